Background: an optimization exercise with open tools, aiming at small area. Do not read the settings as production practice. Only simulation tests tie the RTL to the original design; equivalence was not proved. The runs stand in the order in which they began. Some may have run side by side, so a run need not build on the results above it, and the first need not be the original design. Not every run is shown, and edits may drop behaviour that the tests do not exercise. Power figures rest on the tool's default switching activity, not on a simulated workload.

### design/flow/run.sh
#!/bin/bash
# synth_recipe.tcl (not shown) runs the flow's synth.tcl, then flattens the netlist and writes it again
# the make line also repeats each setting of config.mk as NAME=value (left out here)
make -C /OpenROAD-flow-scripts/flow DESIGN_CONFIG=/design/flow/config.mk WORK_HOME=/design/flow/orfs CLKGATE_MAP_FILE= SYNTH_SCRIPT=/design/flow/synth_recipe.tcl finish
### design/flow/config.mk
export PLATFORM = sky130hd
export DESIGN_NAME = mac_top
export DESIGN_NICKNAME = mac_top
export VERILOG_FILES = /design/flow/design.v
export SDC_FILE = /design/flow/constraint.sdc
export NUM_CORES = 4
export LEC_CHECK = 0
export CAP_MARGIN = 20
export CORE_AREA = 5 5 735 735
export DIE_AREA = 0 0 740 740
export SLEW_MARGIN = 20
### design/flow/constraint.sdc
create_clock -name core_clock -period 6.0 [get_ports {clk}]
set_input_delay 1.2000 -clock core_clock [delete_from_list [all_inputs] [get_ports {clk}]]
set_output_delay 1.2000 -clock core_clock [all_outputs]
set_load 0.01 [all_outputs]
### design/flow/design.v
module crc32(
    input logic clk,
    input logic rst_n,
    input logic valid_in,
    input logic [7:0] data_in,
    input logic last_in,
    output logic [31:0] crc_out,
    output logic crc_valid
);
    logic [31:0] crc;
    always_ff @(posedge clk or negedge rst_n) begin
        if (!rst_n) begin
            crc <= 32'hFFFFFFFF;
            crc_valid <= 0;
        end else begin
            if (valid_in) begin
                crc <= {crc[30:0], crc[31] ^ data_in[0]};  
                crc_valid <= last_in;
            end else begin
                crc_valid <= 0;
            end
        end
    end
    assign crc_out = crc;
endmodule
module mac_rx(
    input logic clk,
    input logic rst_n,
    input logic in_valid,
    input logic [7:0] in_data,
    input logic in_last,
    output logic out_packet_valid,
    output logic [7:0] out_byte,
    output logic out_last,
    output logic crc_ok
);
    logic [31:0] crc;
    logic crc_valid;
    crc32 u_crc(.clk(clk), .rst_n(rst_n), .valid_in(in_valid), .data_in(in_data), .last_in(in_last), .crc_out(crc), .crc_valid(crc_valid));
    always_ff @(posedge clk or negedge rst_n) begin
        if (!rst_n) begin
            out_packet_valid <= 0;
            out_byte <= 0;
            out_last <= 0;
            crc_ok <= 0;
        end else begin
            if (in_valid) begin
                out_packet_valid <= 1;
                out_byte <= in_data;
                out_last <= in_last;
                if (crc_valid) begin
                    crc_ok <= (crc[0] == 0);
                end
            end else begin
                out_packet_valid <= 0;
                out_last <= 0;
            end
        end
    end
endmodule
module mac_tx(
    input logic clk,
    input logic rst_n,
    input logic start,
    input logic [2047:0] payload,  
    input logic signed [31:0] payload_len,
    output logic tx_valid,
    output logic [7:0] tx_byte,
    output logic tx_last
);
    int idx;
    typedef enum logic [1:0] {IDLE, STREAM, CRC} state_t;
    state_t state;
    always_ff @(posedge clk or negedge rst_n) begin
        if (!rst_n) begin
            state <= IDLE; idx <= 0; tx_valid <= 0; tx_byte <= 0; tx_last <= 0;
        end else begin
            case (state)
                IDLE: begin
                    tx_valid <= 0; tx_last <= 0;
                    if (start) begin state <= STREAM; idx <= 0; end
                end
                STREAM: begin
                    if (idx < payload_len) begin
                        tx_valid <= 1; tx_byte <= payload[idx[7:0]*8 +: 8]; tx_last <= 0;
                        idx <= idx + 1;
                    end else begin
                        state <= CRC; tx_valid <= 1; tx_byte <= 8'h00; tx_last <= 1;  
                    end
                end
                CRC: begin
                    tx_valid <= 0; tx_last <= 0; state <= IDLE;
                end
            endcase
        end
    end
endmodule
module mac_top (
    input logic clk,
    input logic rst_n,
    input logic rx_valid,
    input logic [7:0] rx_data,
    input logic rx_last,
    input logic tx_start,
    input logic [2047:0] tx_payload,  
    input logic [31:0] tx_len,  
    output logic tx_valid,
    output logic [7:0] tx_byte,
    output logic tx_last,
    output logic rx_packet_valid,
    output logic rx_byte,
    output logic rx_last_o,
    output logic rx_crc_ok
);
    logic [7:0] rx_byte_w;  
    assign rx_byte = rx_byte_w[0];
    mac_rx u_rx(.clk(clk), .rst_n(rst_n), .in_valid(rx_valid), .in_data(rx_data), .in_last(rx_last), .out_packet_valid(rx_packet_valid), .out_byte(rx_byte_w), .out_last(rx_last_o), .crc_ok(rx_crc_ok));
    mac_tx u_tx(.clk(clk), .rst_n(rst_n), .start(tx_start), .payload(tx_payload), .payload_len(tx_len), .tx_valid(tx_valid), .tx_byte(tx_byte), .tx_last(tx_last));
endmodule
==> results by group, run 1 <==
Power
  • Cell Int Power: 5.60 mW
  • Clock power share: 5.6%
  • Sw Share: 50.3%
  • Part of the power in combinational logic: 86.3%
  • Pleak: 15.6 nW
  • Pwr Density: 217 mW/mm²
  • Flop pwr share: 8.1%
  • Peak VDD IR: 0.152 mV
  • Switching power: 5.67 mW

Finish
  • Final core occ: 9.79%
  • Final std cells w/o fill: 10859
  • # fillers: 61201
  • Final #Nets: 5863
  • P&R area growth vs syn: 144%
  • Final instance area: 0.0520 mm²
  • Layout cells sized above 1: 20.7%

Die
  • Core ar.: 0.532 mm²
  • Die Height: 740 µm
  • # rows: 268
  • Initial Utilization: 4.02%
  • IO Pins: 2107
  • Die X: 740 µm
  • Die area: 0.548 mm²

Global route
  • Antenna violations before repair: 257
  • Total track usage: 11.3%
  • Gr ovfl total: 0
  • Global-route wire length before repair: 388000 µm
  • Largest net degree at the start of global routing: 107
  • Vias in the first global route: 29813

Clock tree
  • Sink Count: 80
  • Clock buffers created by TritonCTS: 9
  • Clk root buf: clkbuf_16
  • Clock Pin Slew Worst Setup and Hold Paths: 0.08 ns
  • CTS tree: yes
  • CTS resizes: 0
  • Latest clock arrival within the worst-skew pair: 0.38 ns
  • Hold Buf Count CTS: 0
  • Post-CTS Repair Setup Buffers: 0
  • CTS H-tree depth: 3
  • CTS Buffer Depth: 2

Flow run
  • Number of max-cap violations: 0

Routing
  • Routed Antenna Nets: 0
  • Detailed-route via count: 28460
  • DRT Pass-1 Iters: 6
  • Drt wl/cell: 30.0 µm
  • DR DRC count: 0
  • Overall routed net length: 326000 µm
  • 1st-iter DRT viols: 2086
  • Vias per inst: 2.62

STA
  • Final Skew: 0.0189 ns
  • Setup tns final: 0 ns
  • RSZ-0062 raised after global routing: no
  • Tightest Pin Transition: 1.17 ns
  • Final setup fails: 0
  • Tmin final: 4.56 ns
  • Final worst-path cycle share: 76.0%
  • Maximum clock frequency: 219 MHz
  • Count of pins over their slew limit: 0
  • Max-slew headroom: 21.7%
  • Hold Slack: 0.499 ns
  • Fin. Hold Viols: 0

Synth
  • YS warnings: 3
  • Synth top cells by count: 523 x mux4_2, 154 x mux2i_1, 91 x clkbuf_1, 89 x nand2_1
  • Synth top area cells: mux4_2 55%, mux2i_1 7.2%, dfrtp_1 5.6%
  • Most common cell in the netlist: mux4_2
  • Post-Synthesis Cell Area: 0.0214 mm²
  • Syn_nets: 3844
  • Number of synthesized flops with an enable pin: 0
  • Post-synth top area cell: mux4_2
  • Mean Syn Cell Area: 12.5 µm²
  • Register area share after synthesis: 9.56%
  • Post-Syn Instances: 1714
  • Synth Flop Type: dfrtp_1
  • Synth top area share: 55.1%
  • Yosys reg bits: 80
  • Ys async rst share: 100%
  • Yosys cell types: 68

Placement
  • Input/output buffers: 2099
  • Placed cell area: 0.0515 mm²
  • GPL Wtd Cong: 0.953
  • Dpl hpwl: 300000 µm
  • Placed cell count: 10742

Setup path
  • Worst EP required: 6.27 ns
  • Crit-path most repeated cell: a21oi_1
  • Cells along the critical path: buf_4 -> buf_12 -> mux4_2 -> o21ai_0 -> nor2_1 -> or4_1 -> a21oi_1 -> a21oi_1 -> a41o_1
  • Critical path buffers and inverters: 2
  • CP delay by family, top: compound AO/OA/AOI/OAI gates
  • Slowest stage cell, crit path: dfrtp_4
  • Arr. time, crit path: 4.82 ns
  • Crit Path Class: reg2reg
  • CP peak stage delay: 0.92 ns
  • Critical Path Sink Type: register
  • CP Launch Type: register
  • CP Max Fanout: 62

Hold path
  • HP Class: reg2reg

Run status
  • Status: timing/DRC/antenna clean
[registers in the layout, summed over array words and instances (netlist names)]
signal and cells:
u_rx.out_last 1, u_tx.idx 32, u_rx.out_packet_valid 1, u_rx.out_byte 1, u_rx.crc_ok 1, u_tx.state 2, u_tx.tx_byte 8, u_tx.tx_valid 1
u_rx.u_crc.crc 32, u_tx.tx_last 1
[power groups by stage]
stage               sequential (mW)  clock [mW]  combinational [mW]
floorplan                     0.807           0                4.84
detailed placement            0.941           0                10.3
finish                        0.917       0.629                9.73
global placement              0.934           0                10.3
CTS                           0.934       0.649                10.3
global route                  0.947       0.670                10.5
[final cells by class]
cell class | instances | area (µm²) | area share [%]
flip-flops and latches | 80 | 2060 | 3.97
well taps | 7020 | 8780 | 16.9
multi-input cells | 1386 | 18300 | 35.2
repair buffers | 2211 | 22100 | 42.5
clock buffers | 11 | 243 | 0.466
diodes | 101 | 253 | 0.486
inverters | 45 | 184 | 0.353
clock inverters | 5 | 80.1 | 0.154
[metal layers]
layer	vias to the layer above	wire length (µm)	GRT usage, %
met5	-	462	0
met4	70	12300	3.20
met3	459	24000	3.10
met2	1946	166000	20.7
met1	14259	123000	12.8
li1	11726	-	-
[tightest hold or removal path, stage by stage (launching register included)]
cell	delay [ns]
dfrtp_1	0.36
nand2_1	0.06
o41ai_1	0.05
[path summary, 6_finish.rpt]
kind,from,end,slack (ns),cells past startpoint
max,u_tx.idx[1],u_tx.tx_byte[7],1.44,9
min,u_tx.tx_last,u_tx.tx_last,0.50,2
max reg2reg,u_tx.idx[1],u_tx.tx_byte[7],1.44,9
min reg2reg,u_tx.tx_last,u_tx.tx_last,0.50,2
max in group asynchronous,rst_n,u_tx.idx[3],4.07,2
min in group asynchronous,rst_n,u_rx.crc_ok,0.80,1
[per-stage QoR]
step	total power [mW]	setup slack, ns
2_1_floorplan	5.65	2.45
3_3_place_gp	11.2	0.667
3_5_place_dp	11.2	0.935
4_1_cts	11.9	0.913
5_1_grt	12.1	1.05
6_report	11.3	1.44
[cells in the final DEF, fill, tap and decap left out, types with 33 or more instances in the layout]
master / Yosys / routed
clkdlybuf4s50_1: 0 / 2098
mux4_2: 523 / 523
mux2i_1: 154 / 149
diode_2: 0 / 101
buf_4: 21 / 90
nand2_1: 89 / 87
nor2_1: 66 / 62
a221oi_1: 66 / 55
nand3_1: 51 / 51
o21ai_0: 48 / 45
a21oi_1: 44 / 44
inv_1: 43 / 41
dfrtp_1: 48 / 40
ha_1: 37 / 36
a22oi_1: 33 / 33
[kinds of logic after synthesis]
logic type | Yosys count | share of synthesized area [%]
mux | 709 | 64.0
simple gates | 319 | 7.37
fa+ha+maj | 37 | 2.17
compound gates | 320 | 11.1
flops | 80 | 9.56
buf+inv | 248 | 5.77
xor+xnor | 1 | 0.0410
==> run 2: changes to the inputs <==
==> design/flow/design.v (replaced) <==
module crc32(
    input logic clk,
    input logic rst_n,
    input logic valid_in,
    input logic data_in,
    output logic [31:0] crc_n  
);
    logic [31:0] shifted, nxt;
    assign shifted = {crc_n[30:0], crc_n[31] ^ data_in};
    for (genvar i = 0; i < 32; i++) begin : g_mux
        mux2 u_m(.a(crc_n[i]), .b(shifted[i]), .s(valid_in), .y(nxt[i]));
    end
    always_ff @(posedge clk or negedge rst_n) begin
        if (!rst_n) crc_n <= '0;
        else crc_n <= nxt;
    end
endmodule
module mux2(input logic a, input logic b, input logic s, output logic y);
    assign y = s ? b : a;
endmodule
module mac_rx(
    input logic clk,
    input logic rst_n,
    input logic in_valid,
    input logic in_bit,
    input logic in_last,
    output logic out_packet_valid,
    output logic out_bit,
    output logic out_last,
    output logic crc_ok
);
    logic [31:0] crc_n;
    crc32 u_crc(.clk(clk), .rst_n(rst_n), .valid_in(in_valid), .data_in(in_bit), .crc_n(crc_n));
    always_ff @(posedge clk) out_bit <= in_bit;
    always_ff @(posedge clk or negedge rst_n) begin
        if (!rst_n) begin
            out_packet_valid <= 1'b0;
            out_last <= 1'b0;
            crc_ok <= 1'b0;
        end else begin
            out_packet_valid <= in_valid;
            out_last <= in_valid & in_last;
            if (in_valid && out_last) crc_ok <= crc_n[0];  
        end
    end
endmodule
module mac_tx(
    input logic clk,
    input logic rst_n,
    input logic start,
    input logic [2047:0] payload,  
    input logic [8:0] payload_len,  
    output logic tx_valid,
    output logic [7:0] tx_byte,
    output logic tx_last
);
    logic streaming;
    logic [8:0] idx;
    logic more;
    logic [255:0] sel_n;
    logic [7:0] byte_sel;
    assign more = idx < payload_len;
    assign tx_last = tx_valid & ~streaming;
    always_ff @(posedge clk or negedge rst_n) begin
        if (!rst_n) begin
            streaming <= 1'b0;
            tx_valid <= 1'b0;
        end else begin
            streaming <= streaming ? more : (start & ~tx_valid);
            tx_valid <= streaming;
        end
    end
    byte_dec u_dec(.idx(idx[7:0]), .sel_n(sel_n));
    for (genvar b = 0; b < 8; b++) begin : g_bit
        logic [255:0] col;
        for (genvar i = 0; i < 256; i++) begin : g_col
            assign col[i] = payload[8*i + b];
        end
        bit_sel u_sel(.d(col), .sel_n(sel_n), .q(byte_sel[b]));
    end
    always_ff @(posedge clk) begin
        idx <= streaming ? idx + 9'd1 : 9'd0;
        tx_byte <= more ? byte_sel : 8'h00;
    end
endmodule
module byte_dec(
    input logic [7:0] idx,
    output logic [255:0] sel_n
);
    logic [15:0] lo, hi;
    always_comb begin
        lo = '0; hi = '0;
        lo[idx[3:0]] = 1'b1;
        hi[idx[7:4]] = 1'b1;
    end
    for (genvar i = 0; i < 256; i++) begin : g_sel
        nand2 u_s(.a(hi[i / 16]), .b(lo[i % 16]), .y(sel_n[i]));
    end
endmodule
module bit_sel(
    input logic [255:0] d,
    input logic [255:0] sel_n,
    output logic q
);
    logic [127:0] z;
    for (genvar k = 0; k < 128; k++) begin : g_pair
        oai22 u_p(.a(d[2*k]), .sa(sel_n[2*k]), .b(d[2*k+1]), .sb(sel_n[2*k+1]), .y(z[k]));
    end
    nor128 u_r(.z(z), .y(q));
endmodule
module nor128(input logic [127:0] z, output logic y);
    assign y = ~|z;
endmodule
module oai22(input logic a, input logic sa, input logic b, input logic sb, output logic y);
    assign y = ~((a | sa) & (b | sb));
endmodule
module nand2(input logic a, input logic b, output logic y);
    assign y = ~(a & b);
endmodule
module mac_top (
    input logic clk,
    input logic rst_n,
    input logic rx_valid,
    input logic [7:0] rx_data,
    input logic rx_last,
    input logic tx_start,
    input logic [2047:0] tx_payload,  
    input logic [31:0] tx_len,  
    output logic tx_valid,
    output logic [7:0] tx_byte,
    output logic tx_last,
    output logic rx_packet_valid,
    output logic rx_byte,
    output logic rx_last_o,
    output logic rx_crc_ok
);
    mac_rx u_rx(.clk(clk), .rst_n(rst_n), .in_valid(rx_valid), .in_bit(rx_data[0]), .in_last(rx_last),
                .out_packet_valid(rx_packet_valid), .out_bit(rx_byte), .out_last(rx_last_o), .crc_ok(rx_crc_ok));
    mac_tx u_tx(.clk(clk), .rst_n(rst_n), .start(tx_start), .payload(tx_payload), .payload_len(tx_len[8:0]),
                .tx_valid(tx_valid), .tx_byte(tx_byte), .tx_last(tx_last));
endmodule
==> design/flow/flow/run.sh (new file) <==
#!/bin/bash
# The standard layout, except that the port buffers are the smallest buffer
# (sky130_fd_sc_hd__buf_1) instead of the cell buffer_ports picks on its own.
# Each ORFS step keeps its own log under orfs/logs/; make's output goes to standard.log.
set -euo pipefail
cd "$(dirname "$0")/.."
bash standard.sh "BUFFER_PORTS_ARGS=-buffer_cell sky130_fd_sc_hd__buf_1" finish > standard.log 2>&1
==> design/flow/standard.sh (new file) <==
#!/bin/bash
# synth_recipe.tcl (not shown) runs the flow's synth.tcl, then flattens the netlist and writes it again
# the make line also repeats each setting of config.mk as NAME=value (left out here)
make -C /OpenROAD-flow-scripts/flow DESIGN_CONFIG=/design/flow/config.mk WORK_HOME=/design/flow/orfs CLKGATE_MAP_FILE= SYNTH_SCRIPT=/design/flow/synth_recipe.tcl "${@:-finish}"
--- a/design/flow/config.mk
+++ b/design/flow/config.mk
@@ -8,4 +8,7 @@
 export CAP_MARGIN = 20
-export CORE_AREA = 5 5 735 735
-export DIE_AREA = 0 0 740 740
+export CORE_AREA = 5 5 615 615
+export CTS_CLUSTER_DIAMETER = 60
+export DIE_AREA = 0 0 620 620
 export SLEW_MARGIN = 20
+export SYNTH_HIERARCHICAL = 1
+export SYNTH_MINIMUM_KEEP_SIZE = 0
removed: design/flow/run.sh
==> run 2 against run 1 <==
  * Non-clock buffer count is 299 higher
  * Wire length is 31% higher
  * Maximum frequency is 18% lower
  * Power is 54% lower
  * Die area is 30% lower
  * Global-route usage is 9.5 points higher
  * Clock power is 39% lower
  * Combinational power is 57% lower
  * Via count is 15% higher
  * Synthesized cell count is 8.9% higher
  * Area after synthesis is 42% lower
  * Final area is 39% lower
==> results by group, run 2 <==
STA
  • Fin. Hold Viols: 0
  • Final worst-path cycle share: 92.6%
  • Final Skew: 0.0308 ns
  • Setup tns final: 0 ns
  • Count of pins over their slew limit: 0
  • RSZ-0062 raised after global routing: no
  • Final setup fails: 0
  • Maximum clock frequency: 180 MHz
  • Max-slew headroom: 14.5%
  • Tightest Pin Transition: 1.28 ns
  • Tmin final: 5.56 ns
  • Setup ws final: 0.444 ns

Placement
  • GPL Wtd Cong: 0.965
  • Placed cell area: 0.0310 mm²
  • Input/output buffers: 2076
  • Dpl hpwl: 398000 µm
  • Placement Setup Slack: 0.360 ns

Synth
  • Post-Synthesis Cell Area: 0.0124 mm²
  • YS warnings: 10
  • Syn_nets: 3976
  • Mean Syn Cell Area: 6.67 µm²
  • Post-Syn Instances: 1866

Setup path
  • CP delay by family, top: simple AND/OR/NAND/NOR gates
  • Slowest stage cell, crit path: nor4_1
  • Worst EP required: 6.30 ns
  • Critical path buffers and inverters: 5
  • CP Max Fanout: 11
  • Crit Path Class: reg2reg
  • Critical Path Sink Type: register
  • CP peak stage delay: 0.75 ns
  • Arr. time, crit path: 5.86 ns
  • Crit-path most repeated cell: buf_4
  • CP Launch Type: register
  • Cells along the critical path: inv_1 -> ha_1 -> nor2b_1 -> a31oi_1 -> nor2b_4 -> buf_12 -> nand2_1 -> buf_4 -> o22ai_1 -> nor4_1 -> buf_4 -> nand4_1 -> buf_4 -> or4_1 -> nor2_1 -> and2_2

Clock tree
  • Sink Count: 55
  • Hold Buf Count CTS: 0
  • Latest clock arrival within the worst-skew pair: 0.36 ns
  • Post-CTS Repair Setup Buffers: 0
  • CTS H-tree depth: 2
  • CTS resizes: 0
  • CTS tree: yes
  • CTS Buffer Depth: 2
  • Clock buffers created by TritonCTS: 5
  • Clk root buf: clkbuf_16
  • Clock Pin Slew Worst Setup and Hold Paths: 0.12 ns

Die
  • Die X: 620 µm
  • Core ar.: 0.371 mm²
  • Die Height: 620 µm
  • Die area: 0.384 mm²
  • IO Pins: 2107
  • # rows: 224
  • Initial Utilization: 3.35%

Routing
  • Routed Antenna Nets: 0
  • Vias per inst: 3.44
  • 1st-iter DRT viols: 2968
  • Overall routed net length: 426000 µm
  • Drt wl/cell: 45.0 µm
  • DR DRC count: 0
  • Detailed-route via count: 32604
  • DRT Pass-1 Iters: 7

Run status
  • Status: timing/DRC/antenna clean

Power
  • Peak VDD IR: 0.189 mV
  • Pleak: 8.92 nW
  • Total power: 5.19 mW
  • Pwr Density: 165 mW/mm²

Global route
  • Gr ovfl total: 0
  • Vias in the first global route: 31228
  • Total track usage: 20.8%
  • Global-route wire length before repair: 483000 µm
  • Antenna violations before repair: 258
  • Largest net degree at the start of global routing: 38

Finish
  • Commonest non-fill, non-tap cell in the layout: buf_1
  • Top reg by flops: u_rx.u_crc.crc_n
  • Layout cells sized above 1: 15.2%
  • P&R area growth vs syn: 153%
  • Final #Nets: 6488
  • Commonest non-fill, non-tap cells in the layout: 2074 x buf_1, 985 x o22ai_1, 411 x buf_4, 260 x nand2_1, 155 x nor4_1
  • Number of flip-flops in the largest register: 32
  • Final instance area: 0.0315 mm²
  • Final core occ: 8.49%
  • Top flop regs: u_rx.u_crc.crc_n: 32 flops, u_tx.idx: 9 flops, u_tx.tx_byte: 8 flops

Flow run
  • Number of max-cap violations: 0

Hold path
  • HP Class: reg2reg
## run 2: stage by stage
stage               instances  hold WS, ns
floorplan                1866        0.394
global placement         9334        0.492
detailed placement       9343        0.493
CTS                      9351        0.482
global route             9418        0.505
finish                   9472        0.497
## run 2: final cells by class
class | instances | area, µm²
antenna | 121 | 303
clock buffer | 5 | 125
clock inverter | 3 | 33.8
fill | 44283 | 340000
inverter | 13 | 48.8
multi-input combinational | 1793 | 12200
sequential | 55 | 1290
tap | 4972 | 6220
timing repair buffer | 2510 | 11300
## run 2: path summary, 6_finish.rpt
check,start,endpoint,slack [ns],depth (start not counted)
worst max-delay path,u_tx.idx[1],u_tx.tx_byte[7],0.44,16
worst min-delay path,u_rx.u_crc.crc_n[8],u_rx.u_crc.crc_n[9],0.50,1
worst max register to register,u_tx.idx[1],u_tx.tx_byte[7],0.44,16
worst min register to register,u_rx.u_crc.crc_n[8],u_rx.u_crc.crc_n[9],0.50,1
max in group asynchronous,rst_n,u_tx.tx_valid,4.46,1
min in group asynchronous,rst_n,u_rx.u_crc.crc_n[6],0.95,1
## run 2: report_power, final
part	switching, mW	total [mW]	internal, mW
registers	0.115	0.623	0.509
logic	2.88	4.19	1.31
clock network	0.218	0.382	0.164
total	3.21	5.19	1.98
## run 2: per-layer routing
layer | GRT usage, % | part of all wire, % | vias up
met1 | 23.6 | 38 | 15833
met4 | 5.42 | 3.1 | 94
met3 | 5.63 | 7.8 | 551
met2 | 38.2 | 51 | 2436
li1 | - | - | 13690
met5 | 0.450 | 0.15 | -
==> run 3: changes to the inputs <==
==> design/flow/flow/run.sh (replaced) <==
#!/bin/bash
# The standard layout, except that:
#  - the port buffers are the smallest buffer (sky130_fd_sc_hd__buf_1) instead of the cell
#    buffer_ports picks on its own;
#  - tx_payload's pins are put in index order around the die edge (flow/pins.tcl) before the
#    I/O placer places the other ports.
# Each ORFS step keeps its own log under orfs/logs/; make's output goes to standard.log.
set -euo pipefail
cd "$(dirname "$0")/.."
bash standard.sh "BUFFER_PORTS_ARGS=-buffer_cell sky130_fd_sc_hd__buf_1" \
  "PRE_IO_PLACEMENT_TCL=$PWD/flow/pins.tcl" finish > standard.log 2>&1
==> design/flow/flow/pins.tcl (new file) <==
# Place tx_payload[0..2047] in index order around the die edge (counter-clockwise from the
# bottom-left corner), at the same pitch and pin shapes the I/O placer uses on its own:
# met2 pins every second met2 track on the bottom and top edges, met3 pins every second
# met3 track on the right and left edges. Neighbouring payload bytes then sit side by side,
# so the byte-select tree stays local. place_pins puts the remaining ports in the free slots.
set block [ord::get_db_block]
set dbu [$block getDbUnitsPerMicron]
set die [$block getDieArea]
set W [expr {double([$die dx]) / $dbu}]
set H [expr {double([$die dy]) / $dbu}]
set hx 0.07;  set hl 0.485
set vy 0.15;  set vl 0.8
set x0 2.07;  set dx 0.92
set y0 1.70;  set dy 1.36
set xs {}
for {set x $x0} {$x < $W - 4.0} {set x [expr {$x + $dx}]} { lappend xs $x }
set ys {}
for {set y $y0} {$y < $H - 1.7} {set y [expr {$y + $dy}]} { lappend ys $y }
set slots {}
foreach x $xs { lappend slots [list met2 $x [expr {$hl / 2}] [expr {2 * $hx}] $hl] }
foreach y $ys { lappend slots [list met3 [expr {$W - $vl / 2}] $y $vl [expr {2 * $vy}]] }
foreach x [lreverse $xs] { lappend slots [list met2 $x [expr {$H - $hl / 2}] [expr {2 * $hx}] $hl] }
foreach y [lreverse $ys] { lappend slots [list met3 [expr {$vl / 2}] $y $vl [expr {2 * $vy}]] }
puts "pins.tcl: [llength $slots] slots on a ${W} x ${H} die"
for {set n 0} {$n < 2048} {incr n} {
  lassign [lindex $slots $n] layer x y w h
  place_pin -pin_name "tx_payload\[$n\]" -layer $layer -location [list $x $y] -pin_size [list $w $h]
}
--- a/design/flow/config.mk
+++ b/design/flow/config.mk
@@ -11,2 +11,3 @@
 export DIE_AREA = 0 0 620 620
+export GPL_TIMING_DRIVEN = 0
 export SLEW_MARGIN = 20
==> run 3 against run 2 <==
  * The run now fails in global routing
  * Area after synthesis unchanged
  * Synthesized cell count unchanged
==> results by group, run 3 <==
Clock tree
  • CTS H-tree depth: 2
  • Clk root buf: clkbuf_16
  • CTS Buffer Depth: 2
  • Post-CTS Repair Setup Buffers: 0
  • Clock buffers created by TritonCTS: 5

Synth
  • Post-Synthesis Cell Area: 0.0124 mm²
  • Post-Syn Instances: 1866
  • Mean Syn Cell Area: 6.67 µm²
  • Syn_nets: 3976
  • YS warnings: 10

Die
  • # rows: 224
  • IO Pins: 59
  • Initial Utilization: 3.35%
  • Die Height: 620 µm
  • Die X: 620 µm

Run status
  • Status: aborted with a tool error
  • Tool Error: [ERROR DRT-0416] Term tx_payload[0] contains offgrid pin shape. Pin shape ( 2000 -2 ) ( 2140 488 ) is not a multiple of the manufacturing grid 5.
  • Fail Step: global routing

Placement
  • Placed cell count: 9120
  • GPL Wtd Cong: 0.957
  • Input/output buffers: 2076
  • Dpl hpwl: 218000 µm
  • Placement Setup Slack: -0.702 ns
  • Placed cell area: 0.0305 mm²
-- run 3: worst min-delay path by stage --
stage / from / to / slack, ns / cells past startpoint
CTS: u_tx.streaming / u_tx.tx_valid / 0.44 / 0
detailed placement: u_tx.streaming / u_tx.tx_valid / 0.41 / 0
global placement: u_tx.streaming / u_tx.tx_valid / 0.42 / 0
floorplan: u_tx.streaming / u_tx.tx_valid / 0.39 / 0
-- run 3: timing repair --
action	in CTS
hold buffers	0
gates resized for setup	38
setup endpoints to repair	8
pin swaps	8
-- run 3: power groups by stage --
stage	combinational (mW)	clock (mW)	sequential (mW)
floorplan	0.931	0	0.603
global placement	4.45	0	0.617
detailed placement	5.28	0	0.617
CTS	5.40	0.294	0.615
==> run 4: changes to the inputs <==
==> design/flow/flow/pins.tcl (replaced) <==
# Place tx_payload[0..2047] in index order around the die edge (counter-clockwise from the
# bottom-left corner), at the same pitch and pin shapes the I/O placer uses on its own:
# met2 pins every second met2 track on the bottom and top edges, met3 pins every second
# met3 track on the right and left edges. Neighbouring payload bytes then sit side by side,
# so the byte-select tree stays local. place_pins puts the remaining ports in the free slots.
# All coordinates are in nm (integers) so that every shape stays on the 5 nm grid.
set block [ord::get_db_block]
set die [$block getDieArea]
set W [$die dx]
set H [$die dy]
proc um {v} { return [format %.3f [expr {$v / 1000.0}]] }
set slots {}
set xs {}
for {set x 2070} {$x < $W - 4000} {incr x 920} { lappend xs $x }
set ys {}
for {set y 1700} {$y < $H - 1700} {incr y 1360} { lappend ys $y }
foreach x $xs { lappend slots [list met2 $x 245 140 490] }
foreach y $ys { lappend slots [list met3 [expr {$W - 400}] $y 800 300] }
foreach x [lreverse $xs] { lappend slots [list met2 $x [expr {$H - 245}] 140 490] }
foreach y [lreverse $ys] { lappend slots [list met3 400 $y 800 300] }
puts "pins.tcl: [llength $slots] slots on a $W x $H nm die"
for {set n 0} {$n < 2048} {incr n} {
  lassign [lindex $slots $n] layer x y w h
  place_pin -pin_name "tx_payload\[$n\]" -layer $layer -location [list [um $x] [um $y]] -pin_size [list [um $w] [um $h]]
}
==> run 4 against run 3 <==
  * Now clean on timing, DRC and antenna
  * Area after synthesis unchanged
  * Synthesized cell count unchanged
==> results by group, run 4 <==
Run status
  • Status: timing/DRC/antenna clean

STA
  • Tightest Pin Transition: 1.22 ns
  • RSZ-0062 raised after global routing: no
  • Count of pins over their slew limit: 0
  • Final Skew: 0.00337 ns
  • Final setup fails: 0
  • Final worst-path cycle share: 97.3%
  • Fin. Hold Viols: 0
  • Max-slew headroom: 18.3%
  • Tmin final: 5.84 ns
  • Maximum clock frequency: 171 MHz
  • Setup tns final: 0 ns

Setup path
  • Worst EP required: 6.23 ns
  • Worst Reg-to-Reg Cells: 14
  • Critical Path Sink Type: register
  • Critical path origin: u_tx.idx[0]
  • Crit Path Class: reg2reg
  • Reg2Reg Setup Slack: 0.16 ns
  • CP Launch Type: register
  • CP Max Fanout: 14
  • Reg2reg end: u_tx.tx_byte[7]
  • Worst reg2reg path startpoint: u_tx.idx[0]
  • Arr. time, crit path: 6.07 ns
  • CP endpoint: u_tx.tx_byte[7]

Clock tree
  • Clock Pin Slew Worst Setup and Hold Paths: 0.07 ns
  • CTS tree: yes
  • Post-CTS Repair Setup Buffers: 0
  • Clock buffers created by TritonCTS: 5
  • CTS Buffer Depth: 2
  • CTS H-tree depth: 2
  • Latest clock arrival within the worst-skew pair: 0.29 ns
  • Hold Buf Count CTS: 0
  • Sink Count: 55
  • Clk root buf: clkbuf_16

Power
  • Cell Int Power: 2.25 mW
  • Sw Share: 62.7%
  • Switching power: 3.77 mW
  • Flop pwr share: 10.3%
  • Total power: 6.01 mW
  • Peak VDD IR: 0.307 mV
  • Pleak: 8.23 nW
  • Part of the power in combinational logic: 85.0%
  • Clock power share: 4.7%
  • Pwr Density: 195 mW/mm²

Finish
  • Commonest non-fill, non-tap cells in the layout: 2074 x buf_1, 984 x o22ai_1, 258 x nand2_1, 146 x nor4_1, 95 x nor4_2
  • Final #Nets: 6260
  • Commonest non-fill, non-tap cell in the layout: buf_1
  • Final core occ: 8.29%
  • Top flop regs: u_rx.u_crc.crc_n: 32 flops, u_tx.idx: 9 flops, u_tx.tx_byte: 8 flops
  • # fillers: 43971
  • Final std cells w/o fill: 9134
  • Final instance area: 0.0308 mm²
  • Layout cells sized above 1: 11.0%
  • Top reg by flops: u_rx.u_crc.crc_n
  • P&R area growth vs syn: 148%
  • Number of flip-flops in the largest register: 32

Die
  • Die Height: 620 µm
  • Die area: 0.384 mm²
  • Core ar.: 0.371 mm²
  • # rows: 224
  • Die X: 620 µm
  • Initial Utilization: 3.35%
  • IO Pins: 59

Flow run
  • Number of max-cap violations: 0

Routing
  • Vias per inst: 3.19
  • DRT Pass-1 Iters: 7
  • Drt wl/cell: 25.3 µm
  • 1st-iter DRT viols: 2918
  • DR DRC count: 0
  • Overall routed net length: 232000 µm
  • Detailed-route via count: 29100
  • Routed Antenna Nets: 0

Synth
  • YS warnings: 10
  • Mean Syn Cell Area: 6.67 µm²
  • Syn_nets: 3976
  • Post-Synthesis Cell Area: 0.0124 mm²
  • Post-Syn Instances: 1866

Global route
  • Antenna violations before repair: 63
  • Largest net degree at the start of global routing: 26
  • Global-route wire length before repair: 272000 µm
  • Gr ovfl total: 0
  • Total track usage: 10.9%
  • Vias in the first global route: 27079

Placement
  • Placed cell count: 9115
  • Input/output buffers: 2076
  • GPL Wtd Cong: 0.945
  • Dpl hpwl: 216000 µm
  • Placed cell area: 0.0304 mm²

Hold path
  • HP Class: reg2reg
-- run 4: critical path, stage by stage, from the launching register on --
cell and delay (ns):
dfxtp_1 0.66, inv_1 0.13, ha_1 0.30, nor2b_1 0.21, a31oi_1 0.62, nor2b_4 0.24
buf_16 0.23, buf_12 0.17, nand2_1 0.21, o22ai_1 0.18, nor4_2 0.60, nand4_1 0.78
or4_4 0.93, nor2_1 0.24, and2_2 0.18
-- run 4: stage by stage --
stage | hold WS (ns) | setup slack (ns)
detailed placement | 0.433 | -0.787
CTS | 0.448 | 0.0320
finish | 0.439 | 0.164
global route | 0.471 | 0.0770
global placement | 0.418 | -13.88
floorplan | 0.394 | 2.78
-- run 4: worst min-delay path by stage --
stage	start	to	slack (ns)	cells past startpoint
floorplan	u_tx.streaming	u_tx.tx_valid	0.39	0
finish	u_tx.streaming	u_tx.tx_valid	0.44	0
detailed placement	u_tx.streaming	u_tx.tx_valid	0.43	0
global route	u_tx.streaming	u_tx.tx_valid	0.47	0
CTS	u_tx.streaming	u_tx.tx_valid	0.45	0
global placement	u_tx.streaming	u_tx.tx_valid	0.42	0
-- run 4: what timing repair did --
action	in CTS	in global routing
endpoints found under the setup margin	8	5
cloned	0	0
pin swaps	9	1
gates resized for setup	41	3
-- run 4: routing by layer --
layer / vias up / wire length, µm / global-route usage (%)
li1: 13078 / - / -
met1: 13944 / 99600 / 15.0
met2: 1932 / 103000 / 17.2
met3: 136 / 23800 / 2.90
met4: 10 / 4540 / 1.86
met5: - / 137 / 0
-- run 4: cell type report --
type | count | area [µm²] | area share [%]
multi-input cells | 1793 | 12500 | 40.4
repair buffers | 2277 | 10600 | 34.4
well taps | 4972 | 6220 | 20.2
flip-flops and latches | 55 | 1290 | 4.18
clock buffers | 6 | 129 | 0.418
inverters | 13 | 48.8 | 0.158
plain buffers | 5 | 32.5 | 0.106
diodes | 11 | 27.5 | 0.0894
clock inverters | 2 | 17.5 | 0.0569
-- run 4: power groups by stage --
| stage | logic, mW | clock network [mW] | registers, mW |
|---|---|---|---|
| after floorplan | 0.931 | 0 | 0.603 |
| after global placement | 4.45 | 0 | 0.616 |
| after detailed placement | 5.25 | 0 | 0.618 |
| after CTS | 5.38 | 0.293 | 0.614 |
| after global routing | 5.43 | 0.308 | 0.636 |
| final | 5.11 | 0.285 | 0.617 |
==> run 5: changes to the inputs <==
--- a/design/flow/design.v
+++ b/design/flow/design.v
@@ -59,3 +59,3 @@
     logic more;
-    logic [255:0] sel_n;
+    logic [255:0] sel;
     logic [7:0] byte_sel;
@@ -72,3 +72,3 @@
     end
-    byte_dec u_dec(.idx(idx[7:0]), .sel_n(sel_n));
+    byte_dec u_dec(.idx(idx[7:0]), .sel(sel));
     for (genvar b = 0; b < 8; b++) begin : g_bit
@@ -78,3 +78,3 @@
         end
-        bit_sel u_sel(.d(col), .sel_n(sel_n), .q(byte_sel[b]));
+        bit_sel u_sel(.d(col), .sel(sel), .q(byte_sel[b]));
     end
@@ -87,12 +87,11 @@
     input logic [7:0] idx,
-    output logic [255:0] sel_n
+    output logic [255:0] sel
 );
-    logic [15:0] lo, hi;
-    always_comb begin
-        lo = '0; hi = '0;
-        lo[idx[3:0]] = 1'b1;
-        hi[idx[7:4]] = 1'b1;
+    logic [15:0] lo_n, hi_n;
+    for (genvar i = 0; i < 16; i++) begin : g_pre
+        assign lo_n[i] = idx[3:0] != i;
+        assign hi_n[i] = idx[7:4] != i;
     end
     for (genvar i = 0; i < 256; i++) begin : g_sel
-        nand2 u_s(.a(hi[i / 16]), .b(lo[i % 16]), .y(sel_n[i]));
+        nor2 u_s(.a(hi_n[i / 16]), .b(lo_n[i % 16]), .y(sel[i]));
     end
@@ -101,16 +100,17 @@
     input logic [255:0] d,
-    input logic [255:0] sel_n,
+    input logic [255:0] sel,
     output logic q
 );
-    logic [127:0] z;
-    for (genvar k = 0; k < 128; k++) begin : g_pair
-        oai22 u_p(.a(d[2*k]), .sa(sel_n[2*k]), .b(d[2*k+1]), .sb(sel_n[2*k+1]), .y(z[k]));
+    logic [85:0] z;
+    for (genvar k = 0; k < 85; k++) begin : g_tri
+        aoi222 u_t(.a(d[3*k]), .sa(sel[3*k]), .b(d[3*k+1]), .sb(sel[3*k+1]), .c(d[3*k+2]), .sc(sel[3*k+2]), .y(z[k]));
     end
-    nor128 u_r(.z(z), .y(q));
+    nand2 u_last(.a(d[255]), .b(sel[255]), .y(z[85]));
+    nand86 u_r(.z(z), .y(q));
 endmodule
-module nor128(input logic [127:0] z, output logic y);
-    assign y = ~|z;
+module nand86(input logic [85:0] z, output logic y);
+    assign y = ~&z;
 endmodule
-module oai22(input logic a, input logic sa, input logic b, input logic sb, output logic y);
-    assign y = ~((a | sa) & (b | sb));
+module aoi222(input logic a, input logic sa, input logic b, input logic sb, input logic c, input logic sc, output logic y);
+    assign y = ~((a & sa) | (b & sb) | (c & sc));
 endmodule
@@ -118,2 +118,5 @@
     assign y = ~(a & b);
+endmodule
+module nor2(input logic a, input logic b, output logic y);
+    assign y = ~(a | b);
 endmodule
==> run 5 against run 4 <==
  * Now fails the layout checks on negative setup slack
  * Utilization fell by 0.27 points
  * Largest cell class is now non-clock buffers
  * Maximum frequency fell by 2.8%
  * Flip-flop and latch count did not move
  * Highest routed layer is now met4
  * Cell count fell by 3.9%
  * Area after synthesis fell by 4.4%
  * Sequential share of layout area rose by 0.17 points
  * Clock-buffer cell count fell by 1
  * Clock skew rose by 0.032 ns
  * Global-route usage rose by 0.95 points
  * Critical path type unchanged
  * Worst setup slack got worse by 0.17 ns
  * Combinational power fell by 28%
  * Wire length rose by 8.7%
==> results by group, run 5 <==
Die
  • Core ar.: 0.371 mm²
  • # rows: 224
  • Die X: 620 µm
  • IO Pins: 59
  • Die Height: 620 µm
  • Die area: 0.384 mm²
  • Initial Utilization: 3.20%

STA
  • Maximum clock frequency: 167 MHz
  • Final setup fails: 1
  • Tmin final: 6.00 ns
  • Final worst-path cycle share: 100%
  • Setup ws final: -0.00472 ns
  • Max-slew headroom: 8.95%
  • Fin. Hold Viols: 0
  • Setup tns final: -0.00472 ns
  • Final Skew: 0.0354 ns
  • RSZ-0062 raised after global routing: no
  • Count of pins over their slew limit: 0
  • Tightest Pin Transition: 1.37 ns

Clock tree
  • Clk root buf: clkbuf_16
  • Clock buffers created by TritonCTS: 5
  • Hold Buf Count CTS: 0
  • Latest clock arrival within the worst-skew pair: 0.36 ns
  • CTS H-tree depth: 2
  • CTS Buffer Depth: 2
  • Sink Count: 55
  • Clock Pin Slew Worst Setup and Hold Paths: 0.13 ns
  • CTS tree: yes

Global route
  • Gr ovfl total: 0
  • Largest net degree at the start of global routing: 32
  • Global-route wire length before repair: 287000 µm
  • Vias in the first global route: 25735
  • Total track usage: 11.8%
  • Antenna violations before repair: 35

Power
  • Pleak: 8.01 nW
  • Pwr Density: 156 mW/mm²
  • Peak VDD IR: 0.252 mV
  • Total power: 4.65 mW

Setup path
  • Crit Path Class: reg2reg
  • Critical Path Sink Type: register
  • Cells along the critical path: clkbuf_2 -> nand4b_1 -> buf_6 -> buf_6 -> buf_6 -> nor2_1 -> a222oi_1 -> nand4_1 -> nor4_4 -> nand4_1 -> or4_1 -> and2_2
  • Worst EP required: 6.27 ns
  • CP Launch Type: register
  • Crit-path most repeated cell: buf_6
  • CP delay by family, top: simple AND/OR/NAND/NOR gates
  • Arr. time, crit path: 6.27 ns
  • CP peak stage delay: 0.97 ns
  • Slowest stage cell, crit path: nand4_1
  • Critical path buffers and inverters: 4
  • CP Max Fanout: 12

Finish
  • Top flop regs: u_rx.u_crc.crc_n: 32 flops, u_tx.idx: 9 flops, u_tx.tx_byte: 8 flops
  • P&R area growth vs syn: 151%
  • Number of flip-flops in the largest register: 32
  • # fillers: 43840
  • Commonest non-fill, non-tap cells in the layout: 2072 x buf_1, 680 x a222oi_1, 257 x nor2_1, 179 x nand4_1, 158 x buf_4
  • Commonest non-fill, non-tap cell in the layout: buf_1
  • Layout cells sized above 1: 11.9%
  • Top reg by flops: u_rx.u_crc.crc_n
  • Final #Nets: 5888

Synth
  • YS warnings: 9
  • Post-Synthesis Cell Area: 0.0119 mm²
  • Mean Syn Cell Area: 8.66 µm²
  • Syn_nets: 3476
  • Post-Syn Instances: 1374

Routing
  • Detailed-route via count: 28903
  • Vias per inst: 3.29
  • Overall routed net length: 252000 µm
  • Routed Antenna Nets: 0
  • DRT Pass-1 Iters: 17
  • DR DRC count: 0
  • Drt wl/cell: 28.7 µm
  • 1st-iter DRT viols: 5981

Placement
  • Input/output buffers: 2076
  • GPL Wtd Cong: 0.960
  • Dpl hpwl: 229000 µm

Run status
  • Status: finished with violations
  • Layout Check Fails: negative setup slack

Flow run
  • Number of max-cap violations: 0

Hold path
  • HP Class: reg2reg
## run 5: final timing paths
check	startpoint	to	slack, ns	depth (start not counted)
min reg2reg	u_tx.streaming	u_tx.tx_valid	0.47	0
max reg2reg	u_tx.idx[3]	u_tx.tx_byte[0]	-0.005	12
min in group asynchronous	rst_n	u_rx.u_crc.crc_n[17]	0.77	1
max in group asynchronous	rst_n	u_rx.u_crc.crc_n[3]	4.79	2
min	u_tx.streaming	u_tx.tx_valid	0.47	0
max	u_tx.idx[3]	u_tx.tx_byte[0]	-0.005	12
## run 5: where the power goes
part           internal (mW)  switching [mW]
sequential             0.508           0.114
clock                  0.163           0.208
combinational           1.22            2.43
## run 5: stage by stage
| stage | utilization [%] | hold slack (ns) | cells | setup WS [ns] | cell area, µm² |
|---|---|---|---|---|---|
| after floorplan | - | 0.394 | 1374 | 2.94 | 11900 |
| final | 8.03 | 0.473 | 8779 | -0.00472 | 29800 |
| after detailed placement | 7.88 | 0.429 | 8734 | -1.37 | 29300 |
| after global routing | 8.02 | 0.495 | 8770 | 0.000871 | 29800 |
| after CTS | 8.01 | 0.486 | 8758 | 0.0102 | 29700 |
| after global placement | 6.98 | 0.415 | 8422 | -6.83 | 25900 |
## run 5: area by class of cell
class                           count  area [µm²]  area share [%]
Tap cell                         4972        6220            20.9
Timing Repair Buffer             2405       11100            37.1
Buffer                             10        73.8           0.248
Inverter                            9        33.8           0.113
Antenna cell                       20        50.0           0.168
Clock buffer                        5         125           0.420
Sequential cell                    55        1300            4.35
Clock inverter                      3        33.8           0.113
Multi-Input combinational cell   1300       10900            36.6
## run 5: worst reg2reg max path: cells and delay by family (launching register included)
kind | cells | cell delay [ns]
AOI/OAI and AO/OA | 1 | 0.75
buffers and inverters | 4 | 0.99
DFF | 1 | 0.51
and+or+nand+nor | 7 | 3.72
## run 5: what timing repair did
action                     CTS  global route
cloned                       0             0
setup endpoints to repair    8             4
setup buffers               16             0
pin swaps                   21             1
gates resized for setup     32             2
## run 5: layer usage
| metal | up-vias | part of all wire (%) | track usage (%) |
|---|---|---|---|
| met4 | 0 | 2.2 | 2.50 |
| met1 | 14091 | 39 | 14.7 |
| met5 | - | 0 | 0 |
| met2 | 2388 | 49 | 20.5 |
| li1 | 12293 | - | - |
| met3 | 131 | 9.9 | 3.13 |
==> run 6: changes to the inputs <==
--- a/design/flow/design.v
+++ b/design/flow/design.v
@@ -59,3 +59,3 @@
     logic more;
-    logic [255:0] sel;
+    logic [255:0] sel_n;
     logic [7:0] byte_sel;
@@ -72,3 +72,3 @@
     end
-    byte_dec u_dec(.idx(idx[7:0]), .sel(sel));
+    byte_dec u_dec(.idx(idx[7:0]), .sel_n(sel_n));
     for (genvar b = 0; b < 8; b++) begin : g_bit
@@ -78,3 +78,3 @@
         end
-        bit_sel u_sel(.d(col), .sel(sel), .q(byte_sel[b]));
+        bit_sel u_sel(.d(col), .sel_n(sel_n), .q(byte_sel[b]));
     end
@@ -87,11 +87,12 @@
     input logic [7:0] idx,
-    output logic [255:0] sel
+    output logic [255:0] sel_n
 );
-    logic [15:0] lo_n, hi_n;
-    for (genvar i = 0; i < 16; i++) begin : g_pre
-        assign lo_n[i] = idx[3:0] != i;
-        assign hi_n[i] = idx[7:4] != i;
+    logic [15:0] lo, hi;
+    always_comb begin
+        lo = '0; hi = '0;
+        lo[idx[3:0]] = 1'b1;
+        hi[idx[7:4]] = 1'b1;
     end
     for (genvar i = 0; i < 256; i++) begin : g_sel
-        nor2 u_s(.a(hi_n[i / 16]), .b(lo_n[i % 16]), .y(sel[i]));
+        nand2 u_s(.a(hi[i / 16]), .b(lo[i % 16]), .y(sel_n[i]));
     end
@@ -100,17 +101,16 @@
     input logic [255:0] d,
-    input logic [255:0] sel,
+    input logic [255:0] sel_n,
     output logic q
 );
-    logic [85:0] z;
-    for (genvar k = 0; k < 85; k++) begin : g_tri
-        aoi222 u_t(.a(d[3*k]), .sa(sel[3*k]), .b(d[3*k+1]), .sb(sel[3*k+1]), .c(d[3*k+2]), .sc(sel[3*k+2]), .y(z[k]));
+    logic [127:0] z;
+    for (genvar k = 0; k < 128; k++) begin : g_pair
+        oai22 u_p(.a(d[2*k]), .sa(sel_n[2*k]), .b(d[2*k+1]), .sb(sel_n[2*k+1]), .y(z[k]));
     end
-    nand2 u_last(.a(d[255]), .b(sel[255]), .y(z[85]));
-    nand86 u_r(.z(z), .y(q));
+    nor128 u_r(.z(z), .y(q));
 endmodule
-module nand86(input logic [85:0] z, output logic y);
-    assign y = ~&z;
+module nor128(input logic [127:0] z, output logic y);
+    assign y = ~|z;
 endmodule
-module aoi222(input logic a, input logic sa, input logic b, input logic sb, input logic c, input logic sc, output logic y);
-    assign y = ~((a & sa) | (b & sb) | (c & sc));
+module oai22(input logic a, input logic sa, input logic b, input logic sb, output logic y);
+    assign y = ~((a | sa) & (b | sb));
 endmodule
@@ -118,5 +118,2 @@
     assign y = ~(a & b);
-endmodule
-module nor2(input logic a, input logic b, output logic y);
-    assign y = ~(a | b);
 endmodule
==> design/flow/flow/run.sh (replaced) <==
#!/bin/bash
# The standard layout, except that:
#  - the port buffers are the smallest buffer (sky130_fd_sc_hd__buf_1) instead of the cell
#    buffer_ports picks on its own;
#  - tx_payload's pins are put in index order along the bottom and top edges
#    (flow/pins2.tcl) before the I/O placer places the other ports.
# Each ORFS step keeps its own log under orfs/logs/; make's output goes to standard.log.
set -euo pipefail
cd "$(dirname "$0")/.."
bash standard.sh "BUFFER_PORTS_ARGS=-buffer_cell sky130_fd_sc_hd__buf_1" \
  "PRE_IO_PLACEMENT_TCL=$PWD/flow/pins2.tcl" finish > standard.log 2>&1
==> design/flow/flow/pins2.tcl (new file) <==
# Place tx_payload[0..2047] in index order along the bottom edge (left to right, bits
# 0..1023) and then the top edge (right to left, bits 1024..2047): one met2 pin on every
# met2 track, with the pin shape the I/O placer uses. Neighbouring payload bytes then sit
# side by side, so the byte-select tree stays local and the die can stay small.
# place_pins then puts the remaining ports on the left and right edges.
# All coordinates are in nm (integers) so that every shape stays on the 5 nm grid.
set block [ord::get_db_block]
set die [$block getDieArea]
set W [$die dx]
set H [$die dy]
proc um {v} { return [format %.3f [expr {$v / 1000.0}]] }
set xs {}
for {set k 0} {$k < 1024} {incr k} { lappend xs [expr {2070 + 460 * $k}] }
if {[lindex $xs end] > $W - 4000} { error "pins2.tcl: die too narrow for 1024 pins per edge" }
set slots {}
foreach x $xs { lappend slots [list $x 245] }
foreach x [lreverse $xs] { lappend slots [list $x [expr {$H - 245}]] }
for {set n 0} {$n < 2048} {incr n} {
  lassign [lindex $slots $n] x y
  place_pin -pin_name "tx_payload\[$n\]" -layer met2 -location [list [um $x] [um $y]] -pin_size {0.14 0.49}
}
--- a/design/flow/config.mk
+++ b/design/flow/config.mk
@@ -8,5 +8,5 @@
 export CAP_MARGIN = 20
-export CORE_AREA = 5 5 615 615
+export CORE_AREA = 5 5 475 155
 export CTS_CLUSTER_DIAMETER = 60
-export DIE_AREA = 0 0 620 620
+export DIE_AREA = 0 0 480 160
 export GPL_TIMING_DRIVEN = 0
removed: design/flow/flow/pins.tcl
==> run 6 against run 5 <==
  * The run now fails in global routing
  * Synthesized cell count grew 36%
  * Area after synthesis grew 4.6%
==> results by group, run 6 <==
Run status
  • Status: aborted with a tool error
  • Fail Step: global routing
  • Tool Error: [ERROR GRT-0116] Global routing finished with congestion. Check the congestion regions in the DRC Viewer.

Synth
  • Post-Syn Instances: 1866
  • Syn_nets: 3976
  • YS warnings: 10
  • Mean Syn Cell Area: 6.67 µm²
  • Post-Synthesis Cell Area: 0.0124 mm²

Placement
  • Placement Setup Slack: 0.314 ns
  • Dpl hpwl: 181000 µm
  • Input/output buffers: 2076
  • GPL Wtd Cong: 1.20

Clock tree
  • Post-CTS Repair Setup Buffers: 0
  • CTS H-tree depth: 2
  • CTS resizes: 0
  • Clock buffers created by TritonCTS: 5
  • Clk root buf: clkbuf_16
  • Hold Buf Count CTS: 0
  • CTS Buffer Depth: 2

Global route
  • Global-route wire length before repair: 272000 µm
  • Gr ovfl total: 20
  • Largest net degree at the start of global routing: 36
  • Vias in the first global route: 32203
  • Total track usage: 52.2%

Die
  • Initial Utilization: 18.0%
  • # rows: 54
  • Die Height: 160 µm
  • IO Pins: 59
  • Die X: 480 µm
[run 6: worst min path at each step]
stage | end | slack, ns | cells after the start | startpoint
after floorplan | u_tx.tx_valid | 0.39 | 0 | u_tx.streaming
after global placement | u_tx.tx_valid | 0.41 | 0 | u_tx.streaming
after detailed placement | u_tx.tx_valid | 0.44 | 0 | u_tx.streaming
after CTS | u_tx.tx_valid | 0.46 | 0 | u_tx.streaming
[run 6: through the flow]
step / cell area, µm² / cells
floorplan: 12400 / 1866
global placement: 21400 / 4894
detailed placement: 22800 / 4974
CTS: 23000 / 4982
[run 6: routing by layer]
| metal | GRT usage [%] | GRT overflow |
|---|---|---|
| met5 | 4.11 | 0 |
| met4 | 52.9 | 2 |
| met3 | 29.2 | 0 |
| met2 | 66.4 | 18 |
| met1 | 58.8 | 0 |
[run 6: power by group through the flow]
stage          registers (mW)  logic, mW  clock network (mW)
4_1_cts                 0.633       3.03               0.391
3_5_place_dp            0.640       3.01                   0
3_3_place_gp            0.627       2.67                   0
2_1_floorplan           0.603      0.931                   0
==> run 7: changes to the inputs <==
==> design/flow/flow/run.sh (replaced) <==
#!/bin/bash
# The standard layout, except that:
#  - synthesis maps with ABC_LOAD_IN_FF=1 (the platform's 5 makes ABC upsize every gate
#    that drives a module port); the registers are the standard synthesis's;
#  - the port buffers are the smallest buffer (sky130_fd_sc_hd__buf_1) instead of the cell
#    buffer_ports picks on its own;
#  - tx_payload's pins are put in index order around the die edge (flow/pins.tcl) before
#    the I/O placer places the other ports.
# Each ORFS step keeps its own log under orfs/logs/; make's output goes to standard.log.
set -euo pipefail
cd "$(dirname "$0")/.."
bash standard.sh ABC_LOAD_IN_FF=1 "BUFFER_PORTS_ARGS=-buffer_cell sky130_fd_sc_hd__buf_1" \
  "PRE_IO_PLACEMENT_TCL=$PWD/flow/pins.tcl" finish > standard.log 2>&1
==> design/flow/flow/pins.tcl (new file) <==
# Place tx_payload[0..2047] in index order around the die edge (counter-clockwise from the
# bottom-left corner), at the same pitch and pin shapes the I/O placer uses on its own:
# met2 pins every second met2 track on the bottom and top edges, met3 pins every second
# met3 track on the right and left edges. Neighbouring payload bytes then sit side by side,
# so the byte-select tree stays local. place_pins puts the remaining ports in the free slots.
# All coordinates are in nm (integers) so that every shape stays on the 5 nm grid.
set block [ord::get_db_block]
set die [$block getDieArea]
set W [$die dx]
set H [$die dy]
proc um {v} { return [format %.3f [expr {$v / 1000.0}]] }
set slots {}
set xs {}
for {set x 2070} {$x < $W - 4000} {incr x 920} { lappend xs $x }
set ys {}
for {set y 1700} {$y < $H - 1700} {incr y 1360} { lappend ys $y }
foreach x $xs { lappend slots [list met2 $x 245 140 490] }
foreach y $ys { lappend slots [list met3 [expr {$W - 400}] $y 800 300] }
foreach x [lreverse $xs] { lappend slots [list met2 $x [expr {$H - 245}] 140 490] }
foreach y [lreverse $ys] { lappend slots [list met3 400 $y 800 300] }
puts "pins.tcl: [llength $slots] slots on a $W x $H nm die"
for {set n 0} {$n < 2048} {incr n} {
  lassign [lindex $slots $n] layer x y w h
  place_pin -pin_name "tx_payload\[$n\]" -layer $layer -location [list [um $x] [um $y]] -pin_size [list [um $w] [um $h]]
}
--- a/design/flow/config.mk
+++ b/design/flow/config.mk
@@ -8,6 +8,7 @@
 export CAP_MARGIN = 20
-export CORE_AREA = 5 5 475 155
+export CORE_AREA = 5 5 615 615
 export CTS_CLUSTER_DIAMETER = 60
-export DIE_AREA = 0 0 480 160
+export DIE_AREA = 0 0 620 620
 export GPL_TIMING_DRIVEN = 0
+export SETUP_SLACK_MARGIN = 0.1
 export SLEW_MARGIN = 20
removed: design/flow/flow/pins2.tcl
==> run 7 against run 6 <==
  * Now clean on timing, DRC and antenna
  * Area after synthesis is 0.96% lower
  * Synthesized cell count stayed put
==> results by group, run 7 <==
Finish
  • Top flop regs: u_rx.u_crc.crc_n: 32 flops, u_tx.idx: 9 flops, u_tx.tx_byte: 8 flops
  • Number of flip-flops in the largest register: 32
  • Commonest non-fill, non-tap cell in the layout: buf_1
  • Top reg by flops: u_rx.u_crc.crc_n
  • Commonest non-fill, non-tap cells in the layout: 2074 x buf_1, 984 x o22ai_1, 258 x nand2_1, 146 x nor4_1, 96 x nor4_2
  • P&R area growth vs syn: 149%
  • Final instance area: 0.0307 mm²
  • Final #Nets: 6258
  • Layout cells sized above 1: 10.1%
  • # fillers: 43980

Clock tree
  • Sink Count: 55
  • CTS tree: yes
  • Latest clock arrival within the worst-skew pair: 0.29 ns
  • Clock Pin Slew Worst Setup and Hold Paths: 0.07 ns
  • Clock buffers created by TritonCTS: 5
  • CTS Buffer Depth: 2
  • CTS H-tree depth: 2
  • Clk root buf: clkbuf_16

Run status
  • Status: timing/DRC/antenna clean

STA
  • Final setup fails: 0
  • Final Skew: 0.00529 ns
  • Count of pins over their slew limit: 0
  • Maximum clock frequency: 172 MHz
  • Fin. Hold Viols: 0
  • Tightest Pin Transition: 1.17 ns
  • Setup tns final: 0 ns
  • Final worst-path cycle share: 97.0%
  • Tmin final: 5.82 ns
  • Max-slew headroom: 21.5%
  • RSZ-0062 raised after global routing: yes

Routing
  • Overall routed net length: 232000 µm
  • Drt wl/cell: 25.4 µm
  • Vias per inst: 3.16
  • Routed Antenna Nets: 0
  • Detailed-route via count: 28864
  • 1st-iter DRT viols: 2638
  • DR DRC count: 0
  • DRT Pass-1 Iters: 5

Setup path
  • Reg2reg end: u_tx.tx_byte[7]
  • Reg2Reg Setup Slack: 0.18 ns
  • Worst EP required: 6.24 ns
  • Worst Reg-to-Reg Cells: 15
  • Arr. time, crit path: 6.06 ns
  • CP Max Fanout: 14
  • CP Launch Type: register
  • Worst reg2reg path startpoint: u_tx.idx[0]
  • Critical path origin: u_tx.idx[0]
  • Critical Path Sink Type: register
  • Crit Path Class: reg2reg

Global route
  • Met3 Resource Use GR: 2.36%
  • Largest net degree at the start of global routing: 36
  • Met1 usage in global routing: 15.2%
  • Total track usage: 10.9%
  • Antenna violations before repair: 52
  • Gr ovfl total: 0
  • Top Usage Layer GRT: met2
  • Vias in the first global route: 26746
  • Global-route wire length before repair: 272000 µm
  • Met2 Resource Use GR: 17.4%

Placement
  • Dpl hpwl: 217000 µm
  • Input/output buffers: 2076
  • GPL Wtd Cong: 0.959
  • Placed cell area: 0.0303 mm²

Die
  • Die Height: 620 µm
  • Core ar.: 0.371 mm²
  • Die X: 620 µm
  • Initial Utilization: 3.32%
  • # rows: 224
  • Die area: 0.384 mm²
  • IO Pins: 59

Hold path
  • Hold EP: u_tx.tx_valid
  • Worst Hold Depth: 0
  • Hold_sp: u_tx.streaming
  • HP Class: reg2reg

Power
  • Pwr Density: 193 mW/mm²
  • Peak VDD IR: 0.326 mV
  • Pleak: 8.11 nW

Synth
  • Syn_nets: 3976
  • Post-Synthesis Cell Area: 0.0123 mm²
  • Post-Syn Instances: 1866
  • YS warnings: 10
  • Mean Syn Cell Area: 6.60 µm²

Flow run
  • Number of max-cap violations: 0
## run 7: critical path: stages, from the launching register on
cell and delay [ns]:
dfxtp_1 0.65, inv_1 0.14, ha_1 0.31, nor2b_1 0.22, a31oi_1 0.28, nor3_2 0.14
buf_6 0.20, buf_4 0.20, nand2_1 0.43, o22ai_4 0.17, buf_16 0.19, nor4_2 0.62
nand4_1 0.80, or4_4 0.93, nor2_1 0.21, and2_0 0.15
## run 7: worst max path at each step
stage | end | slack (ns) | cells past startpoint
2_1_floorplan | u_tx.tx_byte[0] | 2.82 | 13
3_3_place_gp | u_tx.tx_byte[6] | -13.94 | 12
3_5_place_dp | u_tx.tx_byte[7] | -0.75 | 16
4_1_cts | u_tx.tx_byte[7] | 0.13 | 17
5_1_grt | u_tx.tx_byte[6] | 0.08 | 15
6_report | u_tx.tx_byte[7] | 0.18 | 15
## run 7: per-stage QoR
step	instances	total power [mW]	hold WS, ns	setup slack (ns)	util, %
after floorplan	1866	1.43	0.394	2.82	-
after CTS	9121	6.23	0.444	0.126	8.26
final	9129	5.93	0.444	0.181	8.26
after detailed placement	9113	5.78	0.419	-0.753	8.15
after global placement	8914	4.96	0.420	-13.94	7.09
after global routing	9121	6.29	0.493	0.0829	8.26
## run 7: timing repair
action,in CTS,in global routing
gates cloned,0,0
gates resized for setup,46,1
hold buffers,0,0
setup buffers,0,0
endpoints found under the setup margin,8,2
pin swaps,9,0
## run 7: report_power, final
| group | internal, mW | switching (mW) | leakage, nW |
|---|---|---|---|
| Clock | 0.161 | 0.139 | 0.0772 |
| Combinational | 1.49 | 3.54 | 7.43 |
| Sequential | 0.509 | 0.0961 | 0.604 |
| Total | 2.16 | 3.77 | 8.11 |
## run 7: layout make-up
| class | count | area [µm²] | share of cell area (%) |
|---|---|---|---|
| multi-input combinational | 1793 | 12300 | 40.2 |
| timing repair buffer | 2275 | 10600 | 34.5 |
| tap | 4972 | 6220 | 20.3 |
| sequential | 55 | 1290 | 4.20 |
| clock buffer | 5 | 125 | 0.408 |
| inverter | 13 | 48.8 | 0.159 |
| clock inverter | 3 | 33.8 | 0.110 |
| buffer | 5 | 32.5 | 0.106 |
| antenna | 8 | 20.0 | 0.0652 |
## run 7: metal layers
metal / wire (µm) / part of all wire [%] / vias to the layer above
met5: 358 / 0.15 / -
li1: - / - / 13093
met4: 4140 / 1.8 / 4
met1: 101000 / 44 / 13891
met3: 21300 / 9.2 / 108
met2: 104000 / 45 / 1768
==> run 8: changes to the inputs <==
--- a/design/flow/design.v
+++ b/design/flow/design.v
@@ -59,3 +59,3 @@
     logic more;
-    logic [255:0] sel_n;
+    logic [255:0] sel;
     logic [7:0] byte_sel;
@@ -72,3 +72,3 @@
     end
-    byte_dec u_dec(.idx(idx[7:0]), .sel_n(sel_n));
+    byte_dec u_dec(.idx(idx[7:0]), .sel(sel));
     for (genvar b = 0; b < 8; b++) begin : g_bit
@@ -78,3 +78,3 @@
         end
-        bit_sel u_sel(.d(col), .sel_n(sel_n), .q(byte_sel[b]));
+        bit_sel u_sel(.d(col), .sel(sel), .q(byte_sel[b]));
     end
@@ -87,12 +87,11 @@
     input logic [7:0] idx,
-    output logic [255:0] sel_n
+    output logic [255:0] sel
 );
-    logic [15:0] lo, hi;
-    always_comb begin
-        lo = '0; hi = '0;
-        lo[idx[3:0]] = 1'b1;
-        hi[idx[7:4]] = 1'b1;
+    logic [15:0] lo_n, hi_n;
+    for (genvar i = 0; i < 16; i++) begin : g_pre
+        assign lo_n[i] = idx[3:0] != i;
+        assign hi_n[i] = idx[7:4] != i;
     end
     for (genvar i = 0; i < 256; i++) begin : g_sel
-        nand2 u_s(.a(hi[i / 16]), .b(lo[i % 16]), .y(sel_n[i]));
+        nor2 u_s(.a(hi_n[i / 16]), .b(lo_n[i % 16]), .y(sel[i]));
     end
@@ -101,16 +100,17 @@
     input logic [255:0] d,
-    input logic [255:0] sel_n,
+    input logic [255:0] sel,
     output logic q
 );
-    logic [127:0] z;
-    for (genvar k = 0; k < 128; k++) begin : g_pair
-        oai22 u_p(.a(d[2*k]), .sa(sel_n[2*k]), .b(d[2*k+1]), .sb(sel_n[2*k+1]), .y(z[k]));
+    logic [85:0] z;
+    for (genvar k = 0; k < 85; k++) begin : g_tri
+        aoi222 u_t(.a(d[3*k]), .sa(sel[3*k]), .b(d[3*k+1]), .sb(sel[3*k+1]), .c(d[3*k+2]), .sc(sel[3*k+2]), .y(z[k]));
     end
-    nor128 u_r(.z(z), .y(q));
+    nand2 u_last(.a(d[255]), .b(sel[255]), .y(z[85]));
+    nand86 u_r(.z(z), .y(q));
 endmodule
-module nor128(input logic [127:0] z, output logic y);
-    assign y = ~|z;
+module nand86(input logic [85:0] z, output logic y);
+    assign y = ~&z;
 endmodule
-module oai22(input logic a, input logic sa, input logic b, input logic sb, output logic y);
-    assign y = ~((a | sa) & (b | sb));
+module aoi222(input logic a, input logic sa, input logic b, input logic sb, input logic c, input logic sc, output logic y);
+    assign y = ~((a & sa) | (b & sb) | (c & sc));
 endmodule
@@ -118,2 +118,5 @@
     assign y = ~(a & b);
+endmodule
+module nor2(input logic a, input logic b, output logic y);
+    assign y = ~(a | b);
 endmodule
--- a/design/flow/config.mk
+++ b/design/flow/config.mk
@@ -7,3 +7,3 @@
 export LEC_CHECK = 0
-export CAP_MARGIN = 20
+export CAP_MARGIN = 5
 export CORE_AREA = 5 5 615 615
@@ -12,4 +12,4 @@
 export GPL_TIMING_DRIVEN = 0
-export SETUP_SLACK_MARGIN = 0.1
-export SLEW_MARGIN = 20
+export SETUP_SLACK_MARGIN = 0.2
+export SLEW_MARGIN = 5
 export SYNTH_HIERARCHICAL = 1
==> run 8 against run 7 <==
  * The layout now fails its checks (max-slew violations)
  * Clock skew barely moved
  * Hold slack got worse by 0.0063 ns
  * First-iteration DRC count is 110% higher
  * Wire length up 8.6%
  * Register-to-register slack got worse by 0.02 ns
  * Worst setup slack got worse by 0.015 ns
  * Critical path depth is 5 lower
  * Critical endpoint is now u_tx.tx_byte[1]
==> results by group, run 8 <==
STA
  • Tmin final: 5.83 ns
  • RSZ-0062 raised after global routing: yes
  • Maximum clock frequency: 171 MHz
  • Fin. Hold Viols: 0
  • Tightest Pin Transition: 1.72 ns
  • Final setup fails: 0
  • Final Skew: 0.00531 ns
  • Setup tns final: 0 ns
  • Final worst-path cycle share: 97.2%
  • Max-slew headroom: -14.4%
  • Count of pins over their slew limit: 7

Setup path
  • Arr. time, crit path: 6.11 ns
  • Crit Path Class: reg2reg
  • Cells along the critical path: clkbuf_4 -> nand4bb_2 -> nor2_1 -> a222oi_1 -> nand4_1 -> nor4_2 -> buf_4 -> nand4_1 -> or4_4 -> and2_0
  • Worst EP required: 6.28 ns
  • CP delay by family, top: simple AND/OR/NAND/NOR gates
  • Worst reg2reg path startpoint: u_tx.idx[6]
  • Critical path buffers and inverters: 2
  • Critical Path Sink Type: register
  • CP Launch Type: register
  • Crit-path most repeated cell: nand4_1
  • CP peak stage delay: 1.40 ns
  • Critical path origin: u_tx.idx[6]
  • Slowest stage cell, crit path: a222oi_1
  • CP Max Fanout: 16

Placement
  • GPL Wtd Cong: 0.964
  • Input/output buffers: 2076
  • Placed cell area: 0.0287 mm²
  • Dpl hpwl: 229000 µm
  • Placed cell count: 8690

Routing
  • 1st-iter DRT viols: 5473
  • DRT Pass-1 Iters: 17
  • Detailed-route via count: 28726
  • Vias per inst: 3.28
  • Overall routed net length: 252000 µm
  • Drt wl/cell: 28.8 µm
  • DR DRC count: 0
  • Routed Antenna Nets: 0

Finish
  • Final #Nets: 5855
  • Final std cells w/o fill: 8746
  • Final core occ: 7.94%
  • Commonest non-fill, non-tap cells in the layout: 2072 x buf_1, 680 x a222oi_1, 257 x nor2_1, 179 x nand4_1, 135 x buf_4
  • Commonest non-fill, non-tap cell in the layout: buf_1
  • Number of flip-flops in the largest register: 32
  • Layout cells sized above 1: 10.1%
  • Final instance area: 0.0295 mm²
  • P&R area growth vs syn: 151%
  • Top reg by flops: u_rx.u_crc.crc_n
  • Top flop regs: u_rx.u_crc.crc_n: 32 flops, u_tx.idx: 9 flops, u_tx.tx_byte: 8 flops

Clock tree
  • Clock buffers created by TritonCTS: 5
  • CTS tree: yes
  • CTS H-tree depth: 2
  • CTS Buffer Depth: 2
  • Sink Count: 55
  • Latest clock arrival within the worst-skew pair: 0.38 ns
  • Clk root buf: clkbuf_16
  • Clock Pin Slew Worst Setup and Hold Paths: 0.09 ns

Run status
  • Status: finished with violations
  • Layout Check Fails: max-slew violations

Power
  • Pleak: 7.76 nW
  • Peak VDD IR: 0.538 mV
  • Pwr Density: 153 mW/mm²

Synth
  • YS warnings: 9
  • Post-Synthesis Cell Area: 0.0118 mm²
  • Mean Syn Cell Area: 8.56 µm²
  • Syn_nets: 3476
  • Post-Syn Instances: 1374

Global route
  • Antenna violations before repair: 47
  • Largest net degree at the start of global routing: 38
  • Gr ovfl total: 0
  • Vias in the first global route: 25641
  • Total track usage: 11.9%
  • Global-route wire length before repair: 288000 µm

Die
  • # rows: 224
  • Die X: 620 µm
  • IO Pins: 59
  • Die Height: 620 µm
  • Initial Utilization: 3.17%
  • Core ar.: 0.371 mm²
  • Die area: 0.384 mm²

Flow run
  • Number of max-cap violations: 0

Hold path
  • HP Class: reg2reg
  • Hold_sp: u_tx.streaming
==> run 8: cell type report <==
cell class | count | area [µm²]
multi-input cells | 1300 | 10800
clock buffers | 5 | 125
repair buffers | 2372 | 10800
well taps | 4972 | 6220
inverters | 9 | 33.8
diodes | 20 | 50.0
fillers | 43846 | 342000
flip-flops and latches | 55 | 1300
plain buffers | 10 | 73.8
clock inverters | 3 | 33.8
==> run 8: through the flow <==
stage	hold slack, ns	setup slack, ns	power [mW]
after floorplan	0.394	2.99	1.15
after global placement	0.416	-6.73	3.70
after detailed placement	0.424	-1.83	4.25
after CTS	0.436	0.177	4.68
after global routing	0.456	0.173	4.80
final	0.438	0.166	4.50
==> run 8: path summary, 6_finish.rpt <==
check	end	slack (ns)	cells past startpoint
worst max-delay path	u_tx.tx_byte[1]	0.17	10
worst min-delay path	u_tx.tx_valid	0.44	0
worst max register to register	u_tx.tx_byte[1]	0.17	10
worst min register to register	u_tx.tx_valid	0.44	0
max in group asynchronous	u_rx.u_crc.crc_n[23]	4.47	1
min in group asynchronous	u_rx.u_crc.crc_n[20]	1.02	1
==> run 8: layer usage <==
metal	routed length (µm)	GRT usage, %	vias up
met5	115	0	-
met4	5190	2.63	6
met3	23500	3.23	114
met2	124000	20.5	2309
met1	99300	14.7	14063
li1	-	-	12234
==> run 8: power breakdown <==
group | internal, mW | switching [mW]
registers | 0.508 | 0.104
logic | 1.12 | 2.44
clock network | 0.161 | 0.171
==> run 8: repair_timing <==
item / in CTS / in global routing
setup buffers: 25 / 0
hold buffers: 0 / 0
setup endpoints to repair: 8 / 5
pin swaps: 34 / 5
resized for setup: 46 / 6
hold endpoints to repair: 0 / 0
==> run 9: changes to the inputs <==
--- a/design/flow/design.v
+++ b/design/flow/design.v
@@ -108,6 +108,25 @@
     nand2 u_last(.a(d[255]), .b(sel[255]), .y(z[85]));
-    nand86 u_r(.z(z), .y(q));
+    logic [21:0] f1;  
+    logic [5:0] n2;   
+    logic [1:0] f3;   
+    for (genvar k = 0; k < 21; k++) begin : g_l1
+        nand4 u_g(.a(z[4*k]), .b(z[4*k+1]), .c(z[4*k+2]), .d(z[4*k+3]), .y(f1[k]));
+    end
+    nand2 u_l1(.a(z[84]), .b(z[85]), .y(f1[21]));
+    for (genvar k = 0; k < 5; k++) begin : g_l2
+        nor4 u_g(.a(f1[4*k]), .b(f1[4*k+1]), .c(f1[4*k+2]), .d(f1[4*k+3]), .y(n2[k]));
+    end
+    nor2 u_l2(.a(f1[20]), .b(f1[21]), .y(n2[5]));
+    nand3 u_l3a(.a(n2[0]), .b(n2[1]), .c(n2[2]), .y(f3[0]));
+    nand3 u_l3b(.a(n2[3]), .b(n2[4]), .c(n2[5]), .y(f3[1]));
+    assign q = f3[0] | f3[1];
 endmodule
-module nand86(input logic [85:0] z, output logic y);
-    assign y = ~&z;
+module nand4(input logic a, input logic b, input logic c, input logic d, output logic y);
+    assign y = ~(a & b & c & d);
+endmodule
+module nor4(input logic a, input logic b, input logic c, input logic d, output logic y);
+    assign y = ~(a | b | c | d);
+endmodule
+module nand3(input logic a, input logic b, input logic c, output logic y);
+    assign y = ~(a & b & c);
 endmodule
--- a/design/flow/flow/run.sh
+++ b/design/flow/flow/run.sh
@@ -6,3 +6,3 @@
 #    buffer_ports picks on its own;
-#  - tx_payload's pins are put in index order around the die edge (flow/pins.tcl) before
+#  - tx_payload pins are put around the die edge in 12-byte blocks (flow/pins4.tcl) before
 #    the I/O placer places the other ports.
@@ -12,2 +12,2 @@
 bash standard.sh ABC_LOAD_IN_FF=1 "BUFFER_PORTS_ARGS=-buffer_cell sky130_fd_sc_hd__buf_1" \
-  "PRE_IO_PLACEMENT_TCL=$PWD/flow/pins.tcl" finish > standard.log 2>&1
+  "PRE_IO_PLACEMENT_TCL=$PWD/flow/pins4.tcl" finish > standard.log 2>&1
==> design/flow/flow/pins4.tcl (new file) <==
# Place the tx_payload pins around the die edge (counter-clockwise from the bottom-left
# corner) in blocks of 12 payload bytes (one block per first-level group of the byte-select
# tree), and inside a block bit by bit: bit 0 of the block's bytes, then bit 1, and so on.
# Pins go at the same pitch and with the same shapes the I/O placer uses on its own:
# met2 pins every second met2 track on the bottom and top edges, met3 pins every second
# met3 track on the right and left edges. The gates that combine one bit of a block then sit
# next to each other. place_pins puts the remaining ports in the free slots.
# All coordinates are in nm (integers) so that every shape stays on the 5 nm grid.
set block [ord::get_db_block]
set die [$block getDieArea]
set W [$die dx]
set H [$die dy]
proc um {v} { return [format %.3f [expr {$v / 1000.0}]] }
set slots {}
set xs {}
for {set x 2070} {$x < $W - 4000} {incr x 920} { lappend xs $x }
set ys {}
for {set y 1700} {$y < $H - 1700} {incr y 1360} { lappend ys $y }
foreach x $xs { lappend slots [list met2 $x 245 140 490] }
foreach y $ys { lappend slots [list met3 [expr {$W - 400}] $y 800 300] }
foreach x [lreverse $xs] { lappend slots [list met2 $x [expr {$H - 245}] 140 490] }
foreach y [lreverse $ys] { lappend slots [list met3 400 $y 800 300] }
puts "pins.tcl: [llength $slots] slots on a $W x $H nm die"
set order {}
for {set b0 0} {$b0 < 256} {incr b0 12} {
  set b1 [expr {min($b0 + 12, 256)}]
  for {set bit 0} {$bit < 8} {incr bit} {
    for {set j $b0} {$j < $b1} {incr j} { lappend order [expr {8 * $j + $bit}] }
  }
}
for {set k 0} {$k < 2048} {incr k} {
  set n [lindex $order $k]
  lassign [lindex $slots $k] layer x y w h
  place_pin -pin_name "tx_payload\[$n\]" -layer $layer -location [list [um $x] [um $y]] -pin_size [list [um $w] [um $h]]
}
--- a/design/flow/config.mk
+++ b/design/flow/config.mk
@@ -7,3 +7,3 @@
 export LEC_CHECK = 0
-export CAP_MARGIN = 5
+export CAP_MARGIN = 20
 export CORE_AREA = 5 5 615 615
@@ -13,3 +13,3 @@
 export SETUP_SLACK_MARGIN = 0.2
-export SLEW_MARGIN = 5
+export SLEW_MARGIN = 20
 export SYNTH_HIERARCHICAL = 1
removed: design/flow/flow/pins.tcl
==> run 9 against run 8 <==
  * Now clean on timing, DRC and antenna
  * Critical path depth increased by 2
  * Largest power group unchanged
  * Final area decreased by 6.1%
  * Hold slack improved by 0.012 ns
  * Highest routed layer is now met4
  * Synthesized cell count increased by 1.2%
  * Global-route usage decreased by 5.1 points
  * Via count decreased by 5.9%
  * Clock skew decreased by 0.0019 ns
==> results by group, run 9 <==
Setup path
  • Reg2reg end: u_tx.tx_byte[2]
  • Worst reg2reg path startpoint: u_tx.idx[5]
  • Slowest stage cell, crit path: dfxtp_1
  • Arr. time, crit path: 5.56 ns
  • CP Max Fanout: 16
  • Critical Path Sink Type: register
  • Reg2Reg Setup Slack: 0.63 ns
  • Worst EP required: 6.18 ns
  • CP Launch Type: register
  • CP peak stage delay: 0.94 ns
  • Worst Reg-to-Reg Cells: 12
  • Crit Path Class: reg2reg
  • Cells along the critical path: clkbuf_2 -> buf_16 -> nand4bb_1 -> nor2_1 -> a222oi_1 -> nand4_1 -> nor4_2 -> buf_4 -> buf_6 -> nand3_1 -> or2_0 -> and2_0

Placement
  • GPL Wtd Cong: 0.964
  • Placement Setup Slack: 0.631 ns
  • Input/output buffers: 2076
  • Placed cell count: 8534
  • Dpl hpwl: 136000 µm

Global route
  • Antenna violations before repair: 6
  • Vias in the first global route: 22293
  • Gr ovfl total: 0
  • Total track usage: 6.79%
  • Largest net degree at the start of global routing: 36
  • Global-route wire length before repair: 182000 µm

Routing
  • DRT Pass-1 Iters: 17
  • 1st-iter DRT viols: 5439
  • Overall routed net length: 154000 µm
  • Vias per inst: 3.15
  • Routed Antenna Nets: 0
  • Drt wl/cell: 18.0 µm
  • Detailed-route via count: 27026
  • DR DRC count: 0

Synth
  • Mean Syn Cell Area: 8.49 µm²
  • Post-Synthesis Cell Area: 0.0118 mm²
  • Syn_nets: 3492
  • Post-Syn Instances: 1390
  • YS warnings: 9

Clock tree
  • CTS resizes: 0
  • CTS H-tree depth: 2
  • CTS tree: yes
  • Sink Count: 55
  • CTS Buffer Depth: 2
  • Clk root buf: clkbuf_16
  • Latest clock arrival within the worst-skew pair: 0.29 ns
  • Post-CTS Repair Setup Buffers: 0
  • Clock Pin Slew Worst Setup and Hold Paths: 0.07 ns
  • Clock buffers created by TritonCTS: 5
  • Hold Buf Count CTS: 0

Hold path
  • Hold EP: u_tx.tx_valid
  • Hold_sp: u_tx.streaming
  • Worst Hold Depth: 0
  • HP Class: reg2reg

Die
  • IO Pins: 59
  • # rows: 224
  • Die Height: 620 µm
  • Initial Utilization: 3.18%
  • Die area: 0.384 mm²
  • Core ar.: 0.371 mm²
  • Die X: 620 µm

Flow run
  • Number of max-cap violations: 0

Finish
  • Number of flip-flops in the largest register: 32
  • Layout cells sized above 1: 4.82%
  • Multi-input logic area: 0.0108 mm²
  • P&R area growth vs syn: 135%
  • # fillers: 43858
  • Top reg by flops: u_rx.u_crc.crc_n
  • Commonest non-fill, non-tap cells in the layout: 2074 x buf_1, 680 x a222oi_1, 265 x nor2_1, 171 x nand4_1, 45 x buf_6
  • Commonest non-fill, non-tap cell in the layout: buf_1
  • Final #Nets: 5671
  • Final std cells w/o fill: 8567
  • Final core occ: 7.46%
  • Register Area: 0.00129 mm²
  • Top flop regs: u_rx.u_crc.crc_n: 32 flops, u_tx.idx: 9 flops, u_tx.tx_byte: 8 flops

STA
  • Tmin final: 5.37 ns
  • Setup ws final: 0.625 ns
  • Fin. Hold Viols: 0
  • Final Skew: 0.00340 ns
  • Tightest Pin Transition: 0.998 ns
  • Final worst-path cycle share: 89.6%
  • Final setup fails: 0
  • Hold Slack: 0.450 ns
  • Max-slew headroom: 33.1%
  • Count of pins over their slew limit: 0
  • RSZ-0062 raised after global routing: no
  • Maximum clock frequency: 186 MHz

Run status
  • Status: timing/DRC/antenna clean

Power
  • Peak VDD IR: 0.436 mV
  • Total power: 3.88 mW
  • Pwr Density: 140 mW/mm²
  • Pleak: 6.76 nW
run 9: cell count changes in the layout (fill, tap and decap cells not counted), moves of 10 or more:
cell / delta
buf_4: -110
buf_2: -40
buf_6: -36
nor4_2: +22
nand3_1: +16
or4_1: -10
run 9: critical path, delay by kind of cell (launching register included):
| family | cells | cell delay (ns) |
|---|---|---|
| AND/OR/NAND/NOR | 7 | 2.81 |
| buffers and inverters | 4 | 1.03 |
| flip-flops | 1 | 0.94 |
| AO/OA/AOI/OAI | 1 | 0.41 |
run 9: final cells by class:
type | count | area share (%)
clock buffer | 6 | 0.465
antenna | 25 | 0.226
multi-input combinational | 1316 | 39.0
clock inverter | 2 | 0.0587
sequential | 55 | 4.65
timing repair buffer | 2172 | 32.8
inverter | 9 | 0.122
tap | 4972 | 22.5
buffer | 10 | 0.217
run 9: how the worst max path moves through the flow:
stage                start               to  cells past startpoint
2_1_floorplan  u_tx.idx[3]  u_tx.tx_byte[0]                      9
3_3_place_gp   u_tx.idx[3]  u_tx.tx_byte[2]                      9
6_report       u_tx.idx[5]  u_tx.tx_byte[2]                     12
3_5_place_dp   u_tx.idx[4]  u_tx.tx_byte[7]                     11
5_1_grt        u_tx.idx[6]  u_tx.tx_byte[3]                     10
4_1_cts        u_tx.idx[4]  u_tx.tx_byte[7]                     11
run 9: per-stage QoR:
step / cell area, µm² / TNS [ns]
final: 27700 / 0
after global placement: 25800 / -35.95
after floorplan: 11800 / 0
after CTS: 27600 / 0
after detailed placement: 27500 / 0
after global routing: 27600 / 0
run 9: routing by layer:
layer,track usage [%],vias to the layer above,part of all wire (%)
li1,-,11871,-
met1,8.65,12749,38
met2,11.5,2284,48
met3,2.01,122,13
met4,0.915,0,1.4
met5,0.0250,-,0
run 9: report_power, final:
part           switching [mW]  leakage (nW)  internal, mW
combinational            2.03          6.09         0.947
clock                   0.130        0.0676         0.156
sequential              0.107         0.604         0.507
==> run 10: changes to the inputs <==
--- a/design/flow/flow/run.sh
+++ b/design/flow/flow/run.sh
@@ -4,2 +4,3 @@
 #    that drives a module port); the registers are the standard synthesis's;
+#  - after global routing, gates on paths with slack to spare are downsized (RECOVER_POWER=50);
 #  - the port buffers are the smallest buffer (sky130_fd_sc_hd__buf_1) instead of the cell
@@ -11,3 +12,3 @@
 cd "$(dirname "$0")/.."
-bash standard.sh ABC_LOAD_IN_FF=1 "BUFFER_PORTS_ARGS=-buffer_cell sky130_fd_sc_hd__buf_1" \
+bash standard.sh ABC_LOAD_IN_FF=1 RECOVER_POWER=50 "BUFFER_PORTS_ARGS=-buffer_cell sky130_fd_sc_hd__buf_1" \
   "PRE_IO_PLACEMENT_TCL=$PWD/flow/pins4.tcl" finish > standard.log 2>&1
==> run 10 against run 9 <==
  * Now fails the layout checks on max-capacitance violations, max-slew violations
  * First-iteration DRC count is 0.51% higher
  * Clock power hardly changed
  * Hold slack worse by 0.00058 ns
==> results by group, run 10 <==
Synth
  • Post-Synthesis Cell Area: 0.0118 mm²
  • Syn_nets: 3492
  • Mean Syn Cell Area: 8.49 µm²
  • YS warnings: 9
  • Post-Syn Instances: 1390

STA
  • Tmin final: 5.37 ns
  • Max-slew headroom: -17.0%
  • Final worst-path cycle share: 89.5%
  • Maximum clock frequency: 186 MHz
  • Count of pins over their slew limit: 36
  • Setup ws final: 0.628 ns
  • Fin. Hold Viols: 0
  • Final setup fails: 0
  • Final Skew: 0.00362 ns
  • Hold Slack: 0.449 ns
  • RSZ-0062 raised after global routing: no
  • Tightest Pin Transition: 1.76 ns

Run status
  • Layout Check Fails: max-capacitance violations, max-slew violations
  • Status: finished with violations

Finish
  • Top reg by flops: u_rx.u_crc.crc_n
  • Commonest non-fill, non-tap cells in the layout: 2074 x buf_1, 680 x a222oi_1, 265 x nor2_1, 171 x nand4_1, 45 x buf_6
  • # fillers: 43868
  • P&R area growth vs syn: 134%
  • Commonest non-fill, non-tap cell in the layout: buf_1
  • Top flop regs: u_rx.u_crc.crc_n: 32 flops, u_tx.idx: 9 flops, u_tx.tx_byte: 8 flops
  • Final #Nets: 5671
  • Number of flip-flops in the largest register: 32
  • Final core occ: 7.45%
  • Layout cells sized above 1: 4.73%
  • Final std cells w/o fill: 8562

Flow run
  • Number of max-cap violations: 1

Clock tree
  • CTS resizes: 0
  • CTS H-tree depth: 2
  • Clock buffers created by TritonCTS: 5
  • Hold Buf Count CTS: 0
  • Sink Count: 55
  • Clk root buf: clkbuf_16
  • CTS Buffer Depth: 2
  • Post-CTS Repair Setup Buffers: 0
  • Latest clock arrival within the worst-skew pair: 0.29 ns
  • CTS tree: yes
  • Clock Pin Slew Worst Setup and Hold Paths: 0.07 ns

Routing
  • Routed Antenna Nets: 0
  • DRT Pass-1 Iters: 17
  • 1st-iter DRT viols: 5467
  • Overall routed net length: 154000 µm
  • Vias per inst: 3.14
  • Drt wl/cell: 18.0 µm
  • DR DRC count: 0
  • Detailed-route via count: 26900

Placement
  • Placement Setup Slack: 0.631 ns
  • Input/output buffers: 2076
  • Dpl hpwl: 136000 µm
  • GPL Wtd Cong: 0.964
  • Placed cell count: 8534

Setup path
  • CP delay by family, top: simple AND/OR/NAND/NOR gates
  • CP Max Fanout: 16
  • Worst EP required: 6.19 ns
  • CP peak stage delay: 0.83 ns
  • Critical path buffers and inverters: 2
  • Arr. time, crit path: 5.56 ns
  • Crit Path Class: reg2reg
  • CP Launch Type: register
  • Critical Path Sink Type: register
  • Slowest stage cell, crit path: dfxtp_1
  • Cells along the critical path: clkbuf_2 -> or4_1 -> nor2_1 -> a222oi_1 -> nand4_1 -> nor4_2 -> buf_6 -> nand3_1 -> or2_0 -> and2_0

Die
  • Die area: 0.384 mm²
  • # rows: 224
  • Core ar.: 0.371 mm²
  • IO Pins: 59
  • Initial Utilization: 3.18%
  • Die X: 620 µm
  • Die Height: 620 µm

Global route
  • Vias in the first global route: 22293
  • Gr ovfl total: 0
  • Total track usage: 6.79%
  • Largest net degree at the start of global routing: 36
  • Antenna violations before repair: 6
  • Global-route wire length before repair: 182000 µm

Power
  • Pwr Density: 140 mW/mm²
  • Peak VDD IR: 0.438 mV
  • Pleak: 6.75 nW
  • Total power: 3.88 mW

Hold path
  • HP Class: reg2reg
[run 10: area by class of cell]
class                           count  area [µm²]  area share, %
Antenna cell                       20        50.0          0.181
Inverter                            9        33.8          0.122
Tap cell                         4972        6220           22.5
Timing Repair Buffer             2172        9050           32.7
Multi-Input combinational cell   1316       10800           39.1
Clock buffer                        6         129          0.466
Clock inverter                      2        16.3         0.0588
Sequential cell                    55        1290           4.66
Buffer                             10        60.1          0.217
[run 10: path summary, 6_finish.rpt]
| kind | slack [ns] | endpoint | cells past startpoint | from |
|---|---|---|---|---|
| setup / recovery | 0.63 | u_tx.tx_byte[0] | 10 | u_tx.idx[6] |
| hold / removal | 0.45 | u_tx.tx_valid | 0 | u_tx.streaming |
| setup reg to reg | 0.63 | u_tx.tx_byte[0] | 10 | u_tx.idx[6] |
| hold reg to reg | 0.45 | u_tx.tx_valid | 0 | u_tx.streaming |
| max in group asynchronous | 3.55 | u_rx.u_crc.crc_n[4] | 2 | rst_n |
| min in group asynchronous | 1.03 | u_rx.u_crc.crc_n[31] | 1 | rst_n |
[run 10: metal layers]
layer | routed length (µm) | track usage (%)
met2 | 74100 | 11.5
met3 | 19300 | 2.01
met1 | 58300 | 8.65
met5 | 0 | 0.0250
met4 | 2060 | 0.915
[run 10: where the power goes]
group / leakage (nW) / total (mW) / switching, mW / internal, mW
clock: 0.0676 / 0.286 / 0.130 / 0.156
combinational: 6.08 / 2.98 / 2.03 / 0.946
sequential: 0.604 / 0.614 / 0.108 / 0.507
[run 10: metrics by stage]
step | setup TNS, ns | area [µm²]
after global routing | 0 | 27600
after global placement | -35.95 | 25800
after CTS | 0 | 27600
after floorplan | 0 | 11800
after detailed placement | 0 | 27500
final | 0 | 27700
[run 10: worst register-to-register path, cell delays in order (launching register included)]
cell,delay (ns)
dfxtp_1,0.83
clkbuf_2,0.46
or4_1,0.68
nor2_1,0.40
a222oi_1,0.44
nand4_1,0.47
nor4_2,0.63
buf_6,0.22
nand3_1,0.52
or2_0,0.47
and2_0,0.15
==> run 11: changes to the inputs <==
--- a/design/flow/flow/run.sh
+++ b/design/flow/flow/run.sh
@@ -4,3 +4,2 @@
 #    that drives a module port); the registers are the standard synthesis's;
-#  - after global routing, gates on paths with slack to spare are downsized (RECOVER_POWER=50);
 #  - the port buffers are the smallest buffer (sky130_fd_sc_hd__buf_1) instead of the cell
@@ -12,3 +11,3 @@
 cd "$(dirname "$0")/.."
-bash standard.sh ABC_LOAD_IN_FF=1 RECOVER_POWER=50 "BUFFER_PORTS_ARGS=-buffer_cell sky130_fd_sc_hd__buf_1" \
+bash standard.sh ABC_LOAD_IN_FF=1 "BUFFER_PORTS_ARGS=-buffer_cell sky130_fd_sc_hd__buf_1" \
   "PRE_IO_PLACEMENT_TCL=$PWD/flow/pins4.tcl" finish > standard.log 2>&1
--- a/design/flow/config.mk
+++ b/design/flow/config.mk
@@ -7,3 +7,3 @@
 export LEC_CHECK = 0
-export CAP_MARGIN = 20
+export CAP_MARGIN = 10
 export CORE_AREA = 5 5 615 615
@@ -13,3 +13,3 @@
 export SETUP_SLACK_MARGIN = 0.2
-export SLEW_MARGIN = 20
+export SLEW_MARGIN = 10
 export SYNTH_HIERARCHICAL = 1
==> run 11 against run 10 <==
  * Now clean on timing, DRC and antenna
  * Cell count is 0.32% lower
  * Non-clock buffer count is 16 lower
  * Maximum frequency fell by 5.0%
  * Worst setup slack lost 0.28 ns
  * Sequential power grew 0.7%
  * Combinational power increased by 1%
  * Wire length rose by 0.22%
  * Power grew 2.3%
  * Area after synthesis stayed put
  * Global-route usage about the same
  * Largest power group unchanged
==> results by group, run 11 <==
Synth
  • Mean Syn Cell Area: 8.49 µm²
  • Syn_nets: 3492
  • Post-Syn Instances: 1390
  • YS warnings: 9
  • Post-Synthesis Cell Area: 0.0118 mm²

Setup path
  • Critical path buffers and inverters: 2
  • CP peak stage delay: 0.92 ns
  • CP Max Fanout: 16
  • Slowest stage cell, crit path: dfxtp_1
  • Cells along the critical path: clkbuf_2 -> nand4bb_1 -> nor2_1 -> a222oi_1 -> nand4_1 -> nor4_4 -> buf_8 -> nand3_1 -> or2_0 -> and2_0
  • Worst Reg-to-Reg Cells: 10
  • Worst EP required: 6.18 ns
  • CP delay by family, top: simple AND/OR/NAND/NOR gates
  • Critical Path Sink Type: register
  • Reg2Reg Setup Slack: 0.35 ns
  • CP Launch Type: register
  • Crit Path Class: reg2reg
  • Arr. time, crit path: 5.84 ns
  • WP depth: 10

Flow run
  • Number of max-cap violations: 0

Routing
  • DR DRC count: 0
  • 1st-iter DRT viols: 5457
  • Detailed-route via count: 26780
  • DRT Pass-1 Iters: 20
  • Routed Antenna Nets: 0
  • Overall routed net length: 154000 µm
  • Drt wl/cell: 18.1 µm
  • Vias per inst: 3.14

Placement
  • Placement Setup Slack: -0.144 ns
  • Dpl hpwl: 135000 µm
  • GPL Wtd Cong: 0.964
  • Input/output buffers: 2076
  • Placed cell area: 0.0273 mm²

Finish
  • Final instance area: 0.0276 mm²
  • Layout cells sized above 1: 4.36%
  • Number of flip-flops in the largest register: 32
  • Commonest non-fill, non-tap cell in the layout: buf_1
  • Top reg by flops: u_rx.u_crc.crc_n
  • Top flop regs: u_rx.u_crc.crc_n: 32 flops, u_tx.idx: 9 flops, u_tx.tx_byte: 8 flops
  • Commonest non-fill, non-tap cells in the layout: 2074 x buf_1, 680 x a222oi_1, 265 x nor2_1, 171 x nand4_1, 37 x dfrtp_1
  • P&R area growth vs syn: 134%
  • Final #Nets: 5655
  • # fillers: 43962

Global route
  • Vias in the first global route: 22441
  • Antenna violations before repair: 9
  • Total track usage: 6.78%
  • Largest net degree at the start of global routing: 38
  • Gr ovfl total: 0
  • Global-route wire length before repair: 181000 µm

Power
  • Pwr Density: 144 mW/mm²
  • Peak VDD IR: 0.382 mV
  • Total power: 3.97 mW
  • Pleak: 6.76 nW

Die
  • # rows: 224
  • Die X: 620 µm
  • Initial Utilization: 3.18%
  • IO Pins: 59
  • Die Height: 620 µm
  • Die area: 0.384 mm²
  • Core ar.: 0.371 mm²

Clock tree
  • CTS H-tree depth: 2
  • CTS tree: yes
  • Clock buffers created by TritonCTS: 5
  • CTS Buffer Depth: 2
  • Clock Pin Slew Worst Setup and Hold Paths: 0.07 ns
  • Clk root buf: clkbuf_16
  • Latest clock arrival within the worst-skew pair: 0.29 ns
  • Sink Count: 55
  • Hold Buf Count CTS: 0

Hold path
  • HP Class: reg2reg
  • Worst Hold Depth: 0

STA
  • Fin. Hold Viols: 0
  • Maximum clock frequency: 177 MHz
  • Max-slew headroom: 29.4%
  • Final setup fails: 0
  • RSZ-0062 raised after global routing: yes
  • Count of pins over their slew limit: 0
  • Tmin final: 5.65 ns
  • Final worst-path cycle share: 94.2%
  • Setup tns final: 0 ns
  • Tightest Pin Transition: 1.05 ns
  • Final Skew: 0.00352 ns
  • Setup ws final: 0.348 ns

Run status
  • Status: timing/DRC/antenna clean
## run 11: layer usage
layer | part of all wire [%] | track usage [%] | routed length (µm)
met1 | 38 | 8.53 | 58500
met2 | 47 | 11.3 | 73000
met3 | 12 | 2.13 | 19000
met4 | 2.2 | 1.41 | 3400
met5 | 0.20 | 0.375 | 303
## run 11: per-stage QoR
step                      hold WS, ns  utilization [%]  instances
after floorplan                 0.394                -       1390
after global placement          0.417             6.95       8438
after detailed placement        0.415             7.36       8518
after CTS                       0.440             7.41       8526
after global routing            0.455             7.43       8526
final                           0.444             7.44       8535
## run 11: report_power, final
group / switching, mW / internal [mW]
registers: 0.112 / 0.507
clock network: 0.131 / 0.200
logic: 2.08 / 0.940
## run 11: what timing repair did
action                                  4_1_cts  5_1_grt
endpoints found under the setup margin        6        7
resized for setup                             3        9
buffers inserted                              0        0
## run 11: cell type report
type	instances	area [µm²]	area share, %
clock buffer	6	129	0.467
inverter	9	33.8	0.122
clock inverter	2	41.3	0.149
sequential	55	1290	4.67
antenna	9	22.5	0.0815
tap	4972	6220	22.5
multi-input combinational	1316	10900	39.4
timing repair buffer	2156	8950	32.4
buffer	10	60.1	0.217
## run 11: worst paths after layout
path                                start                   end
hold reg to reg            u_tx.streaming         u_tx.tx_valid
setup / recovery              u_tx.idx[5]       u_tx.tx_byte[0]
setup reg to reg              u_tx.idx[5]       u_tx.tx_byte[0]
hold / removal             u_tx.streaming         u_tx.tx_valid
max in group asynchronous           rst_n  u_rx.u_crc.crc_n[18]
min in group asynchronous           rst_n           u_rx.crc_ok

[re-timing with driven ports]
The results above use ideal ports. As a check the final layouts listed here were re-extracted and re-timed, cells and wires unchanged.
Step 1: set_driving_cell puts a clkbuf_16 on clk and a buf_2 on each other input, an assumption about the parent block.
Step 2 also shifts input and output timing later by t, the mid clock arrival at the registers, as if the neighbouring blocks saw the same clock.
a / b / c = ideal ports / drivers / drivers and shift; a / b = the first two.
run	t (ns)	slack for setup (ns)	hold WS [ns]	clock arrival spread, ns	cell pins on the clock port's net
run 1	0.425	1.440 / 1.440 / 1.135	0.499 / 0.499 / 0.499	0.024 / 0.024	1
run 2	0.409	0.444 / 0.444 / 0.444	0.497 / 0.497 / 0.497	0.031 / 0.031	1
run 4	0.315	0.164 / 0.164 / 0.164	0.439 / 0.439 / 0.439	0.004 / 0.004	1
run 5	0.463	-0.005 / -0.005 / -0.005	0.473 / 0.473 / 0.473	0.038 / 0.038	1
run 7	0.321	0.181 / 0.181 / 0.181	0.444 / 0.444 / 0.444	0.009 / 0.009	1
run 8	0.470	0.166 / 0.166 / 0.166	0.438 / 0.438 / 0.438	0.009 / 0.009	1
run 9	0.321	0.625 / 0.625 / 0.625	0.450 / 0.450 / 0.450	0.004 / 0.004	1
run 10	0.321	0.628 / 0.628 / 0.628	0.449 / 0.449 / 0.449	0.005 / 0.005	1
run 11	0.321	0.348 / 0.348 / 0.348	0.444 / 0.444 / 0.444	0.007 / 0.007	1
The setup slack of run 1, which loses most, moves by 0.000 ns with the drivers and by -0.305 ns with both steps.
